What follows belongs to an exercise in optimizing a design on an open flow for small area; a production flow would make more cautious choices. In this exercise RTL edits were held to simulation tests only and were not proved equivalent to the original. Runs are listed by start time; runs that overlapped did not see each other's results, and the first one shown may already differ from the original design. The series may have gaps, and a smaller design here may also do less where the tests do not look. In runs 10 to 14 the design's own scripts or RTL, not TritonCTS, make the clock network. The flow treats the clock pin as an ideal source. Dropping or thinning the clock tree relies on that and would not hold on a real chip.

File: design/flow/config.mk
export PLATFORM = sky130hd
export DESIGN_NAME = fifo16x8
export DESIGN_NICKNAME = fifo16x8
export VERILOG_FILES = /design/flow/design.v
export SDC_FILE = /design/flow/constraint.sdc
export NUM_CORES = 4
export LEC_CHECK = 0
export CAP_MARGIN = 20
export CORE_MARGIN = 2
export CORE_UTILIZATION = 40
export SLEW_MARGIN = 20
File: design/flow/constraint.sdc
create_clock -name core_clock -period 5.0 [get_ports {clock}]
set_input_delay 1.0000 -clock core_clock [delete_from_list [all_inputs] [get_ports {clock}]]
set_output_delay 1.0000 -clock core_clock [all_outputs]
set_load 0.01 [all_outputs]
File: design/flow/design.v
module  fifo16x8(
    output full,
    output empty,
    output reg [7:0] data,
    input [7:0] wr_data,
    input we,re,
    input reset,
    input clock
);
    reg [4:0] count;
    reg [3:0] wr_pntr;
    reg [3:0] rd_pntr;
    reg [7:0] mem[15:0];
    integer i;
    assign full = (count >= 5'b01111) ? 1'b1 : 1'b0;
    assign empty = (count == 5'b0) ? 1'b1 : 1'b0;
    always @(posedge clock)
    begin
        if (reset)
            count <= 5'b0;
        else if ((we && !full) && !(re && !empty))
            count <= count + 1;
        else if ((re && !empty) && !(we && !full))
            count <= count - 1;
    end
    always @(posedge clock)
    begin
        if (reset)
        begin
            wr_pntr <= 4'b0;
            for (i = 0; i < 16; i = i + 1)
                mem[i] <= 8'b0;
        end
        else if (we && !full)
        begin
            mem[wr_pntr] <= wr_data;
            wr_pntr <= wr_pntr + 1;
        end
    end
    always @(posedge clock)
    begin
        if (reset)
        begin
            rd_pntr <= 4'b0;
            data <= 8'd00;
        end
        else if (re && !empty)
        begin
            data <= mem[rd_pntr];
            rd_pntr <= rd_pntr + 1;
        end
    end
endmodule
File: design/flow/run.sh
#!/bin/bash
# synth_recipe.tcl (not shown) runs the flow's synth.tcl, then flattens the netlist and writes it again
# the make line also repeats each setting of config.mk as NAME=value (left out here)
make -C /OpenROAD-flow-scripts/flow DESIGN_CONFIG=/design/flow/config.mk WORK_HOME=/design/flow/orfs CLKGATE_MAP_FILE= SYNTH_SCRIPT=/design/flow/synth_recipe.tcl finish
==> results of run 1 <==
==> sequential cells by signal, indices dropped and copies added, names as in the netlist <==
name,flops
mem,128
data,8
wr_pntr,4
rd_pntr,4
count,5
==> synthesized netlist by cell type, types with 2 or more instances <==
library cell / instances / area (um^2)
mux2i_1: 35 / 350
a21o_1: 2 / 15.0
edfxtp_1: 128 / 3840
inv_1: 6 / 22.5
a311oi_2: 8 / 120
o22ai_1: 16 / 100
nand2_1: 3 / 11.3
a21oi_1: 4 / 20.0
nand3b_1: 2 / 15.0
buf_1: 3 / 11.3
nor3_2: 2 / 20.0
xnor2_1: 3 / 26.3
nor3_1: 2 / 10.0
o211ai_1: 2 / 15.0
buf_6: 2 / 22.5
ha_1: 9 / 113
and2_1: 128 / 801
nand4b_1: 2 / 17.5
and3_1: 2 / 12.5
xor2_1: 6 / 52.6
mux4_2: 16 / 360
or2_2: 16 / 100
nor2_1: 44 / 165
buf_2: 6 / 30.0
clkbuf_1: 16 / 60.1
nand2b_1: 4 / 25.0
nor2b_1: 3 / 18.8
dfxtp_1: 21 / 420
nand3_1: 4 / 20.0
a22oi_1: 8 / 60.1
==> layer usage <==
layer / part of all wire / vias to the layer above / routed length, um
met4: 0.020 / 0 / 305
met5: 0 / - / 0
li1: - / 1894 / -
met2: 0.49 / 91 / 7510
met3: 0.039 / 21 / 592
met1: 0.45 / 1956 / 6930
==> stage by stage <==
step	std cells	hold WS (ps)	util	worst slack, ps	area [um^2]
final	770	514	0.464	1820	7940
after global routing	769	543	0.464	1680	7930
after CTS	769	512	0.464	1820	7930
after detailed placement	737	502	0.430	1370	7370
after global placement	737	508	0.430	1360	7370
after floorplan	512	477	-	1990	6950
==> tightest hold or removal path, stage by stage, from the launching register on <==
cell     delay [ps]
dfxtp_1         350
nand2_1          70
a21oi_1          50
==> worst paths after layout <==
path                                   end        from  slack (ps)
worst max-delay path              count[4]          re        1820
worst min-delay path            wr_pntr[1]  wr_pntr[1]         510
worst max register to register    count[4]    count[1]        1920
worst min register to register  wr_pntr[1]  wr_pntr[1]         510
==> cell families (layout without fill, tap and decap cells) <==
| family | Yosys count | after routing |
|---|---|---|
| AND/OR/NAND/NOR | 216 | 216 |
| flip-flops | 149 | 149 |
| multiplexers | 52 | 52 |
| AO/OA/AOI/OAI | 43 | 43 |
| buffers and inverters | 33 | 65 |
| adder cells (fa/ha/maj) | 10 | 10 |
| XOR/XNOR | 9 | 9 |
| other | 0 | 1 |
==> final cells by class <==
type / instances / area (um^2) / share of cell area
flip-flops and latches: 149 / 4270 / 0.537
multi-input cells: 330 / 2540 / 0.321
clock buffers: 21 / 492 / 0.0620
well taps: 225 / 282 / 0.0355
repair buffers: 27 / 255 / 0.0322
clock inverters: 11 / 73.8 / 0.00930
inverters: 6 / 22.5 / 0.00284
diodes: 1 / 2.50 / 0.000315
==> impl_metrics.yaml, run 1 <==
global_routing:
  antenna_found_initial: 0
  use_met3: 0.0433
  grt_pass1_wl_mm: 23.8
  grt_use_met1: 0.235
  globalRouteMet2Util: 0.292
  gr-max-usage-layer: "met2"
  gr-total-overflow: 0
  grt_max_degree: 51
  grt_pass1_vias: 4113
  grt.total_usage: 0.179
place:
  io_buffers: 21
  hpwl_mm: 10.2
  place_congestion: 0.801
floorplan:
  fp-row-count: 48
  pin_count: 22
  die_w_um: 136
  dieHeight_um: 136
  core-area_um2: 17100
  start_util: 0.406
  die_area_um2: 18500
run_status:
  status: "finished clean"
cells_and_area:
  fill_cells: 1539
  drive_above_1_share: 0.156
  syn2layout_area_growth_pct: 14.1
  nNetsFinal: 553
  mostFrequentLayoutCells: "and2_1 (128), edfxtp_1 (128), nor2_1 (44), mux2i_1 (35), clkdlybuf4s50_1 (21)"
clock_tree:
  clock_latency_ps: 420
  cts_max_level: 4
  cts_tree: "built"
  cts_resized: 0
  cts_root_buf: "clkbuf_16"
  cts_hold_buffers: 0
  clk_pin_slew_ps: 60
  cts_setup_buffers: 0
  clock_sinks: 149
  cts_buffer_depth: 2
  numCtsBuffers: 17
worst_setup_path:
  worst_ep_required_time_ps: 5310
  worstPathMaxFanout: 19
  criticalPathCategory: "input pin to flop"
  critPathLaunchType: "input pin"
  cp.arrival_ps: 3490
  endpoint_kind: "flop"
  max_stage_delay_ps: 500
  path_buf_inv: 4
  cp.depth: 11
  rr_worst_depth: 11
  cpMaxStageDelayCell: "clkdlybuf4s50_1"
  path_cells: "clkdlybuf4s50_1 > o21a_1 > buf_4 > inv_1 > ha_1 > inv_1 > ha_1 > a21o_1 > a21oi_1 > mux2i_1 > mux2_2"
  crit_family: "buffers and inverters"
synth:
  synth_compound_area_frac: 0.0520
  synth_xor_area_frac: 0.0113
  synth_fp_nets: 534
  synth_flop_cell: "edfxtp_1"
  synth-simple-area-share: 0.180
  netlist_instances: 512
  synthMuxAreaShare: 0.104
  synth_top_family_by_area: "simple AND/OR/NAND/NOR gates"
  ys_ff_latch: 149
  ys_seq_area_frac: 0.613
  mappedNetlistArea_um2: 6950
  synth.distinct_cells: 39
  synth_edf_count: 128
  async_reset_ff_frac: 0
  yosys.area_share.adder: 0.0191
  synth_area_per_cell_um2: 13.6
  ys_warn_count: 1
routing:
  vias: 3962
  firstDrtPassIters: 4
  drtIter0Drc: 332
  drc: 0
  via_per_inst: 5.15
  drt_wl_total_mm: 15.3
  wl_per_cell_um: 19.9
  antenna_left: 0
sta:
  max_slew_margin: 0.412
  finalCritPeriodShare: 0.636
  rsz0062_at_grt: "false"
  hold_viol: 0
  setup_viol: 0
  finalClockSkew_ps: 6.95
  fmax_mhz: 315
  worst_slew_pin_slew_ps: 875
  period_minus_slack_ps: 3180
  drv_slew: 0
  tns_ps: 0
worst_hold_path:
  min_path_cells: 2
  min_path_type: "flop to flop"
run:
  maxCapViolCount: 0
Power of run 1 is not shown: the default activity estimate is doubtful for this run.
==> inputs of run 2 (changes only) <==
==> design/flow/design.v (replaced) <==
module  fifo16x8(
    output reg full,
    output reg empty,
    output reg [7:0] data,
    input [7:0] wr_data,
    input we,re,
    input reset,
    input clock
);
    reg [3:0] wr_pntr;
    reg [3:0] rd_pntr;
    reg [7:0] mem[1:15];
    wire wr_ok = we & ~full;
    wire rd_ok = re & ~empty;
    wire [3:0] wr_next = {wr_pntr[2:0], wr_pntr[3] ^ wr_pntr[2]};
    wire [3:0] rd_next = {rd_pntr[2:0], rd_pntr[3] ^ rd_pntr[2]};
    always @(posedge clock)
        if (wr_ok)
            mem[wr_pntr] <= wr_data;
    always @(posedge clock)
    begin
        if (reset)
        begin
            wr_pntr <= 4'b0001;
            rd_pntr <= 4'b0001;
            data    <= 8'd0;
            full    <= 1'b0;
            empty   <= 1'b1;
        end
        else
        begin
            if (wr_ok)
                wr_pntr <= wr_next;
            if (rd_ok)
            begin
                data    <= mem[rd_pntr];
                rd_pntr <= rd_next;
            end
            if (wr_ok && !rd_ok)
            begin
                empty <= 1'b0;
                full  <= (wr_next == rd_pntr);
            end
            else if (rd_ok && !wr_ok)
            begin
                full  <= 1'b0;
                empty <= (rd_next == wr_pntr);
            end
        end
    end
endmodule
==> run 2 against run 1 <==
First-iteration DRC count is 34% lower; via count is 26% lower; synthesized cell count is 35% lower; maximum frequency is 19% higher; area after synthesis is 21% lower; global-route usage is 1.1 points lower; critical path depth is 6 lower; routed wire length is 27% lower; count of clock-buffer cells in the layout is 3 higher; clock skew is 5.2 ps higher; critical path type unchanged; final area is 18% lower; still clean on timing, DRC and antenna; register-to-register slack better by 740 ps.
==> impl_metrics.yaml, run 2 <==
synth:
  netlist_instances: 332
  synth_area_leaders: "edfxtp_1 (65%), dfxtp_1 (6.5%), mux4_1 (4.3%)"
  synthMuxAreaShare: 0.127
  mappedNetlistArea_um2: 5520
  synth_fp_nets: 349
  yosysMostFrequentCell: "edfxtp_1"
  synth_area_per_cell_um2: 16.6
  synth-simple-area-share: 0.0612
  ys_ff_latch: 138
  ys_warn_count: 1
  yosys.area_share.adder: 0.0113
  synthTopCellsByCount: "edfxtp_1 (120), nor2_1 (34), mux2i_1 (23)"
  synth_top_family_by_area: "multiplexers"
  async_reset_ff_frac: 0
  synth_top_area_share: 0.653
  synth_edf_count: 120
  synth_flop_cell: "edfxtp_1"
  synth_xor_area_frac: 0.00635
  ys_seq_area_frac: 0.718
  synth_largest_area_cell: "edfxtp_1"
  synth.distinct_cells: 41
  synth_compound_area_frac: 0.0510
global_routing:
  grt_max_degree: 40
  gr-total-overflow: 0
  antenna_found_initial: 0
  grt.total_usage: 0.168
  grt_pass1_wl_mm: 17.3
  grt_pass1_vias: 2997
cells_and_area:
  final_common_cell: "edfxtp_1"
  fin_area_um2: 6540
  regMostFlops: "mem"
  largest_reg_flops: 120
  n_antenna_cell: 0
  nNetsFinal: 375
  syn2layout_area_growth_pct: 18.5
  reg_top3: "mem (120), data (8)"
  mostFrequentLayoutCells: "edfxtp_1 (120), nor2_1 (34), mux2i_1 (23), clkbuf_16 (21), clkdlybuf4s50_1 (21)"
  drive_above_1_share: 0.146
sta:
  finalCritPeriodShare: 0.533
  worst_slew_pin_slew_ps: 1050
  setup_viol: 0
  max_slew_margin: 0.294
  finalClockSkew_ps: 12.2
  drv_slew: 0
  period_minus_slack_ps: 2670
  tns_ps: 0
  rsz0062_at_grt: "false"
  fmax_mhz: 375
  hold_viol: 0
worst_setup_path:
  criticalPathCategory: "input pin to flop"
  endpoint_kind: "flop"
  worst_ep_required_time_ps: 5030
  path_buf_inv: 2
  max_stage_delay_ps: 810
  path_cells: "clkdlybuf4s50_1 > nor2b_1 > buf_4 > nand2_1 > nor3_1"
  cp.arrival_ps: 2690
  crit_family: "simple AND/OR/NAND/NOR gates"
  cpMaxStageDelayCell: "nor3_1"
  critPathLaunchType: "input pin"
  worstPathMaxFanout: 12
floorplan:
  core-area_um2: 13300
  fp-row-count: 42
  pin_count: 22
  die_w_um: 121
  dieHeight_um: 121
  start_util: 0.413
  die_area_um2: 14800
clock_tree:
  numCtsBuffers: 17
  cts_tree: "built"
  cts_root_buf: "clkbuf_16"
  clock_latency_ps: 420
  clk_pin_slew_ps: 60
  cts_max_level: 4
  cts_setup_buffers: 0
  cts_hold_buffers: 0
  cts_resized: 0
  cts_buffer_depth: 2
  clock_sinks: 138
place:
  hpwl_mm: 7.08
  place_congestion: 0.797
  io_buffers: 21
  placed_cell_area_um2: 5890
run:
  maxCapViolCount: 0
routing:
  drt_wl_total_mm: 11.2
  drtIter0Drc: 218
  antenna_left: 0
  drc: 0
  firstDrtPassIters: 4
  wl_per_cell_um: 20.4
  vias: 2915
  via_per_inst: 5.33
run_status:
  status: "finished clean"
worst_hold_path:
  min_path_type: "flop to flop"
==> run 2: cell type report <==
| type | count | area, um^2 |
|---|---|---|
| fillers | 1117 | 6810 |
| flip-flops and latches | 138 | 3970 |
| multi-input cells | 167 | 1420 |
| clock buffers | 24 | 557 |
| repair buffers | 27 | 255 |
| well taps | 176 | 220 |
| clock inverters | 8 | 98.8 |
| inverters | 7 | 26.3 |
==> run 2: path summary, 6_finish.rpt <==
path	from	to	slack, ps	depth (start not counted)
setup / recovery	we	mem[4][3]	2330	5
hold reg to reg	data[5]	data[5]	460	2
setup reg to reg	rd_pntr[0]	data[5]	2660	5
hold / removal	data[5]	data[5]	460	2
==> run 2: per-layer routing <==
| layer | vias up | track usage | part of all wire |
|---|---|---|---|
| met1 | 1480 | 0.226 | 0.45 |
| met2 | 71 | 0.256 | 0.47 |
| li1 | 1351 | - | - |
| met3 | 13 | 0.0526 | 0.058 |
| met5 | - | 0 | 0 |
| met4 | 0 | 0.0675 | 0.019 |
==> run 2: through the flow <==
step	util	hold slack, ps	setup slack, ps	cells
3_3_place_gp	0.441	451	1880	515
6_report	0.490	459	2330	547
5_1_grt	0.490	495	2080	547
2_1_floorplan	-	481	2370	332
4_1_cts	0.490	464	2340	547
3_5_place_dp	0.441	456	1910	515
==> run 2: worst register-to-register path: stages, from the launching register on <==
cell and delay, ps:
dfxtp_2 700, buf_4 530, mux4_2 590, a22oi_1 160, a31o_2 170, a21oi_1 50
==> run 2: cell families after synthesis <==
group,count (synthesis)
and+or+nand+nor,75
adders and majority gates,5
muxes,45
AOI/OAI and AO/OA,38
DFF,138
xor gates and xnor gates,4
buffers and inverters,27
Power of run 2 is not shown: the default activity estimate is doubtful for this run.
==> inputs of run 3 (changes only) <==
--- a/design/flow/design.v
+++ b/design/flow/design.v
@@ -10,20 +10,31 @@
     reg [3:0] wr_pntr;
     reg [3:0] rd_pntr;
     reg [7:0] mem[1:15];
+    integer i;
     wire wr_ok = we & ~full;
     wire rd_ok = re & ~empty;
     wire [3:0] wr_next = {wr_pntr[2:0], wr_pntr[3] ^ wr_pntr[2]};
     wire [3:0] rd_next = {rd_pntr[2:0], rd_pntr[3] ^ rd_pntr[2]};
+    reg [7:0] rd_word;
+    always @*
+    begin
+        rd_word = 8'd0;
+        for (i = 1; i < 16; i = i + 1)
+            rd_word = rd_word | (mem[i] & {8{rd_pntr == i && !reset}});
+    end
     always @(posedge clock)
-        if (wr_ok)
-            mem[wr_pntr] <= wr_data;
+        for (i = 1; i < 16; i = i + 1)
+            if (wr_ok && wr_pntr == i)
+                mem[i] <= wr_data;
+    always @(posedge clock)
+        if (reset || rd_ok)
+            data <= rd_word;
     always @(posedge clock)
     begin
         if (reset)
         begin
             wr_pntr <= 4'b0001;
             rd_pntr <= 4'b0001;
-            data    <= 8'd0;
             full    <= 1'b0;
             empty   <= 1'b1;
         end
@@ -32,10 +43,7 @@
             if (wr_ok)
                 wr_pntr <= wr_next;
             if (rd_ok)
-            begin
-                data    <= mem[rd_pntr];
                 rd_pntr <= rd_next;
-            end
             if (wr_ok && !rd_ok)
             begin
                 empty <= 1'b0;
==> run 3 against run 2 <==
First-iteration DRC count increased by 2.8%; critical path type unchanged; worst hold slack improved by 28 ps; critical endpoint is now data[6]; sequential share of layout area increased by 1.1 points; via count increased by 4.9%.
==> impl_metrics.yaml, run 3 <==
run_status:
  status: "finished clean"
synth:
  synth_edf_count: 128
  mappedNetlistArea_um2: 5650
  synth.distinct_cells: 48
  synth_fp_nets: 380
  async_reset_ff_frac: 0
  ys_warn_count: 2
  synth_area_per_cell_um2: 15.7
  synthTopCellsByCount: "edfxtp_1 (128), a21oi_1 (23), nand2_1 (20)"
  synth_largest_area_cell: "edfxtp_1"
  ys_ff_latch: 138
  synth_top_area_share: 0.680
  yosysMostFrequentCell: "edfxtp_1"
  netlist_instances: 359
  synth_flop_cell: "edfxtp_1"
  synth_area_leaders: "edfxtp_1 (68%), dfxtp_1 (3.5%), mux4_2 (3.2%)"
  ys_seq_area_frac: 0.716
place:
  hpwl_mm: 7.73
  io_buffers: 21
  place_congestion: 0.857
  dp_cells: 542
floorplan:
  die_area_um2: 15100
  core-area_um2: 13800
  die_w_um: 123
  fp-row-count: 43
  pin_count: 22
  start_util: 0.409
  dieHeight_um: 123
worst_setup_path:
  worst_ep_required_time_ps: 5250
  rr_worst_depth: 4
  cpMaxStageDelayCell: "clkdlybuf4s50_1"
  critPathLaunchType: "input pin"
  endpoint_kind: "flop"
  path_buf_inv: 1
  crit_family: "buffers and inverters"
  max_stage_delay_ps: 780
  cp.depth: 5
  r2r_slack_ps: 2460
  criticalPathCategory: "input pin to flop"
  path_cells: "clkdlybuf4s50_1 > nor2b_1 > a21oi_1 > o2111a_1 > o211ai_1"
  worstPathMaxFanout: 19
  cp.arrival_ps: 2950
cells_and_area:
  layoutNonFillerInstCount: 572
  regMostFlops: "mem"
  nNetsFinal: 402
  fill_cells: 1181
  largest_reg_flops: 120
  drive_above_1_share: 0.117
  mostFrequentLayoutCells: "edfxtp_1 (128), a21oi_1 (23), clkdlybuf4s50_1 (21), nand2_1 (20), clkbuf_16 (17)"
  n_antenna_cell: 0
  syn2layout_area_growth_pct: 16.0
  reg_top3: "mem (120), data (8)"
  final_common_cell: "edfxtp_1"
routing:
  vias: 3057
  drtIter0Drc: 224
  firstDrtPassIters: 5
  wl_per_cell_um: 20.7
  via_per_inst: 5.34
  drt_wl_total_mm: 11.9
  drc: 0
  antenna_left: 0
sta:
  whs_ps: 487
  hold_viol: 0
  tns_ps: 0
  finalCritPeriodShare: 0.541
  worst_slew_pin_slew_ps: 1040
  finalClockSkew_ps: 3.69
  max_slew_margin: 0.308
  period_minus_slack_ps: 2700
  setup_viol: 0
  drv_slew: 0
  fmax_mhz: 370
  rsz0062_at_grt: "false"
clock_tree:
  cts_buffer_depth: 2
  cts_root_buf: "clkbuf_16"
  numCtsBuffers: 17
  cts_max_level: 4
  cts_hold_buffers: 0
  cts_resized: 0
  clock_latency_ps: 420
  cts_tree: "built"
  cts_setup_buffers: 0
  clk_pin_slew_ps: 60
  clock_sinks: 138
global_routing:
  antenna_found_initial: 0
  grt.total_usage: 0.172
  grt_pass1_wl_mm: 18.1
  grt_max_degree: 37
  gr-total-overflow: 0
  grt_pass1_vias: 3019
run:
  maxCapViolCount: 0
worst_hold_path:
  min_path_type: "flop to flop"
  min_path_cells: 2
## run 3: cell types whose count changed in the layout (fill, tap and decap cells not counted), moves of 6 or more
cell      before  now
nand3_1        0   11
mux2i_1       23   15
nand2_1       14   20
and2_1         1   15
edfxtp_1     120  128
a211oi_1      12    1
dfxtp_1       17    9
nor2_1        34   16
a21oi_1        7   23
nor3_1        12    5
mux4_1         9    1
## run 3: final timing paths
| kind | start | to |
|---|---|---|
| max | reset | data[6] |
| min | full | full |
| max reg2reg | rd_pntr[0] | data[4] |
| min reg2reg | full | full |
## run 3: through the flow
| stage | setup WS (ps) | area (um^2) | util |
|---|---|---|---|
| after floorplan | 2830 | 5650 | - |
| after global placement | 2000 | 5950 | 0.431 |
| after detailed placement | 1910 | 5950 | 0.431 |
| after CTS | 2330 | 6560 | 0.474 |
| after global routing | 2170 | 6560 | 0.474 |
| final | 2300 | 6560 | 0.474 |
## run 3: routing by layer
metal | global-route usage | up-vias | wire length (um) | part of all wire
met5 | 0 | - | 0 | 0
met4 | 0.0776 | 0 | 202 | 0.017
met3 | 0.0400 | 15 | 582 | 0.049
met2 | 0.253 | 94 | 5500 | 0.46
met1 | 0.243 | 1519 | 5570 | 0.47
li1 | - | 1429 | - | -
## run 3: final cells by class
type / instances / area (um^2) / area share
inverter: 11 / 41.3 / 0.00630
tap: 180 / 225 / 0.0343
clock buffer: 17 / 425 / 0.0649
timing repair buffer: 22 / 218 / 0.0332
sequential: 138 / 4050 / 0.617
clock inverter: 13 / 179 / 0.0273
multi-input combinational: 191 / 1420 / 0.217
## run 3: worst min-delay path: stages (launching register included)
cell and delay (ps):
dfxtp_1 310, nand2_1 70, a21oi_1 60
## run 3: logic make-up after synthesis
logic type,Yosys count,share of synthesized area
XOR/XNOR,5,0.00775
flip-flops,138,0.716
multiplexers,25,0.0651
AO/OA/AOI/OAI,56,0.0662
adder cells (fa/ha/maj),9,0.0199
AND/OR/NAND/NOR,96,0.0930
buffers and inverters,30,0.0325
Power of run 3 is not shown: the default activity estimate is doubtful for this run.
==> inputs of run 4 (changes only) <==
==> design/flow/design.v (replaced) <==
module  fifo16x8(
    output reg full,
    output reg empty,
    output reg [7:0] data,
    input [7:0] wr_data,
    input we,re,
    input reset,
    input clock
);
    reg [3:0] wr_pntr;
    reg [3:0] rd_pntr;
    reg [7:0] mem[1:15];
    wire wr_ok = we & ~full;
    wire rd_ok = re & ~empty;
    wire [3:0] wr_next = {wr_pntr[2:0], wr_pntr[3] ^ wr_pntr[2]};
    wire [3:0] rd_next = {rd_pntr[2:0], rd_pntr[3] ^ rd_pntr[2]};
    always @(posedge clock)
        if (wr_ok)
            mem[wr_pntr] <= wr_data;
    always @(posedge clock)
    begin
        if (reset)
        begin
            wr_pntr <= 4'b0001;
            rd_pntr <= 4'b0001;
            data    <= 8'd0;
            full    <= 1'b0;
            empty   <= 1'b1;
        end
        else
        begin
            if (wr_ok)
                wr_pntr <= wr_next;
            if (rd_ok)
            begin
                data    <= mem[rd_pntr];
                rd_pntr <= rd_next;
            end
            if (wr_ok && !rd_ok)
            begin
                empty <= 1'b0;
                full  <= (wr_next == rd_pntr);
            end
            else if (rd_ok && !wr_ok)
            begin
                full  <= 1'b0;
                empty <= (rd_next == wr_pntr);
            end
        end
    end
endmodule
--- a/design/flow/config.mk
+++ b/design/flow/config.mk
@@ -8,4 +8,7 @@
 export CAP_MARGIN = 20
 export CORE_MARGIN = 2
 export CORE_UTILIZATION = 40
+export CTS_BUF_LIST = sky130_fd_sc_hd__clkbuf_4
+export CTS_CLUSTER_DIAMETER = 100
+export CTS_CLUSTER_SIZE = 30
 export SLEW_MARGIN = 20
==> run 4 against run 3 <==
Clock skew grew 9.3 ps; register-to-register slack gained 190 ps; die area shrank 2.3%; core utilization shrank 0.59 points; final area shrank 4.7%; setup slack gained 160 ps; non-clock buffer count grew 5; critical path type unchanged.
==> impl_metrics.yaml, run 4 <==
cells_and_area:
  regMostFlops: "mem"
  nNetsFinal: 375
  fill_cells: 1154
  utilization: 0.468
  final_common_cell: "edfxtp_1"
  mostFrequentLayoutCells: "edfxtp_1 (120), nor2_1 (34), mux2i_1 (23), clkdlybuf4s50_1 (21), clkbuf_4 (18)"
  syn2layout_area_growth_pct: 13.3
  drive_above_1_share: 0.143
  largest_reg_flops: 120
  reg_top3: "mem (120), data (8)"
worst_setup_path:
  criticalPathCategory: "input pin to flop"
  cp.arrival_ps: 2690
  crit_family: "simple AND/OR/NAND/NOR gates"
  worstPathMaxFanout: 12
  path_buf_inv: 2
  endpoint_kind: "flop"
  path_cells: "clkdlybuf4s50_1 > nor2b_1 > buf_4 > nand2_1 > nor3_1"
  max_stage_delay_ps: 810
  critPathLaunchType: "input pin"
  cpMaxStageDelayCell: "nor3_1"
  worst_ep_required_time_ps: 5150
synth:
  yosys.area_share.adder: 0.0113
  synth_area_leaders: "edfxtp_1 (65%), dfxtp_1 (6.5%), mux4_1 (4.3%)"
  ys_warn_count: 1
  mappedNetlistArea_um2: 5520
  synth_fp_nets: 349
  synthMuxAreaShare: 0.127
  async_reset_ff_frac: 0
  synth_flop_cell: "edfxtp_1"
  synth_area_per_cell_um2: 16.6
  synth.distinct_cells: 41
  synth_top_area_share: 0.653
  ys_seq_area_frac: 0.718
  synth-simple-area-share: 0.0612
  synth_edf_count: 120
  synth_top_family_by_area: "multiplexers"
  synth_compound_area_frac: 0.0510
  synth_largest_area_cell: "edfxtp_1"
  yosysMostFrequentCell: "edfxtp_1"
  synth_xor_area_frac: 0.00635
  ys_ff_latch: 138
  synthTopCellsByCount: "edfxtp_1 (120), nor2_1 (34), mux2i_1 (23)"
  netlist_instances: 332
floorplan:
  core-area_um2: 13300
  die_area_um2: 14800
  fp-row-count: 42
  start_util: 0.413
  pin_count: 22
  die_w_um: 121
  dieHeight_um: 121
routing:
  drc: 0
  highest_layer: "met4"
  drtIter0Drc: 167
  wl_met3_um: 795
  wl_per_cell_um: 20.4
  via_per_inst: 5.32
  met2_length_mm: 5.25
  vias: 2913
  met1_length_mm: 4.87
  antenna_left: 0
  drt_wl_total_mm: 11.2
  firstDrtPassIters: 4
sta:
  max_slew_margin: 0.294
  worst_slew_pin_slew_ps: 1050
  finalClockSkew_ps: 13.0
  finalCritPeriodShare: 0.508
  hold_viol: 0
  drv_slew: 0
  period_minus_slack_ps: 2540
  rsz0062_at_grt: "false"
  fin_ws_ps: 2460
  fmax_mhz: 394
  setup_viol: 0
  tns_ps: 0
clock_tree:
  cts_root_buf: "clkbuf_4"
  cts_resized: 0
  clock_latency_ps: 530
  numCtsBuffers: 17
  cts_buffer_depth: 2
  cts_tree: "built"
  cts_setup_buffers: 0
  clk_pin_slew_ps: 110
  cts_hold_buffers: 0
  clock_sinks: 138
  cts_max_level: 4
run_status:
  status: "finished clean"
place:
  hpwl_mm: 7.08
  place_congestion: 0.797
  post-place-ws_ps: 1910
  io_buffers: 21
global_routing:
  grt_max_degree: 40
  grt_pass1_vias: 2969
  gr-total-overflow: 0
  grt.total_usage: 0.169
  grt_pass1_wl_mm: 17.4
  antenna_found_initial: 1
run:
  maxCapViolCount: 0
worst_hold_path:
  min_path_type: "flop to flop"
[run 4: cell count changes in the layout (fill, tap and decap cells not counted), sizes merged, moves of 8 or more]
cell	previous run	this run
mux2i	15	23
mux4	9	17
a21oi	23	7
nor2	17	34
a211oi	1	12
dfxtp	10	18
and2	16	1
nand3	11	0
edfxtp	128	120
[run 4: area by class of cell]
cell class / instances / area [um^2] / area share
Antenna cell: 1 / 2.50 / 0.000400
Sequential cell: 138 / 3970 / 0.634
Inverter: 7 / 26.3 / 0.00420
Timing Repair Buffer: 27 / 255 / 0.0408
Tap cell: 176 / 220 / 0.0352
Clock inverter: 14 / 226 / 0.0362
Multi-Input combinational cell: 167 / 1420 / 0.227
Clock buffer: 18 / 135 / 0.0216
[run 4: through the flow]
stage | hold slack, ps | area (um^2) | cells
5_1_grt | 504 | 6250 | 548
3_3_place_gp | 451 | 5890 | 515
4_1_cts | 472 | 6250 | 547
3_5_place_dp | 456 | 5890 | 515
6_report | 466 | 6250 | 548
2_1_floorplan | 481 | 5520 | 332
[run 4: path summary, 6_finish.rpt]
check	from	end	slack (ps)	cells past startpoint
hold reg to reg	data[5]	data[5]	470	2
setup / recovery	we	mem[4][2]	2460	5
hold / removal	data[5]	data[5]	470	2
setup reg to reg	rd_pntr[0]	data[5]	2650	5
[run 4: cell families (layout without fill, tap and decap cells)]
kind of cell | after synthesis | count (layout)
compound gates | 38 | 38
xor+xnor | 4 | 4
fa+ha+maj | 5 | 5
buf+inv | 27 | 66
flops | 138 | 138
mux | 45 | 45
other cells | 0 | 1
simple gates | 75 | 75
[run 4: worst register-to-register path: cells and delay by family (launching register included)]
kind                   cells  cell delay [ps]
AOI/OAI and AO/OA          3              370
buffers and inverters      1              530
DFF                        1              730
muxes                      1              590
[run 4: metal layers]
metal	track usage	up-vias
met1	0.228	1460
li1	-	1348
met2	0.257	87
met3	0.0503	18
met4	0.0668	0
met5	0	-
Power of run 4 is not shown: the default activity estimate is doubtful for this run.
==> inputs of run 5 (changes only) <==
--- a/design/flow/config.mk
+++ b/design/flow/config.mk
@@ -8,7 +8,7 @@
 export CAP_MARGIN = 20
 export CORE_MARGIN = 2
 export CORE_UTILIZATION = 40
-export CTS_BUF_LIST = sky130_fd_sc_hd__clkbuf_4
-export CTS_CLUSTER_DIAMETER = 100
-export CTS_CLUSTER_SIZE = 30
+export CTS_BUF_LIST = sky130_fd_sc_hd__clkbuf_8
+export CTS_CLUSTER_DIAMETER = 200
+export CTS_CLUSTER_SIZE = 50
 export SLEW_MARGIN = 20
==> run 5 against run 4 <==
Register-to-register slack about the same; sequential share of layout area down 1.2 points; core utilization is 0.90 points higher; worst hold slack lost 5.4 ps; die area did not move; global-route usage is 0.14 points higher; via count is 0.24% lower; non-clock buffer count did not move; cell count down 0.18%; critical path depth stayed put.
==> impl_metrics.yaml, run 5 <==
worst_setup_path:
  worstPathMaxFanout: 12
  critPathLaunchType: "input pin"
  timing.rr.start: "rd_pntr[0]"
  cp.arrival_ps: 2690
  rr_worst_depth: 5
  criticalPathCategory: "input pin to flop"
  reg2reg_to: "data[5]"
  worst_ep_required_time_ps: 5070
  endpoint_kind: "flop"
  r2r_slack_ps: 2660
cells_and_area:
  regMostFlops: "mem"
  largest_reg_flops: 120
  seqCellArea_um2: 3970
  mostFrequentLayoutCells: "edfxtp_1 (120), nor2_1 (34), mux2i_1 (23), clkdlybuf4s50_1 (21), clkbuf_8 (19)"
  n_antenna_cell: 0
  fill_cells: 1136
  reg_top3: "mem (120), data (8)"
  multi_input_area_um2: 1420
  drive_above_1_share: 0.146
  final_common_cell: "edfxtp_1"
  utilization: 0.477
  nNetsFinal: 375
  syn2layout_area_growth_pct: 15.4
synth:
  mappedNetlistArea_um2: 5520
  yosys.area_share.adder: 0.0113
  synth_area_per_cell_um2: 16.6
  synth_top_area_share: 0.653
  synth_flop_cell: "edfxtp_1"
  netlist_instances: 332
  ys_seq_area_frac: 0.718
  yosysMostFrequentCell: "edfxtp_1"
  synth.distinct_cells: 41
  synth_xor_area_frac: 0.00635
  synthTopCellsByCount: "edfxtp_1 (120), nor2_1 (34), mux2i_1 (23)"
  ys_warn_count: 1
  synth_fp_nets: 349
  async_reset_ff_frac: 0
  synth_top_family_by_area: "multiplexers"
  ys_ff_latch: 138
  synth_compound_area_frac: 0.0510
  synth-simple-area-share: 0.0612
  synth_edf_count: 120
  synth_largest_area_cell: "edfxtp_1"
  synth_area_leaders: "edfxtp_1 (65%), dfxtp_1 (6.5%), mux4_1 (4.3%)"
  synthMuxAreaShare: 0.127
routing:
  wl_per_cell_um: 20.6
  drc: 0
  vias: 2906
  drtIter0Drc: 166
  firstDrtPassIters: 5
  antenna_left: 0
  drt_wl_total_mm: 11.2
  via_per_inst: 5.31
global_routing:
  grt.total_usage: 0.170
  grt_pass1_wl_mm: 17.5
  gr-total-overflow: 0
  grt_max_degree: 40
  antenna_found_initial: 0
  grt_pass1_vias: 2964
sta:
  period_minus_slack_ps: 2620
  whs_ps: 461
  finalCritPeriodShare: 0.525
  worst_slew_pin_slew_ps: 1050
  fmax_mhz: 381
  rsz0062_at_grt: "false"
  finalClockSkew_ps: 10.3
  tns_ps: 0
  setup_viol: 0
  max_slew_margin: 0.296
  fin_ws_ps: 2380
  hold_viol: 0
  drv_slew: 0
clock_tree:
  clk_pin_slew_ps: 70
  cts_setup_buffers: 0
  clock_latency_ps: 450
  cts_tree: "built"
  cts_max_level: 4
  numCtsBuffers: 17
  cts_resized: 0
  clock_sinks: 138
  cts_root_buf: "clkbuf_8"
  cts_hold_buffers: 0
  cts_buffer_depth: 2
place:
  io_buffers: 21
  hpwl_mm: 7.08
  place_congestion: 0.797
  post-place-ws_ps: 1910
floorplan:
  die_area_um2: 14800
  fp-row-count: 42
  die_w_um: 121
  pin_count: 22
  core-area_um2: 13300
  dieHeight_um: 121
  start_util: 0.413
run_status:
  status: "finished clean"
worst_hold_path:
  min_from: "data[5]"
  min_path_cells: 2
  hold_end: "data[5]"
  min_path_type: "flop to flop"
run:
  maxCapViolCount: 0
run 5: area by class of cell:
class	count	share of cell area
flip-flops and latches	138	0.622
multi-input cells	167	0.223
clock buffers	19	0.0410
repair buffers	27	0.0401
clock inverters	13	0.0350
well taps	176	0.0346
inverters	7	0.00412
run 5: routing by layer:
layer | share of wire | global-route usage
met1 | 0.44 | 0.231
met2 | 0.47 | 0.256
met3 | 0.071 | 0.0503
met4 | 0.020 | 0.0711
met5 | 0 | 0
run 5: metrics by stage:
step / std cells / area (um^2)
final: 547 / 6370
after global routing: 547 / 6370
after CTS: 547 / 6370
after detailed placement: 515 / 5890
after global placement: 515 / 5890
after floorplan: 332 / 5520
run 5: worst max-delay path, stage by stage:
cell             delay [ps]
clkdlybuf4s50_1         450
nor2b_1                 120
buf_4                   190
nand2_1                 120
nor3_1                  810
run 5: how the worst max path moves through the flow:
stage               startpoint         to  slack, ps  depth (start not counted)
floorplan                   we  mem[8][0]       2370                          4
global placement            we  mem[4][2]       1880                          5
detailed placement          re       full       1910                          8
CTS                         we  mem[4][2]       2390                          5
global route                re       full       2130                          8
finish                      we  mem[4][2]       2380                          5
run 5: kinds of logic after synthesis:
family,after synthesis
AO/OA/AOI/OAI,38
XOR/XNOR,4
adder cells (fa/ha/maj),5
buffers and inverters,27
flip-flops,138
multiplexers,45
AND/OR/NAND/NOR,75
Power of run 5 is not shown: the default activity estimate is doubtful for this run.
==> inputs of run 6 (changes only) <==
==> design/flow/flow/run.sh (new file) <==
#!/bin/bash
# Standard ORFS layout with two changes: clock tree synthesis inserts no dummy
# loads and uses small clock buffers, and port buffers use the smallest buffer.
set -euo pipefail
export CTS_ARGS="-sink_clustering_enable -repair_clock_nets -dont_use_dummy_load -buf_list sky130_fd_sc_hd__clkbuf_8"
export BUFFER_PORTS_ARGS="-buffer_cell sky130_fd_sc_hd__buf_1"
bash standard.sh > standard.log 2>&1
==> design/flow/standard.sh (new file) <==
#!/bin/bash
# synth_recipe.tcl (not shown) runs the flow's synth.tcl, then flattens the netlist and writes it again
# the make line also repeats each setting of config.mk as NAME=value (left out here)
make -C /OpenROAD-flow-scripts/flow DESIGN_CONFIG=/design/flow/config.mk WORK_HOME=/design/flow/orfs CLKGATE_MAP_FILE= SYNTH_SCRIPT=/design/flow/synth_recipe.tcl "${@:-finish}"
--- a/design/flow/config.mk
+++ b/design/flow/config.mk
@@ -8,7 +8,4 @@
 export CAP_MARGIN = 20
 export CORE_MARGIN = 2
 export CORE_UTILIZATION = 40
-export CTS_BUF_LIST = sky130_fd_sc_hd__clkbuf_8
-export CTS_CLUSTER_DIAMETER = 200
-export CTS_CLUSTER_SIZE = 50
 export SLEW_MARGIN = 20
removed: design/flow/run.sh
==> run 6 against run 5 <==
Sequential cell count unchanged; routed wire length down 2.2%; sequential share of layout area grew 4.0 points; via count shrank 2.9%; critical path depth is the same.
==> impl_metrics.yaml, run 6 <==
cells_and_area:
  reg_top3: "mem (120), data (8)"
  regMostFlops: "mem"
  syn2layout_area_growth_pct: 8.52
  nNetsFinal: 373
  mostFrequentLayoutCells: "edfxtp_1 (120), nor2_1 (34), mux2i_1 (23), buf_1 (21)"
  drive_above_1_share: 0.116
  n_antenna_cell: 0
  final_common_cell: "edfxtp_1"
  largest_reg_flops: 120
  fill_cells: 1173
clock_tree:
  cts_hold_buffers: 0
  clk_pin_slew_ps: 70
  cts_tree: "built"
  clock_latency_ps: 430
  cts_resized: 0
  cts_buffer_depth: 2
  numCtsBuffers: 17
  cts_setup_buffers: 0
  cts_root_buf: "clkbuf_8"
  clock_sinks: 138
  cts_max_level: 4
sta:
  tns_ps: 0
  rsz0062_at_grt: "false"
  worst_slew_pin_slew_ps: 965
  period_minus_slack_ps: 2620
  finalCritPeriodShare: 0.524
  fmax_mhz: 382
  drv_slew: 0
  finalClockSkew_ps: 33.6
  max_slew_margin: 0.356
  setup_viol: 0
  fin_ws_ps: 2380
  hold_viol: 0
  whs_ps: 459
run:
  maxCapViolCount: 0
global_routing:
  gr-total-overflow: 0
  antenna_found_initial: 0
  grt.total_usage: 0.162
  grt_pass1_wl_mm: 16.7
  grt_pass1_vias: 2930
  grt_max_degree: 29
place:
  io_buffers: 21
  post-place-ws_ps: 2180
  hpwl_mm: 7.16
  place_congestion: 0.787
synth:
  synth_area_leaders: "edfxtp_1 (65%), dfxtp_1 (6.5%), mux4_1 (4.3%)"
  synth_largest_area_cell: "edfxtp_1"
  ys_warn_count: 1
  mappedNetlistArea_um2: 5520
  ys_seq_area_frac: 0.718
  yosysMostFrequentCell: "edfxtp_1"
  synthTopCellsByCount: "edfxtp_1 (120), nor2_1 (34), mux2i_1 (23)"
  synth_top_area_share: 0.653
  async_reset_ff_frac: 0
  synth.distinct_cells: 41
  ys_ff_latch: 138
  synth_fp_nets: 349
  synth_area_per_cell_um2: 16.6
  synth_flop_cell: "edfxtp_1"
  synth_edf_count: 120
  netlist_instances: 332
floorplan:
  dieHeight_um: 121
  start_util: 0.413
  fp-row-count: 42
  die_w_um: 121
  die_area_um2: 14800
  pin_count: 22
  core-area_um2: 13300
routing:
  drtIter0Drc: 251
  wl_per_cell_um: 20.7
  drc: 0
  antenna_left: 0
  firstDrtPassIters: 4
  vias: 2821
  drt_wl_total_mm: 11.0
  via_per_inst: 5.32
run_status:
  status: "finished clean"
worst_setup_path:
  cp.arrival_ps: 2880
  critPathLaunchType: "flop"
  endpoint_kind: "flop"
  criticalPathCategory: "flop to flop"
  worstPathMaxFanout: 28
  worst_ep_required_time_ps: 5260
worst_hold_path:
  min_path_type: "flop to flop"
-- run 6: cell counts after synthesis --
Identical to the previous run, type by type.
-- run 6: final cells by class --
| cell class | count | area (um^2) | share of cell area |
|---|---|---|---|
| Clock buffer | 17 | 234 | 0.0391 |
| Timing Repair Buffer | 25 | 109 | 0.0182 |
| Sequential cell | 138 | 3970 | 0.662 |
| Inverter | 7 | 26.3 | 0.00439 |
| Tap cell | 176 | 220 | 0.0368 |
| Multi-Input combinational cell | 167 | 1440 | 0.240 |
-- run 6: logic make-up after synthesis --
family	Yosys count	share of synthesized area
flops	138	0.718
compound gates	38	0.0510
mux	45	0.127
simple gates	75	0.0612
buf+inv	27	0.0245
xor+xnor	4	0.00635
fa+ha+maj	5	0.0113
-- run 6: worst paths after layout --
| check | from | to | slack (ps) | cells past startpoint |
|---|---|---|---|---|
| worst max register to register | rd_pntr[0] | data[4] | 2380 | 5 |
| worst max-delay path | rd_pntr[0] | data[4] | 2380 | 5 |
| worst min-delay path | data[5] | data[5] | 460 | 2 |
| worst min register to register | data[5] | data[5] | 460 | 2 |
-- run 6: through the flow --
stage,utilization,std cells,area (um^2)
finish,0.449,530,5990
global route,0.449,530,5990
CTS,0.448,530,5970
detailed placement,0.430,513,5740
global placement,0.430,513,5740
floorplan,-,332,5520
-- run 6: metal layers --
metal / wire length, um / global-route usage
met2: 5170 / 0.247
met1: 5110 / 0.218
met4: 211 / 0.0697
met5: 0 / 0
met3: 509 / 0.0446
-- run 6: critical path, cell delays in order (launching register included) --
cell	delay, ps
dfxtp_2	670
buf_4	530
mux4_1	620
mux2_2	300
a211oi_1	240
nor3_1	80
Power of run 6 is not shown: the default activity estimate is doubtful for this run.
==> inputs of run 7 (changes only) <==
==> design/flow/design.v (replaced) <==
module  fifo16x8(
    output full,
    output empty,
    output reg [7:0] data,
    input [7:0] wr_data,
    input we,re,
    input reset,
    input clock
);
    reg [3:0] wr_pntr;
    reg [3:0] rd_pntr;
    reg       last_up;
    reg [7:0] mem[1:15];
    integer i;
    wire same = (wr_pntr == rd_pntr);
    assign full  = same & last_up;
    assign empty = same & ~last_up;
    wire wr_ok = we & ~full;
    wire rd_ok = re & ~empty;
    wire [3:0] wr_next = {wr_pntr[2:0], wr_pntr[3] ^ wr_pntr[2]};
    wire [3:0] rd_next = {rd_pntr[2:0], rd_pntr[3] ^ rd_pntr[2]};
    wire [15:1] wr_sel, rd_sel;
    fifo_dec15 u_wr_dec (.a(wr_pntr), .en(wr_ok),  .y(wr_sel));
    fifo_dec15 u_rd_dec (.a(rd_pntr), .en(~reset), .y(rd_sel));
    wire [119:0] words;
    genvar g;
    generate
        for (g = 1; g < 16; g = g + 1) begin : w
            assign words[8*g-1 -: 8] = mem[g];
        end
    endgenerate
    wire [7:0] rd_word;
    fifo_rdmux u_rdmux (.words(words), .sel(rd_sel), .y(rd_word));
    always @(posedge clock)
        for (i = 1; i < 16; i = i + 1)
            if (wr_sel[i])
                mem[i] <= wr_data;
    always @(posedge clock)
        if (reset || rd_ok)
            data <= rd_word;
    always @(posedge clock)
    begin
        if (reset)
        begin
            wr_pntr <= 4'b0001;
            rd_pntr <= 4'b0001;
            last_up <= 1'b0;
        end
        else
        begin
            if (wr_ok)
                wr_pntr <= wr_next;
            if (rd_ok)
                rd_pntr <= rd_next;
            if (wr_ok != rd_ok)
                last_up <= wr_ok;
        end
    end
endmodule
module fifo_dec15(
    input [3:0] a,
    input en,
    output [15:1] y
);
    wire [3:0] lo = {a[1] & a[0], a[1] & ~a[0], ~a[1] & a[0], ~a[1] & ~a[0]};
    wire [3:0] hi = {a[3] & a[2], a[3] & ~a[2], ~a[3] & a[2], ~a[3] & ~a[2]} & {4{en}};
    genvar k;
    generate
        for (k = 1; k < 16; k = k + 1) begin : d
            assign y[k] = hi[k / 4] & lo[k % 4];
        end
    endgenerate
endmodule
module fifo_rdmux(
    input [119:0] words,
    input [15:1] sel,
    output [7:0] y
);
    genvar b;
    generate
        for (b = 0; b < 8; b = b + 1) begin : bt
            wire [14:0] col;
            genvar k;
            for (k = 1; k < 16; k = k + 1) begin : e
                assign col[k-1] = words[8*(k-1) + b];
            end
            fifo_or15 u_or (.d(col), .s(sel), .y(y[b]));
        end
    endgenerate
endmodule
module fifo_or15(
    input [14:0] d,
    input [14:0] s,
    output y
);
    assign y = |(d & s);
endmodule
--- a/design/flow/config.mk
+++ b/design/flow/config.mk
@@ -9,3 +9,5 @@
 export CORE_MARGIN = 2
 export CORE_UTILIZATION = 40
 export SLEW_MARGIN = 20
+export SYNTH_HIERARCHICAL = 1
+export SYNTH_MINIMUM_KEEP_SIZE = 0
==> run 7 against run 6 <==
Maximum frequency down 11%; global-route usage is 0.98 points higher; area after synthesis down 5.5%; core utilization increased by 0.29 points; sequential share of layout area is 4.1 points higher; register-to-register slack got worse by 320 ps; count of clock-buffer cells in the layout unchanged; routed wire length rose by 2.6%; critical path type unchanged.
==> impl_metrics.yaml, run 7 <==
routing:
  via_per_inst: 5.67
  firstDrtPassIters: 7
  drtIter0Drc: 287
  wl_per_cell_um: 21.4
  vias: 2989
  drc: 0
  antenna_left: 0
  drt_wl_total_mm: 11.3
synth:
  synth_area_leaders: "edfxtp_1 (74%), a22oi_1 (4.6%), dfxtp_1 (3.5%)"
  netlist_instances: 323
  synth_largest_area_cell: "edfxtp_1"
  ys_warn_count: 8
  synth_edf_count: 128
  synth_xor_area_frac: 0.0101
  yosysMostFrequentCell: "edfxtp_1"
  synth_top_family_by_area: "compound AO/OA/AOI/OAI gates"
  ys_seq_area_frac: 0.771
  synth-simple-area-share: 0.0918
  synth_compound_area_frac: 0.115
  yosys.area_share.adder: 0
  async_reset_ff_frac: 0
  synth_area_per_cell_um2: 16.2
  synth_flop_cell: "edfxtp_1"
  synth.distinct_cells: 29
  synth_top_area_share: 0.737
  mappedNetlistArea_um2: 5220
  synthMuxAreaShare: 0.00216
  synth_fp_nets: 335
  synthTopCellsByCount: "edfxtp_1 (128), a22oi_1 (32), nor2_1 (32)"
  ys_ff_latch: 137
sta:
  rsz0062_at_grt: "false"
  finalCritPeriodShare: 0.589
  fmax_mhz: 340
  drv_slew: 0
  hold_viol: 0
  period_minus_slack_ps: 2940
  finalClockSkew_ps: 27.7
  max_slew_margin: 0.282
  tns_ps: 0
  setup_viol: 0
  worst_slew_pin_slew_ps: 1070
clock_tree:
  cts_resized: 0
  cts_hold_buffers: 0
  clock_latency_ps: 430
  cts_root_buf: "clkbuf_8"
  clock_sinks: 137
  cts_buffer_depth: 2
  numCtsBuffers: 17
  clk_pin_slew_ps: 60
  cts_setup_buffers: 0
  cts_tree: "built"
  cts_max_level: 4
worst_hold_path:
  hold_end: "data[7]"
  min_path_type: "flop to flop"
  min_path_cells: 2
  min_from: "mem[14][7]"
cells_and_area:
  reg_top3: "mem (120), data (8)"
  fill_cells: 1105
  syn2layout_area_growth_pct: 9.69
  regMostFlops: "mem"
  final_common_cell: "edfxtp_1"
  n_antenna_cell: 0
  largest_reg_flops: 120
  nNetsFinal: 369
  drive_above_1_share: 0.0620
  mostFrequentLayoutCells: "edfxtp_1 (128), nor2_1 (32), a22oi_1 (32), buf_1 (21), clkbuf_8 (17)"
floorplan:
  fp-row-count: 41
  dieHeight_um: 118
  core-area_um2: 12700
  die_area_um2: 14000
  pin_count: 22
  die_w_um: 118
  start_util: 0.412
worst_setup_path:
  path_cells: "xnor2_1 > nand4_1 > buf_4 > nor2_1 > nor2b_1 > or3b_1 > nor2_1"
  worstPathMaxFanout: 20
  criticalPathCategory: "flop to flop"
  critPathLaunchType: "flop"
  reg2reg_to: "mem[8][4]"
  cp.arrival_ps: 2970
  endpoint_kind: "flop"
  cpMaxStageDelayCell: "nor2_1"
  r2r_slack_ps: 2060
  rr_worst_depth: 7
  cp_common_cell: "nor2_1"
  max_stage_delay_ps: 730
  timing.rr.start: "wr_pntr[2]"
  worst_ep_required_time_ps: 5030
  crit_family: "simple AND/OR/NAND/NOR gates"
  path_buf_inv: 1
global_routing:
  grt_max_degree: 21
  grt.total_usage: 0.171
  grt_pass1_wl_mm: 17.3
  antenna_found_initial: 0
  gr-total-overflow: 0
  grt_pass1_vias: 2978
place:
  place_congestion: 0.785
  io_buffers: 21
  hpwl_mm: 7.37
run:
  maxCapViolCount: 0
run_status:
  status: "finished clean"
==> run 7: cell count changes after synthesis, sizes merged, moves of 8 or more <==
cell and change:
a221oi +8, nand3 +8, dfxtp -9, mux4 -17, a211oi -12, mux2i -23
edfxtp +8, a22oi +31, a31oi +8, nand4 +9
==> run 7: how the worst max path moves through the flow <==
stage          cells after the start  slack (ps)    endpoint       start
6_report                           7        2060   mem[8][4]  wr_pntr[2]
5_1_grt                            7        1860   mem[8][4]  rd_pntr[2]
4_1_cts                            7        2040   mem[1][1]  rd_pntr[2]
3_5_place_dp                       4        1780   mem[1][1]          we
3_3_place_gp                       4        1730   mem[3][3]          we
2_1_floorplan                      4        2350  mem[12][0]          we
==> run 7: cell families (layout without fill, tap and decap cells) <==
group,after synthesis,after routing
xor gates and xnor gates,6,6
DFF,137,137
buffers and inverters,9,41
muxes,1,1
AOI/OAI and AO/OA,75,75
and+or+nand+nor,95,95
==> run 7: through the flow <==
step	instances	setup WS, ps	utilization	instance area [um^2]	hold slack (ps)
global placement	510	1730	0.432	5470	551
floorplan	323	2350	-	5220	521
CTS	527	2040	0.451	5710	567
finish	527	2060	0.452	5720	560
detailed placement	510	1780	0.432	5480	550
global route	527	1860	0.452	5720	601
==> run 7: worst register-to-register path, stage by stage, from the launching register on <==
cell and delay [ps]:
dfxtp_1 630, xnor2_1 120, nand4_1 100, buf_4 230, nor2_1 100, nor2b_1 230, or3b_1 410, nor2_1 730
==> run 7: final cells by class <==
type	instances	area (um^2)	area share
Timing Repair Buffer	22	86.3	0.0151
Tap cell	172	215	0.0376
Multi-Input combinational cell	177	1160	0.202
Sequential cell	137	4020	0.703
Inverter	2	7.51	0.00131
Clock buffer	17	234	0.0409
==> run 7: layer usage <==
layer  global-route usage  vias to the layer above  part of all wire
li1                     -                     1388                 -
met1                0.209                     1488              0.43
met5                    0                        -                 0
met4               0.0602                        0             0.011
met3               0.0526                       10             0.058
met2                0.288                      103              0.50
==> run 7: Yosys stat by module, one instance, submodules excluded, a selection <==
module,area [um^2],copies in the design
fifo16x8,4450,1
fifo_dec15,105,2
fifo_or15,70.1,8
Power of run 7 is not shown: the default activity estimate is doubtful for this run.
==> inputs of run 8 (changes only) <==
==> design/flow/design.v (replaced) <==
module  fifo16x8(
    output full,
    output empty,
    output reg [7:0] data,
    input [7:0] wr_data,
    input we,re,
    input reset,
    input clock
);
    reg [3:0] wr_pntr;
    reg [3:0] rd_pntr;
    reg       last_up;
    reg [7:0] mem[1:15];
    integer i;
    wire wr_ok, rd_ok, data_en, last_up_d;
    fifo_flags u_flags (.wr_pntr(wr_pntr), .rd_pntr(rd_pntr), .last_up(last_up),
                        .we(we), .re(re), .reset(reset),
                        .full(full), .empty(empty), .wr_ok(wr_ok), .rd_ok(rd_ok),
                        .data_en(data_en), .last_up_d(last_up_d));
    wire [3:0] wr_d, rd_d;
    fifo_lfsr u_wr_step (.q(wr_pntr), .en(wr_ok), .reset(reset), .d(wr_d));
    fifo_lfsr u_rd_step (.q(rd_pntr), .en(rd_ok), .reset(reset), .d(rd_d));
    wire [15:1] wr_sel, rd_sel;
    fifo_dec15 u_wr_dec (.a(wr_pntr), .en(wr_ok), .y(wr_sel));
    fifo_dec15n u_rd_dec (.a(rd_pntr), .en_n(reset), .y(rd_sel));
    wire [119:0] words;
    genvar g;
    generate
        for (g = 1; g < 16; g = g + 1) begin : w
            assign words[8*g-1 -: 8] = mem[g];
        end
    endgenerate
    wire [7:0] rd_word;
    fifo_rdmux u_rdmux (.words(words), .sel(rd_sel), .y(rd_word));
    always @(posedge clock)
        for (i = 1; i < 16; i = i + 1)
            if (wr_sel[i])
                mem[i] <= wr_data;
    always @(posedge clock)
        if (data_en)
            data <= rd_word;
    always @(posedge clock)
    begin
        wr_pntr <= wr_d;
        rd_pntr <= rd_d;
        last_up <= last_up_d;
    end
endmodule
module fifo_flags(
    input [3:0] wr_pntr,
    input [3:0] rd_pntr,
    input last_up,
    input we, re, reset,
    output full, empty, wr_ok, rd_ok, data_en, last_up_d
);
    wire same = (wr_pntr == rd_pntr);
    assign full  = same & last_up;
    assign empty = same & ~last_up;
    assign wr_ok = we & ~full;
    assign rd_ok = re & ~empty;
    assign data_en = reset | rd_ok;
    assign last_up_d = ~reset & ((wr_ok & ~rd_ok) | (last_up & ~(rd_ok & ~wr_ok)));
endmodule
module fifo_lfsr(
    input [3:0] q,
    input en, reset,
    output [3:0] d
);
    wire [3:0] step = {q[2:0], q[3] ^ q[2]};
    wire [3:0] held = en ? step : q;
    assign d = reset ? 4'b0001 : held;
endmodule
module fifo_dec15(
    input [3:0] a,
    input en,
    output [15:1] y
);
    wire [3:0] lo = {a[1] & a[0], a[1] & ~a[0], ~a[1] & a[0], ~a[1] & ~a[0]};
    wire [3:0] hi = {a[3] & a[2], a[3] & ~a[2], ~a[3] & a[2], ~a[3] & ~a[2]} & {4{en}};
    genvar k;
    generate
        for (k = 1; k < 16; k = k + 1) begin : d
            assign y[k] = hi[k / 4] & lo[k % 4];
        end
    endgenerate
endmodule
module fifo_dec15n(
    input [3:0] a,
    input en_n,
    output [15:1] y
);
    wire [3:0] lo = {a[1] & a[0], a[1] & ~a[0], ~a[1] & a[0], ~a[1] & ~a[0]};
    wire [3:0] hi = {a[3] & a[2], a[3] & ~a[2], ~a[3] & a[2], ~a[3] & ~a[2]} & {4{~en_n}};
    genvar k;
    generate
        for (k = 1; k < 16; k = k + 1) begin : d
            assign y[k] = hi[k / 4] & lo[k % 4];
        end
    endgenerate
endmodule
module fifo_rdmux(
    input [119:0] words,
    input [15:1] sel,
    output [7:0] y
);
    genvar b;
    generate
        for (b = 0; b < 8; b = b + 1) begin : bt
            wire [14:0] col;
            genvar k;
            for (k = 1; k < 16; k = k + 1) begin : e
                assign col[k-1] = words[8*(k-1) + b];
            end
            fifo_or15 u_or (.d(col), .s(sel), .y(y[b]));
        end
    endgenerate
endmodule
module fifo_or15(
    input [14:0] d,
    input [14:0] s,
    output y
);
    wire [4:0] n;
    genvar k;
    generate
        for (k = 0; k < 5; k = k + 1) begin : grp
            fifo_aoi222 u_g (.a1(d[3*k]), .a2(s[3*k]), .b1(d[3*k+1]), .b2(s[3*k+1]),
                             .c1(d[3*k+2]), .c2(s[3*k+2]), .y(n[k]));
        end
    endgenerate
    wire n012;
    fifo_and3 u_a (.a(n[0]), .b(n[1]), .c(n[2]), .y(n012));
    fifo_nand3 u_n (.a(n012), .b(n[3]), .c(n[4]), .y(y));
endmodule
module fifo_aoi222(input a1, a2, b1, b2, c1, c2, output y);
    assign y = ~((a1 & a2) | (b1 & b2) | (c1 & c2));
endmodule
module fifo_and3(input a, b, c, output y);
    assign y = a & b & c;
endmodule
module fifo_nand3(input a, b, c, output y);
    assign y = ~(a & b & c);
endmodule
==> run 8 against run 7 <==
Setup slack worse by 210 ps; still clean on timing, DRC and antenna; sequential share of layout area is 2.7 points higher; routed wire length is 9.5% lower; critical path type unchanged; register-to-register slack worse by 210 ps; count of clock-buffer cells in the layout stayed put; area after synthesis is 4.4% lower; clock skew is 1.2 ps lower; critical path depth is 1 lower; cell count is 8.9% lower; via count is 10% lower; maximum frequency is 6.7% lower.
==> impl_metrics.yaml, run 8 <==
floorplan:
  die_area_um2: 13400
  dieHeight_um: 116
  fp-row-count: 40
  core-area_um2: 12100
  start_util: 0.412
  die_w_um: 116
  pin_count: 22
clock_tree:
  cts_max_level: 4
  cts_setup_buffers: 0
  clock_sinks: 137
  cts_hold_buffers: 0
  cts_buffer_depth: 2
  clk_pin_slew_ps: 60
  cts_root_buf: "clkbuf_8"
  cts_resized: 0
  clock_latency_ps: 430
  numCtsBuffers: 17
  cts_tree: "built"
sta:
  worst_slew_pin_slew_ps: 1090
  drv_slew: 0
  rsz0062_at_grt: "false"
  finalClockSkew_ps: 26.5
  fmax_mhz: 317
  hold_viol: 0
  tns_ps: 0
  setup_viol: 0
  max_slew_margin: 0.270
  period_minus_slack_ps: 3160
  finalCritPeriodShare: 0.631
place:
  place_congestion: 0.787
  io_buffers: 21
  hpwl_mm: 6.70
routing:
  firstDrtPassIters: 8
  vias: 2676
  drtIter0Drc: 499
  wl_per_cell_um: 21.3
  drt_wl_total_mm: 10.2
  antenna_left: 0
  drc: 0
  via_per_inst: 5.58
synth:
  synth_edf_count: 128
  synth_area_per_cell_um2: 18.2
  async_reset_ff_frac: 0
  ys_ff_latch: 137
  ys_seq_area_frac: 0.806
  synth_area_leaders: "edfxtp_1 (77%), a222oi_1 (8.0%), dfxtp_1 (3.6%)"
  yosysMostFrequentCell: "edfxtp_1"
  synth_flop_cell: "edfxtp_1"
  synth_fp_nets: 286
  netlist_instances: 274
  synth_top_area_share: 0.770
  synth_largest_area_cell: "edfxtp_1"
  synth.distinct_cells: 24
  ys_warn_count: 8
  mappedNetlistArea_um2: 4990
  synthTopCellsByCount: "edfxtp_1 (128), a222oi_1 (40), nor2_1 (31)"
global_routing:
  grt_pass1_wl_mm: 15.6
  gr-total-overflow: 0
  antenna_found_initial: 0
  grt_pass1_vias: 2659
  grt.total_usage: 0.165
  grt_max_degree: 17
worst_hold_path:
  min_path_type: "flop to flop"
  min_path_cells: 2
  min_from: "last_up"
  hold_end: "last_up"
worst_setup_path:
  rr_worst_depth: 6
  endpoint_kind: "flop"
  worstPathMaxFanout: 10
  path_cells: "xor2_1 > nor4_4 > and2_1 > nor2b_1 > nand3b_1 > nor3_1"
  cp.arrival_ps: 3170
  r2r_slack_ps: 1840
  cpMaxStageDelayCell: "nor3_1"
  max_stage_delay_ps: 890
  critPathLaunchType: "flop"
  worst_ep_required_time_ps: 5020
  reg2reg_to: "mem[2][3]"
  criticalPathCategory: "flop to flop"
  timing.rr.start: "wr_pntr[2]"
run:
  maxCapViolCount: 0
cells_and_area:
  regMostFlops: "mem"
  drive_above_1_share: 0.0641
  reg_top3: "mem (120), data (8)"
  n_antenna_cell: 0
  syn2layout_area_growth_pct: 10.4
  nNetsFinal: 326
  final_common_cell: "edfxtp_1"
  mostFrequentLayoutCells: "edfxtp_1 (128), a222oi_1 (40), nor2_1 (31), buf_1 (21), clkbuf_8 (17)"
  largest_reg_flops: 120
run_status:
  status: "finished clean"
==> run 8: kinds of logic (layout without fill, tap and decap cells) <==
logic type,after synthesis,count (layout),share of synthesized area
buf+inv,5,43,0.00526
mux,6,6,0.0120
flops,137,137,0.806
xor+xnor,6,6,0.0105
compound gates,45,45,0.0865
simple gates,75,75,0.0792
==> run 8: stage by stage <==
| stage | hold WS [ps] | instances | utilization | area [um^2] | setup slack (ps) |
|---|---|---|---|---|---|
| floorplan | 484 | 274 | - | 4990 | 2570 |
| global placement | 505 | 461 | 0.435 | 5260 | 1760 |
| detailed placement | 533 | 461 | 0.435 | 5260 | 1730 |
| CTS | 541 | 478 | 0.454 | 5500 | 1830 |
| global route | 581 | 480 | 0.455 | 5510 | 1640 |
| finish | 541 | 480 | 0.455 | 5510 | 1840 |
==> run 8: layer usage <==
metal / wire [um] / GRT usage / vias up
li1: - / - / 1238
met1: 4460 / 0.224 / 1324
met2: 4850 / 0.253 / 101
met3: 731 / 0.0497 / 13
met4: 173 / 0.0595 / 0
met5: 0 / 0 / -
==> run 8: critical path: cells and delay by family, from the launching register on <==
kind / cells / cell delay [ps]
XOR/XNOR: 1 / 270
flip-flops: 1 / 560
AND/OR/NAND/NOR: 5 / 1930
==> run 8: modules after synthesis, one instance, submodules excluded, a selection <==
module	times used	flip-flops and latches
fifo16x8	1	137
fifo_flags	1	0
fifo_dec15n	1	0
fifo_dec15	1	0
fifo_lfsr	2	0
fifo_aoi222	40	0
fifo_and3	8	0
fifo_nand3	8	0
==> run 8: cell type report <==
class | instances | area, um^2
flip-flops and latches | 137 | 4020
multi-input cells | 132 | 940
repair buffers | 23 | 88.8
clock buffers | 17 | 234
fillers | 1064 | 6600
inverters | 3 | 11.3
well taps | 168 | 210
==> run 8: worst max path at each step <==
stage                     startpoint   endpoint  cells past startpoint
after CTS                 wr_pntr[2]  mem[2][3]                      6
after global placement            we  mem[2][2]                      4
final                     wr_pntr[2]  mem[2][3]                      6
after global routing      rd_pntr[3]  mem[2][3]                      6
after detailed placement          we  mem[1][4]                      4
after floorplan                reset    data[0]                      5
Power of run 8 is not shown: the default activity estimate is doubtful for this run.
==> inputs of run 9 (changes only) <==
--- a/design/flow/config.mk
+++ b/design/flow/config.mk
@@ -7,7 +7,7 @@
 export LEC_CHECK = 0
 export CAP_MARGIN = 20
 export CORE_MARGIN = 2
-export CORE_UTILIZATION = 40
+export CORE_UTILIZATION = 70
 export SLEW_MARGIN = 20
 export SYNTH_HIERARCHICAL = 1
 export SYNTH_MINIMUM_KEEP_SIZE = 0
==> run 9 against run 8 <==
Non-clock buffer count down 1; sequential cell count unchanged; via count up 6.2%; critical path depth unchanged; die area down 42%; synthesized cell count unchanged; routed wire length down 3.0%; sequential share of layout area up 1.2 points; register-to-register slack about the same; setup slack better by 8.1 ps; critical path type unchanged.
==> impl_metrics.yaml, run 9 <==
clock_tree:
  cts_buffer_depth: 2
  cts_tree: "built"
  cts_setup_buffers: 0
  clock_latency_ps: 430
  cts_hold_buffers: 0
  cts_root_buf: "clkbuf_8"
  cts_resized: 0
  clk_pin_slew_ps: 50
  cts_max_level: 4
  clock_sinks: 137
  numCtsBuffers: 17
synth:
  synth_edf_count: 128
  synth_flop_cell: "edfxtp_1"
  synth_top_area_share: 0.770
  ys_warn_count: 8
  synthTopCellsByCount: "edfxtp_1 (128), a222oi_1 (40), nor2_1 (31)"
  mappedNetlistArea_um2: 4990
  yosysMostFrequentCell: "edfxtp_1"
  synth_area_per_cell_um2: 18.2
  synth_area_leaders: "edfxtp_1 (77%), a222oi_1 (8.0%), dfxtp_1 (3.6%)"
  synth.distinct_cells: 24
  ys_ff_latch: 137
  netlist_instances: 274
  synth_largest_area_cell: "edfxtp_1"
  ys_seq_area_frac: 0.806
  synth_fp_nets: 286
  async_reset_ff_frac: 0
place:
  place_congestion: 0.801
  io_buffers: 21
  hpwl_mm: 6.45
floorplan:
  core-area_um2: 6830
  die_w_um: 88.4
  start_util: 0.730
  pin_count: 22
  die_area_um2: 7820
  fp-row-count: 30
  dieHeight_um: 88.4
sta:
  setup_viol: 0
  tns_ps: 0
  rsz0062_at_grt: "false"
  whs_ps: 532
  worst_slew_pin_slew_ps: 1130
  drv_slew: 0
  hold_viol: 0
  finalCritPeriodShare: 0.629
  period_minus_slack_ps: 3150
  max_slew_margin: 0.242
  finalClockSkew_ps: 25.8
  fmax_mhz: 318
global_routing:
  grt_max_degree: 17
  grt.total_usage: 0.278
  gr-total-overflow: 0
  grt_pass1_vias: 2640
  grt_pass1_wl_mm: 14.8
  antenna_found_initial: 0
worst_setup_path:
  worst_ep_required_time_ps: 5020
  cpMaxStageDelayCell: "nor3_1"
  path_cells: "xor2_1 > nor4_4 > and2_1 > nor2b_1 > nand3b_1 > nor3_1"
  cp.arrival_ps: 3170
  worstPathMaxFanout: 10
  path_buf_inv: 0
  max_stage_delay_ps: 910
  endpoint_kind: "flop"
  criticalPathCategory: "flop to flop"
  crit_family: "simple AND/OR/NAND/NOR gates"
  critPathLaunchType: "flop"
routing:
  vias: 2841
  firstDrtPassIters: 10
  via_per_inst: 6.98
  antenna_left: 0
  wl_per_cell_um: 24.4
  drtIter0Drc: 515
  drt_wl_total_mm: 9.91
  drc: 0
cells_and_area:
  regMostFlops: "mem"
  mostFrequentLayoutCells: "edfxtp_1 (128), a222oi_1 (40), nor2_1 (31), buf_1 (21), clkbuf_8 (17)"
  syn2layout_area_growth_pct: 8.58
  n_antenna_cell: 0
  largest_reg_flops: 120
  nNetsFinal: 325
  reg_top3: "mem (120), data (8)"
  drive_above_1_share: 0.0643
  final_common_cell: "edfxtp_1"
run:
  maxCapViolCount: 0
worst_hold_path:
  min_path_type: "flop to flop"
run_status:
  status: "finished clean"
-- run 9: cell count changes in the layout (fill, tap and decap cells not counted) --
| cell | before | now |
|---|---|---|
| clkbuf_2 | 1 | 0 |
| nor3_1 | 8 | 7 |
| nor3_2 | 0 | 1 |
-- run 9: final timing paths --
| check | start | to | slack (ps) | depth (start not counted) |
|---|---|---|---|---|
| worst max-delay path | wr_pntr[2] | mem[2][2] | 1850 | 6 |
| worst min-delay path | last_up | last_up | 530 | 2 |
| worst min register to register | last_up | last_up | 530 | 2 |
| worst max register to register | wr_pntr[2] | mem[2][2] | 1850 | 6 |
-- run 9: cell families (layout without fill, tap and decap cells) --
group / count (synthesis) / count (layout) / synth area share
mux: 6 / 6 / 0.0120
buf+inv: 5 / 42 / 0.00526
compound gates: 45 / 45 / 0.0865
simple gates: 75 / 75 / 0.0792
flops: 137 / 137 / 0.806
xor+xnor: 6 / 6 / 0.0105
-- run 9: layer usage --
metal / routed length [um] / GRT usage
met5: 0 / 0
met4: 414 / 0.161
met3: 962 / 0.0672
met2: 4780 / 0.414
met1: 3750 / 0.385
-- run 9: modules after synthesis, one instance, submodules excluded, excerpt --
module,cells,times used,flops+latches
fifo16x8,137,1,137
fifo_flags,15,1,0
fifo_dec15n,22,1,0
fifo_lfsr,11,2,0
fifo_and3,1,8,0
fifo_nand3,1,8,0
-- run 9: cell type report --
class                      instances  area, um^2
multi-input combinational        132         945
timing repair buffer              22        83.8
tap                               96         120
fill                             406        1410
sequential                       137        4020
inverter                           3        11.3
clock buffer                      17         234
-- run 9: stage by stage --
stage                     cells  utilization  setup WS [ps]  area, um^2
after global routing        407        0.793           1690        5420
after detailed placement    389        0.757           1620        5170
final                       407        0.793           1850        5420
after CTS                   406        0.792           1730        5410
after floorplan             274            -           2570        4990
after global placement      389        0.757           1730        5170
-- run 9: worst reg2reg max path, cell delays in order (launching register included) --
cell and delay, ps:
dfxtp_1 550, xor2_1 280, nor4_4 70, and2_1 180, nor2b_1 500, nand3b_1 260, nor3_1 910
Power of run 9 is not shown: the default activity estimate is doubtful for this run.
==> inputs of run 10 (changes only) <==
--- a/design/flow/design.v
+++ b/design/flow/design.v
@@ -53,13 +53,42 @@
     input we, re, reset,
     output full, empty, wr_ok, rd_ok, data_en, last_up_d
 );
-    wire same = (wr_pntr == rd_pntr);
-    assign full  = same & last_up;
-    assign empty = same & ~last_up;
-    assign wr_ok = we & ~full;
-    assign rd_ok = re & ~empty;
-    assign data_en = reset | rd_ok;
-    assign last_up_d = ~reset & ((wr_ok & ~rd_ok) | (last_up & ~(rd_ok & ~wr_ok)));
+    wire [3:0] diff;
+    wire same, rd_ok_n, up;
+    fifo_xor2 u_x0 (.a(wr_pntr[0]), .b(rd_pntr[0]), .y(diff[0]));
+    fifo_xor2 u_x1 (.a(wr_pntr[1]), .b(rd_pntr[1]), .y(diff[1]));
+    fifo_xor2 u_x2 (.a(wr_pntr[2]), .b(rd_pntr[2]), .y(diff[2]));
+    fifo_xor2 u_x3 (.a(wr_pntr[3]), .b(rd_pntr[3]), .y(diff[3]));
+    fifo_nor4 u_same (.a(diff[0]), .b(diff[1]), .c(diff[2]), .d(diff[3]), .y(same));
+    fifo_and2 u_full (.a(same), .b(last_up), .y(full));
+    fifo_andn u_empty (.a(same), .b_n(last_up), .y(empty));
+    fifo_andn u_wr_ok (.a(we), .b_n(full), .y(wr_ok));
+    fifo_andn u_rd_ok (.a(re), .b_n(empty), .y(rd_ok));
+    fifo_nandn u_rd_ok_n (.a(re), .b_n(empty), .y(rd_ok_n));
+    fifo_orn u_data_en (.a(reset), .b_n(rd_ok_n), .y(data_en));
+    fifo_maj3 u_up (.a(wr_ok), .b(rd_ok_n), .c(last_up), .y(up));
+    fifo_andn u_last (.a(up), .b_n(reset), .y(last_up_d));
+endmodule
+module fifo_xor2(input a, b, output y);
+    assign y = a ^ b;
+endmodule
+module fifo_nor4(input a, b, c, d, output y);
+    assign y = ~(a | b | c | d);
+endmodule
+module fifo_and2(input a, b, output y);
+    assign y = a & b;
+endmodule
+module fifo_andn(input a, b_n, output y);
+    assign y = a & ~b_n;
+endmodule
+module fifo_nandn(input a, b_n, output y);
+    assign y = ~(a & ~b_n);
+endmodule
+module fifo_orn(input a, b_n, output y);
+    assign y = a | ~b_n;
+endmodule
+module fifo_maj3(input a, b, c, output y);
+    assign y = (a & b) | (a & c) | (b & c);
 endmodule
 module fifo_lfsr(
     input [3:0] q,
==> design/flow/flow/run.sh (replaced) <==
#!/bin/bash
# Standard ORFS layout with three changes:
#  - port buffers use the smallest buffer (buf_1);
#  - before global placement every combinational cell is set to its smallest
#    drive strength (downsize.tcl); the resizer sizes up what needs it;
#  - the clock tree is built by manual_cts.tcl: the clock port drives
#    MCTS_N (4) buffers, each driving an equal share of the registers
#    grouped by position (every register is one buffer from the port).
set -euo pipefail
here=$(pwd)
export BUFFER_PORTS_ARGS="-buffer_cell sky130_fd_sc_hd__buf_1"
export PRE_GLOBAL_PLACE_TCL=$here/flow/downsize.tcl
export PRE_CTS_TCL=$here/flow/manual_cts.tcl
export MCTS_N=4 MCTS_CELL=sky130_fd_sc_hd__clkbuf_16 MCTS_ROOT=none
bash standard.sh > standard.log 2>&1
==> design/flow/flow/downsize.tcl (new file) <==
# Sourced as PRE_GLOBAL_PLACE_TCL: set every combinational cell to the
# smallest-area drive strength of its kind. The resizer's repairs later in the
# flow size up whatever then needs it for slew, capacitance or timing.
set db [ord::get_db]
set block [ord::get_db_block]
set smallest [dict create]
foreach lib [$db getLibs] {
  foreach m [$lib getMasters] {
    set n [$m getName]
    if {![regexp {^(sky130_fd_sc_hd__[a-z0-9]+)_([0-9]+)$} $n -> base size]} { continue }
    if {[string match "*lpflow*" $n] || [string match "*probe*" $n]} { continue }
    set a [expr {[$m getWidth] * [$m getHeight]}]
    if {![dict exists $smallest $base] || $a < [lindex [dict get $smallest $base] 0]} {
      dict set smallest $base [list $a $m]
    }
  }
}
set count 0
foreach inst [$block getInsts] {
  set m [$inst getMaster]
  set n [$m getName]
  if {![regexp {^(sky130_fd_sc_hd__[a-z0-9]+)_([0-9]+)$} $n -> base size]} { continue }
  if {[$m isSequential]} { continue }
  if {[regexp {^sky130_fd_sc_hd__(tap|fill|decap|clk|dly|conb)} $n]} { continue }
  if {![dict exists $smallest $base]} { continue }
  lassign [dict get $smallest $base] a sm
  if {$sm ne $m && $a < [$m getWidth] * [$m getHeight]} {
    if {[$inst swapMaster $sm]} { incr count } 
  }
}
puts "downsize: $count cells set to their smallest size"
==> design/flow/flow/manual_cts.tcl (new file) <==
# Manual clock tree, sourced as PRE_CTS_TCL by the ORFS cts step.
# The clock port drives one root buffer (MCTS_ROOT), which drives MCTS_N leaf
# buffers (MCTS_CELL); the registers are split
# into MCTS_N groups of equal size by position, each driven by one buffer
# placed at its group's centre. Every register sees the same buffer depth.
# clock_tree_synthesis is then made a no-op for the rest of the cts step.
set mcts_n [expr {[info exists ::env(MCTS_N)] ? $::env(MCTS_N) : 4}]
set mcts_cell [expr {[info exists ::env(MCTS_CELL)] ? $::env(MCTS_CELL) : "sky130_fd_sc_hd__clkbuf_8"}]
set mcts_root [expr {[info exists ::env(MCTS_ROOT)] ? $::env(MCTS_ROOT) : "sky130_fd_sc_hd__clkbuf_4"}]
set block [ord::get_db_block]
set master [[ord::get_db] findMaster $mcts_cell]
set clknet [$block findNet clock]
set sinks {}
foreach it [$clknet getITerms] {
  set inst [$it getInst]
  set bb [$inst getBBox]
  lappend sinks [list [expr {([$bb xMin] + [$bb xMax]) / 2}] [expr {([$bb yMin] + [$bb yMax]) / 2}] $it]
}
puts "manual cts: [llength $sinks] sinks, $mcts_n groups of $mcts_cell"

# split a list of sinks into n groups, alternating cuts across x and y
proc mcts_split {sinks n axis} {
  if {$n <= 1} { return [list $sinks] }
  set n1 [expr {$n / 2}]
  set n2 [expr {$n - $n1}]
  set sorted [lsort -integer -index $axis $sinks]
  set cut [expr {int(round([llength $sorted] * double($n1) / $n))}]
  set a [lrange $sorted 0 [expr {$cut - 1}]]
  set b [lrange $sorted $cut end]
  set next [expr {1 - $axis}]
  return [concat [mcts_split $a $n1 $next] [mcts_split $b $n2 $next]]
}

set groups [mcts_split $sinks $mcts_n 0]
if {$mcts_root eq "none"} {
  set root ""
  set rootnet $clknet
} else {
  set rmaster [[ord::get_db] findMaster $mcts_root]
  set root [odb::dbInst_create $block $rmaster "mcts_root"]
  set rootnet [odb::dbNet_create $block "mcts_net_root"]
  $rootnet setSigType CLOCK
  foreach it [$root getITerms] {
    set mt [$it getMTerm]
    if {[$mt getName] eq "A"} { $it connect $clknet }
    if {[$mt getName] eq "X"} { $it connect $rootnet }
  }
}
set rx 0; set ry 0
set k 0
foreach g $groups {
  set sx 0; set sy 0
  foreach s $g { incr sx [lindex $s 0]; incr sy [lindex $s 1] }
  set cx [expr {$sx / [llength $g]}]
  set cy [expr {$sy / [llength $g]}]
  set buf [odb::dbInst_create $block $master "mcts_buf_$k"]
  set net [odb::dbNet_create $block "mcts_net_$k"]
  $net setSigType CLOCK
  foreach s $g {
    set it [lindex $s 2]
    $it disconnect
    $it connect $net
  }
  foreach it [$buf getITerms] {
    set mt [$it getMTerm]
    if {[$mt getName] eq "A"} { $it connect $rootnet }
    if {[$mt getName] eq "X"} { $it connect $net }
  }
  $buf setLocation [expr {$cx - [$master getWidth] / 2}] [expr {$cy - [$master getHeight] / 2}]
  $buf setPlacementStatus PLACED
  puts "manual cts: group $k has [llength $g] sinks, buffer at $cx $cy"
  incr rx $cx; incr ry $cy
  incr k
}
if {$root ne ""} {
  set rx [expr {$rx / $k}]
  set ry [expr {$ry / $k}]
  $root setLocation [expr {$rx - [$rmaster getWidth] / 2}] [expr {$ry - [$rmaster getHeight] / 2}]
  $root setPlacementStatus PLACED
}
detailed_placement

proc clock_tree_synthesis {args} { puts "clock_tree_synthesis replaced by the manual clock tree" }
--- a/design/flow/config.mk
+++ b/design/flow/config.mk
@@ -7,7 +7,7 @@
 export LEC_CHECK = 0
 export CAP_MARGIN = 20
 export CORE_MARGIN = 2
-export CORE_UTILIZATION = 70
+export CORE_UTILIZATION = 40
 export SLEW_MARGIN = 20
 export SYNTH_HIERARCHICAL = 1
 export SYNTH_MINIMUM_KEEP_SIZE = 0
==> run 10 against run 9 <==
Final area decreased by 1.1%; die area increased by 72%; cell count increased by 14%; area after synthesis increased by 0.30%; setup slack improved by 27 ps; sequential share of layout area increased by 0.85 points; first-iteration DRC count decreased by 26%; via count decreased by 7.1%; global-route usage decreased by 13 points; register-to-register slack improved by 90 ps; clock skew decreased by 17 ps; critical endpoint is now data[3].
==> impl_metrics.yaml, run 10 <==
clock_tree:
  cts_hold_buffers: 0
  clk_pin_slew_ps: 120
  cts_resized: 0
  clock_latency_ps: 180
  cts_setup_buffers: 0
floorplan:
  dieHeight_um: 116
  fp-row-count: 40
  start_util: 0.413
  pin_count: 22
  die_w_um: 116
  die_area_um2: 13400
  core-area_um2: 12100
cells_and_area:
  fill_cells: 1098
  seqCellArea_um2: 4020
  syn2layout_area_growth_pct: 7.03
  drive_above_1_share: 0.0237
  n_antenna_cell: 0
  mostFrequentLayoutCells: "edfxtp_1 (128), a222oi_1 (40), nor2_1 (30), buf_1 (21)"
  nNetsFinal: 309
  final_common_cell: "edfxtp_1"
  multi_input_area_um2: 936
  reg_top3: "mem (120), data (8)"
  regMostFlops: "mem"
  largest_reg_flops: 120
sta:
  worst_slew_pin_slew_ps: 896
  tns_ps: 0
  rsz0062_at_grt: "false"
  drv_slew: 0
  hold_viol: 0
  fmax_mhz: 320
  period_minus_slack_ps: 3120
  setup_viol: 0
  finalClockSkew_ps: 8.59
  finalCritPeriodShare: 0.624
  max_slew_margin: 0.401
worst_setup_path:
  worstPathMaxFanout: 16
  rr_worst_depth: 6
  cpMaxStageDelayCell: "nor3_1"
  endpoint_kind: "flop"
  criticalPathCategory: "input pin to flop"
  worst_ep_required_time_ps: 5050
  critPathLaunchType: "input pin"
  crit_family: "simple AND/OR/NAND/NOR gates"
  max_stage_delay_ps: 680
  timing.rr.start: "wr_pntr[2]"
  path_cells: "buf_1 > or3b_1 > nor3_1 > a222oi_1 > and3_1 > nand3_1"
  r2r_slack_ps: 1940
  reg2reg_to: "mem[13][1]"
  path_buf_inv: 1
  cp.arrival_ps: 3170
routing:
  drtIter0Drc: 381
  drc: 0
  drt_wl_total_mm: 10.3
  vias: 2640
  wl_per_cell_um: 22.2
  via_per_inst: 5.70
  antenna_left: 0
  firstDrtPassIters: 8
global_routing:
  grt.total_usage: 0.153
  grt_pass1_vias: 2586
  antenna_found_initial: 0
  grt_pass1_wl_mm: 15.6
  gr-total-overflow: 0
  grt_max_degree: 36
place:
  hpwl_mm: 6.89
  place_congestion: 0.789
  io_buffers: 21
worst_hold_path:
  min_path_cells: 2
  min_from: "mem[14][1]"
  min_path_type: "flop to flop"
  hold_end: "data[1]"
synth:
  mappedNetlistArea_um2: 5000
  ys_seq_area_frac: 0.804
  synth_area_leaders: "edfxtp_1 (77%), a222oi_1 (8.0%), dfxtp_1 (3.6%)"
  synth_top_area_share: 0.768
  synth_edf_count: 128
  synth_largest_area_cell: "edfxtp_1"
  synth_flop_cell: "edfxtp_1"
  synth_fp_nets: 284
  yosysMostFrequentCell: "edfxtp_1"
  ys_warn_count: 8
  ys_ff_latch: 137
  synth_area_per_cell_um2: 18.4
  synth.distinct_cells: 22
  async_reset_ff_frac: 0
  synthTopCellsByCount: "edfxtp_1 (128), a222oi_1 (40), nor2_1 (30)"
  netlist_instances: 272
run:
  maxCapViolCount: 0
run_status:
  status: "finished clean"
-- run 10: per-stage QoR --
step                      instances  instance area (um^2)  hold slack [ps]  setup WS [ps]   util
after global routing            463                  5360              621           1730  0.442
final                           463                  5360              578           1880  0.442
after floorplan                 272                  5000              521           2570      -
after global placement          459                  5240              545           1670  0.433
after CTS                       463                  5350              549           1670  0.441
after detailed placement        459                  5250              549           1640  0.433
-- run 10: worst max-delay path by stage --
stage | from | endpoint | cells past startpoint
floorplan | reset | data[0] | 5
CTS | we | mem[1][7] | 4
finish | reset | data[3] | 6
global route | wr_pntr[2] | mem[13][1] | 6
global placement | we | mem[3][7] | 4
detailed placement | we | mem[1][7] | 4
-- run 10: per-layer routing --
layer,vias up,wire length [um],global-route usage
met1,1338,4650,0.227
met4,0,181,0.0238
met5,-,0,0
met2,91,4890,0.254
li1,1200,-,-
met3,11,557,0.0131
-- run 10: cells by family (layout without fill, tap and decap cells) --
family | Yosys count | after routing | synth area share
mux | 6 | 6 | 0.0120
compound gates | 42 | 42 | 0.0825
simple gates | 76 | 76 | 0.0843
fa+ha+maj | 1 | 1 | 0.00225
flops | 137 | 137 | 0.804
xor+xnor | 6 | 6 | 0.0105
buf+inv | 4 | 27 | 0.00450
-- run 10: area by class of cell --
class,instances,share of cell area
buffer,4,0.0187
inverter,2,0.00140
multi-input combinational,131,0.175
sequential,137,0.751
tap,168,0.0392
timing repair buffer,21,0.0147
-- run 10: tightest hold or removal path: stages (launching register included) --
cell and delay (ps):
edfxtp_1 340, a222oi_1 60, nand3_1 80
-- run 10: per-module statistics from Yosys (local to each module, per instance), excerpt --
module	times used	cell area, um^2
fifo_maj3	1	11.3
fifo_andn	4	13.8
fifo_xor2	4	8.76
fifo_nandn	1	6.26
fifo_nand3	8	5.00
fifo_and3	8	6.26
fifo_lfsr	2	72.6
fifo_aoi222	40	10.0
fifo_orn	1	6.26
fifo16x8	1	4020
fifo_dec15n	1	108
Power of run 10 is not shown: the default activity estimate is doubtful for this run.
==> inputs of run 11 (changes only) <==
==> design/flow/flow/run.sh (replaced) <==
#!/bin/bash
# Standard ORFS layout with three changes:
#  - port buffers use the smallest buffer (buf_1);
#  - before global placement every combinational cell is set to its smallest
#    drive strength (downsize.tcl); the resizer sizes up what needs it;
#  - the clock tree is built by manual_cts.tcl: the clock port drives one
#    root buffer, which drives MCTS_N (8) leaf buffers, each driving an equal
#    share of the registers grouped by position (all at the same depth).
set -euo pipefail
here=$(pwd)
export BUFFER_PORTS_ARGS="-buffer_cell sky130_fd_sc_hd__buf_1"
export PRE_GLOBAL_PLACE_TCL=$here/flow/downsize.tcl
export PRE_CTS_TCL=$here/flow/manual_cts.tcl
export MCTS_N=8 MCTS_CELL=sky130_fd_sc_hd__clkbuf_8 MCTS_ROOT=sky130_fd_sc_hd__clkbuf_8
bash standard.sh > standard.log 2>&1
==> run 11 against run 10 <==
Cell count increased by 1.1%; register-to-register slack barely moved; maximum frequency grew 2.0%.
==> impl_metrics.yaml, run 11 <==
synth:
  synth_fp_nets: 284
  synth_area_leaders: "edfxtp_1 (77%), a222oi_1 (8.0%), dfxtp_1 (3.6%)"
  ys_ff_latch: 137
  async_reset_ff_frac: 0
  synth.distinct_cells: 22
  synth_largest_area_cell: "edfxtp_1"
  mappedNetlistArea_um2: 5000
  synth_area_per_cell_um2: 18.4
  synthTopCellsByCount: "edfxtp_1 (128), a222oi_1 (40), nor2_1 (30)"
  synth_flop_cell: "edfxtp_1"
  netlist_instances: 272
  ys_seq_area_frac: 0.804
  ys_warn_count: 8
  yosysMostFrequentCell: "edfxtp_1"
  synth_top_area_share: 0.768
  synth_edf_count: 128
worst_hold_path:
  min_path_cells: 2
  min_from: "mem[14][1]"
  min_path_type: "flop to flop"
floorplan:
  dieHeight_um: 116
  die_area_um2: 13400
  fp-row-count: 40
  pin_count: 22
  start_util: 0.413
  die_w_um: 116
  core-area_um2: 12100
global_routing:
  grt.total_usage: 0.155
  antenna_found_initial: 0
  grt_pass1_vias: 2602
  gr-total-overflow: 0
  grt_max_degree: 19
  grt_pass1_wl_mm: 15.7
routing:
  drt_wl_total_mm: 10.3
  firstDrtPassIters: 6
  wl_per_cell_um: 22.0
  via_per_inst: 5.62
  antenna_left: 0
  vias: 2631
  drtIter0Drc: 466
  drc: 0
clock_tree:
  cts_resized: 0
  cts_hold_buffers: 0
  clock_latency_ps: 380
  clk_pin_slew_ps: 100
  cts_setup_buffers: 0
sta:
  rsz0062_at_grt: "false"
  fmax_mhz: 327
  fin_ws_ps: 1940
  tns_ps: 0
  hold_viol: 0
  finalCritPeriodShare: 0.612
  max_slew_margin: 0.402
  finalClockSkew_ps: 8.57
  drv_slew: 0
  period_minus_slack_ps: 3060
  worst_slew_pin_slew_ps: 891
  setup_viol: 0
place:
  io_buffers: 21
  place_congestion: 0.789
  hpwl_mm: 6.89
  post-place-ws_ps: 1640
worst_setup_path:
  crit_family: "simple AND/OR/NAND/NOR gates"
  critPathLaunchType: "flop"
  timing.rr.start: "wr_pntr[2]"
  worstPathMaxFanout: 10
  cp.arrival_ps: 3080
  cp.depth: 6
  path_cells: "xor2_1 > nor4_1 > and2_1 > nor2b_1 > or3b_1 > nor2_1"
  worst_ep_required_time_ps: 5020
  criticalPathCategory: "flop to flop"
  cpMaxStageDelayCell: "nor2_1"
  max_stage_delay_ps: 630
  path_buf_inv: 0
  rr_worst_depth: 6
  crit_start: "wr_pntr[2]"
  endpoint_kind: "flop"
cells_and_area:
  drive_above_1_share: 0.0400
  seqCellArea_um2: 4020
  syn2layout_area_growth_pct: 7.50
  regMostFlops: "mem"
  largest_reg_flops: 120
  reg_top3: "mem (120), data (8)"
  n_antenna_cell: 0
  final_common_cell: "edfxtp_1"
  mostFrequentLayoutCells: "edfxtp_1 (128), a222oi_1 (40), nor2_1 (30), buf_1 (21)"
  multi_input_area_um2: 936
  nNetsFinal: 314
  fill_cells: 1095
run:
  maxCapViolCount: 0
run_status:
  status: "finished clean"
[run 11: cell counts after synthesis]
No cell type changed its count.
[run 11: tightest hold or removal path: cells and delay by family, from the launching register on]
family | cells | cell delay, ps
AOI/OAI and AO/OA | 1 | 60
DFF | 1 | 340
and+or+nand+nor | 1 | 80
[run 11: metrics by stage]
step | instances | utilization | cell area (um^2) | hold slack, ps
floorplan | 272 | - | 5000 | 521
global placement | 459 | 0.433 | 5240 | 545
detailed placement | 459 | 0.433 | 5250 | 549
CTS | 468 | 0.443 | 5370 | 549
global route | 468 | 0.444 | 5380 | 608
finish | 468 | 0.444 | 5380 | 576
[run 11: layer usage]
layer,GRT usage,up-vias,share of wire
met4,0.0206,0,0.015
met2,0.255,93,0.48
met5,0,-,0
met3,0.0188,11,0.073
li1,-,1207,-
met1,0.229,1320,0.43
[run 11: worst paths after layout]
| check | to | slack [ps] |
|---|---|---|
| max | mem[12][4] | 1940 |
| max reg2reg | mem[12][4] | 1940 |
| min | data[1] | 580 |
| min reg2reg | data[1] | 580 |
[run 11: area by class of cell]
type | instances | area share
inverters | 2 | 0.00140
plain buffers | 9 | 0.0230
flip-flops and latches | 137 | 0.748
repair buffers | 21 | 0.0147
well taps | 168 | 0.0391
multi-input cells | 131 | 0.174
[run 11: logic make-up (layout without fill, tap and decap cells)]
group / count (synthesis) / count (layout) / synth area share
AOI/OAI and AO/OA: 42 / 42 / 0.0825
xor gates and xnor gates: 6 / 6 / 0.0105
adders and majority gates: 1 / 1 / 0.00225
buffers and inverters: 4 / 32 / 0.00450
DFF: 137 / 137 / 0.804
muxes: 6 / 6 / 0.0120
and+or+nand+nor: 76 / 76 / 0.0843
[run 11: per-module statistics from Yosys, one instance, submodules excluded, excerpt]
module       cells inside  flops+latches  copies in the design  cell area, um^2
fifo16x8              137            137                     1             4020
fifo_nor4               1              0                     1             12.5
fifo_orn                1              0                     1             6.26
fifo_nand3              1              0                     8             5.00
fifo_dec15             22              0                     1              105
fifo_aoi222             1              0                    40             10.0
fifo_lfsr              11              0                     2             72.6
fifo_andn               1              0                     4             13.8
fifo_dec15n            22              0                     1              108
Power of run 11 is not shown: the default activity estimate is doubtful for this run.
==> inputs of run 12 (changes only) <==
==> design/flow/flow/run.sh (replaced) <==
#!/bin/bash
# Standard ORFS layout with three changes:
#  - port buffers use the smallest buffer (buf_1);
#  - before global placement every combinational cell is set to its smallest
#    drive strength (downsize.tcl); the resizer sizes up what needs it;
#  - the clock tree is built by manual_cts.tcl: the clock port drives
#    MCTS_N (4) buffers, each driving an equal share of the registers
#    grouped by position (every register is one buffer from the port).
set -euo pipefail
here=$(pwd)
export BUFFER_PORTS_ARGS="-buffer_cell sky130_fd_sc_hd__buf_1"
export PRE_GLOBAL_PLACE_TCL=$here/flow/downsize.tcl
export PRE_CTS_TCL=$here/flow/manual_cts.tcl
export MCTS_N=4 MCTS_CELL=sky130_fd_sc_hd__clkbuf_16 MCTS_ROOT=none
bash standard.sh > standard.log 2>&1
--- a/design/flow/config.mk
+++ b/design/flow/config.mk
@@ -7,7 +7,7 @@
 export LEC_CHECK = 0
 export CAP_MARGIN = 20
 export CORE_MARGIN = 2
-export CORE_UTILIZATION = 40
+export CORE_UTILIZATION = 70
 export SLEW_MARGIN = 20
 export SYNTH_HIERARCHICAL = 1
 export SYNTH_MINIMUM_KEEP_SIZE = 0
==> run 12 against run 11 <==
Synthesized cell count stayed put; sequential share of layout area is 1.6 points higher; register-to-register slack worse by 170 ps; critical path type unchanged; highest routed layer unchanged.
==> impl_metrics.yaml, run 12 <==
worst_setup_path:
  timing.rr.start: "rd_pntr[2]"
  cp.arrival_ps: 3030
  endpoint: "mem[4][1]"
  rr_worst_depth: 6
  cpMaxStageDelayCell: "nor2_1"
  max_stage_delay_ps: 690
  worstPathMaxFanout: 10
  crit_start: "rd_pntr[2]"
  criticalPathCategory: "flop to flop"
  cp.depth: 6
  critPathLaunchType: "flop"
  path_buf_inv: 0
  crit_family: "simple AND/OR/NAND/NOR gates"
  reg2reg_to: "mem[4][1]"
  worst_ep_required_time_ps: 4810
  r2r_slack_ps: 1780
  path_cells: "xor2_1 > nor4_1 > and2_1 > nor2b_1 > or3b_1 > nor2_1"
  endpoint_kind: "flop"
cells_and_area:
  nNetsFinal: 310
  reg_top3: "mem (120), data (8)"
  regMostFlops: "mem"
  syn2layout_area_growth_pct: 5.22
  final_common_cell: "edfxtp_1"
  largest_reg_flops: 120
  drive_above_1_share: 0.0236
  mostFrequentLayoutCells: "edfxtp_1 (128), a222oi_1 (40), nor2_1 (30), buf_1 (21)"
  utilization: 0.767
  n_antenna_cell: 0
clock_tree:
  cts_setup_buffers: 0
  clock_latency_ps: 180
  clk_pin_slew_ps: 120
  cts_hold_buffers: 0
  cts_resized: 0
synth:
  synth.distinct_cells: 22
  ys_seq_area_frac: 0.804
  async_reset_ff_frac: 0
  synthTopCellsByCount: "edfxtp_1 (128), a222oi_1 (40), nor2_1 (30)"
  netlist_instances: 272
  synth_flop_cell: "edfxtp_1"
  synth_top_area_share: 0.768
  mappedNetlistArea_um2: 5000
  synth_edf_count: 128
  ys_warn_count: 8
  synth_largest_area_cell: "edfxtp_1"
  yosysMostFrequentCell: "edfxtp_1"
  synth_area_leaders: "edfxtp_1 (77%), a222oi_1 (8.0%), dfxtp_1 (3.6%)"
  ys_ff_latch: 137
  synth_area_per_cell_um2: 18.4
  synth_fp_nets: 284
floorplan:
  start_util: 0.729
  die_area_um2: 7840
  core-area_um2: 6870
  die_w_um: 88.6
  fp-row-count: 30
  pin_count: 22
  dieHeight_um: 88.6
sta:
  rsz0062_at_grt: "false"
  tns_ps: 0
  setup_viol: 0
  max_slew_margin: 0.327
  period_minus_slack_ps: 3220
  finalCritPeriodShare: 0.645
  hold_viol: 0
  fmax_mhz: 310
  finalClockSkew_ps: 10.9
  drv_slew: 0
  worst_slew_pin_slew_ps: 1000
routing:
  drtIter0Drc: 468
  vias: 2729
  drt_wl_total_mm: 9.61
  drc: 0
  wl_per_cell_um: 24.5
  antenna_left: 0
  firstDrtPassIters: 10
  via_per_inst: 6.96
global_routing:
  antenna_found_initial: 0
  gr-total-overflow: 0
  grt_pass1_wl_mm: 14.7
  grt_pass1_vias: 2616
  grt_max_degree: 36
  grt.total_usage: 0.261
place:
  io_buffers: 21
  hpwl_mm: 6.35
  place_congestion: 0.847
worst_hold_path:
  min_path_type: "flop to flop"
run:
  maxCapViolCount: 0
run_status:
  status: "finished clean"
==> run 12: cell counts after synthesis <==
No cell type changed its count.
==> run 12: layout make-up <==
cell class                 instances  area [um^2]
timing repair buffer              22         83.8
fill                             413         1600
sequential                       137         4020
buffer                             4          100
inverter                           2         7.51
multi-input combinational        131          931
tap                               96          120
==> run 12: through the flow <==
step,hold slack (ps),setup slack (ps),instances,cell area [um^2]
global placement,547,1660,387,5150
global route,616,1660,392,5270
detailed placement,561,1640,387,5160
CTS,561,1630,391,5260
floorplan,521,2570,272,5000
finish,582,1780,392,5270
==> run 12: cell families after synthesis <==
kind of cell | count (synthesis) | share of synthesized area
buffers and inverters | 4 | 0.00450
adder cells (fa/ha/maj) | 1 | 0.00225
flip-flops | 137 | 0.804
AND/OR/NAND/NOR | 76 | 0.0843
multiplexers | 6 | 0.0120
XOR/XNOR | 6 | 0.0105
AO/OA/AOI/OAI | 42 | 0.0825
==> run 12: worst min path at each step <==
stage | start | end | slack (ps) | cells after the start
6_report | mem[14][4] | data[4] | 580 | 2
5_1_grt | mem[14][2] | data[2] | 620 | 2
4_1_cts | mem[14][4] | data[4] | 560 | 2
3_5_place_dp | mem[14][4] | data[4] | 560 | 2
3_3_place_gp | mem[14][4] | data[4] | 550 | 2
2_1_floorplan | mem[11][0] | data[0] | 520 | 2
==> run 12: routing by layer <==
layer | share of wire | GRT usage
met5 | 0 | 0
met2 | 0.51 | 0.440
met3 | 0.093 | 0.0215
met1 | 0.37 | 0.381
met4 | 0.029 | 0.0661
==> run 12: per-module statistics from Yosys (local to each module, per instance), a selection <==
| module | flip-flops and latches | cell area, um^2 |
|---|---|---|
| fifo16x8 | 137 | 4020 |
| fifo_and2 | 0 | 6.26 |
| fifo_and3 | 0 | 6.26 |
| fifo_andn | 0 | 13.8 |
| fifo_lfsr | 0 | 72.6 |
| fifo_orn | 0 | 6.26 |
| fifo_xor2 | 0 | 8.76 |
==> run 12: worst min-delay path, delay by kind of cell, from the launching register on <==
family / cells / cell delay [ps]
AND/OR/NAND/NOR: 1 / 80
flip-flops: 1 / 340
AO/OA/AOI/OAI: 1 / 60
Power of run 12 is not shown: the default activity estimate is doubtful for this run.
==> inputs of run 13 (changes only) <==
--- a/design/flow/design.v
+++ b/design/flow/design.v
@@ -96,8 +96,23 @@
     output [3:0] d
 );
     wire [3:0] step = {q[2:0], q[3] ^ q[2]};
-    wire [3:0] held = en ? step : q;
-    assign d = reset ? 4'b0001 : held;
+    wire [3:0] held_n;
+    genvar k;
+    generate
+        for (k = 0; k < 4; k = k + 1) begin : b
+            fifo_mux2i u_m (.s(en), .a0(q[k]), .a1(step[k]), .y(held_n[k]));
+        end
+    endgenerate
+    fifo_nandn u_r0 (.a(held_n[0]), .b_n(reset), .y(d[0]));
+    fifo_nor2 u_r1 (.a(held_n[1]), .b(reset), .y(d[1]));
+    fifo_nor2 u_r2 (.a(held_n[2]), .b(reset), .y(d[2]));
+    fifo_nor2 u_r3 (.a(held_n[3]), .b(reset), .y(d[3]));
+endmodule
+module fifo_mux2i(input s, a0, a1, output y);
+    assign y = ~(s ? a1 : a0);
+endmodule
+module fifo_nor2(input a, b, output y);
+    assign y = ~(a | b);
 endmodule
 module fifo_dec15(
     input [3:0] a,
--- a/design/flow/config.mk
+++ b/design/flow/config.mk
@@ -7,7 +7,7 @@
 export LEC_CHECK = 0
 export CAP_MARGIN = 20
 export CORE_MARGIN = 2
-export CORE_UTILIZATION = 70
+export CORE_UTILIZATION = 40
 export SLEW_MARGIN = 20
 export SYNTH_HIERARCHICAL = 1
 export SYNTH_MINIMUM_KEEP_SIZE = 0
==> run 13 against run 12 <==
Register-to-register slack improved by 270 ps; die area rose by 71%; core utilization fell by 32 points; via count fell by 1.3%; critical path type is now input pin to flop; still clean on timing, DRC and antenna; sequential share of layout area fell by 1.3 points; maximum frequency rose by 5.3%; setup slack improved by 160 ps; worst hold slack got worse by 1.5 ps; clock skew barely moved; first-iteration DRC count fell by 15%; critical path depth did not move.
==> impl_metrics.yaml, run 13 <==
cells_and_area:
  utilization: 0.442
  syn2layout_area_growth_pct: 7.34
  drive_above_1_share: 0.0239
  largest_reg_flops: 120
  reg_top3: "mem (120), data (8)"
  n_antenna_cell: 0
  final_common_cell: "edfxtp_1"
  mostFrequentLayoutCells: "edfxtp_1 (128), a222oi_1 (40), nor2_1 (30), buf_1 (21)"
  regMostFlops: "mem"
  fin_area_um2: 5360
  nNetsFinal: 307
global_routing:
  grt_pass1_vias: 2559
  grt.total_usage: 0.152
  gr-total-overflow: 0
  grt_max_degree: 36
  antenna_found_initial: 0
  grt_pass1_wl_mm: 15.3
routing:
  highest_layer: "met4"
  met2_length_mm: 4.94
  via_per_inst: 5.84
  wl_per_cell_um: 22.3
  vias: 2693
  firstDrtPassIters: 9
  wl_met3_um: 591
  drt_wl_total_mm: 10.3
  drtIter0Drc: 396
  antenna_left: 0
  met1_length_mm: 4.64
  drc: 0
clock_tree:
  cts_resized: 0
  clock_latency_ps: 180
  cts_hold_buffers: 0
  clk_pin_slew_ps: 110
  cts_setup_buffers: 0
place:
  placed_cell_area_um2: 5250
  hpwl_mm: 6.69
  io_buffers: 21
  place_congestion: 0.805
floorplan:
  start_util: 0.412
  die_area_um2: 13400
  fp-row-count: 40
  pin_count: 22
  die_w_um: 116
  core-area_um2: 12100
  dieHeight_um: 116
worst_setup_path:
  crit_start: "reset"
  cpMaxStageDelayCell: "nor3_1"
  r2r_slack_ps: 2050
  path_buf_inv: 1
  worst_ep_required_time_ps: 5050
  timing.rr.start: "wr_pntr[3]"
  criticalPathCategory: "input pin to flop"
  endpoint: "data[1]"
  rr_worst_depth: 6
  max_stage_delay_ps: 700
  endpoint_kind: "flop"
  crit_family: "simple AND/OR/NAND/NOR gates"
  cp.arrival_ps: 3110
  path_cells: "buf_1 > or3b_1 > nor3_1 > a222oi_1 > and3_1 > nand3_1"
  cp.depth: 6
  critPathLaunchType: "input pin"
  reg2reg_to: "mem[8][3]"
  worstPathMaxFanout: 14
synth:
  synth_fp_nets: 280
  ys_ff_latch: 137
  yosysMostFrequentCell: "edfxtp_1"
  synth_largest_area_cell: "edfxtp_1"
  mappedNetlistArea_um2: 4990
  synth.distinct_cells: 18
  async_reset_ff_frac: 0
  synth_flop_cell: "edfxtp_1"
  ys_warn_count: 8
  synthTopCellsByCount: "edfxtp_1 (128), a222oi_1 (40), nor2_1 (30)"
  synth_top_area_share: 0.770
  ys_seq_area_frac: 0.806
  synth_edf_count: 128
  synth_area_leaders: "edfxtp_1 (77%), a222oi_1 (8.0%), dfxtp_1 (3.6%)"
  synth_area_per_cell_um2: 18.6
  netlist_instances: 268
run:
  maxCapViolCount: 0
sta:
  worst_slew_pin_slew_ps: 884
  rsz0062_at_grt: "false"
  drv_slew: 0
  max_slew_margin: 0.406
  finalClockSkew_ps: 11.2
  tns_ps: 0
  hold_viol: 0
  fmax_mhz: 326
  finalCritPeriodShare: 0.613
  period_minus_slack_ps: 3060
  setup_viol: 0
run_status:
  status: "finished clean"
worst_hold_path:
  min_path_type: "flop to flop"
## run 13: cell types whose count changed after synthesis, sizes merged
| cell | change |
|---|---|
| xnor2 | -2 |
| nor3 | -2 |
| inv | -2 |
| a31oi | -2 |
| xor2 | +2 |
| buf | -2 |
| nand2b | +2 |
| mux2i | +2 |
## run 13: kinds of logic (layout without fill, tap and decap cells)
kind of cell               after synthesis  count (layout)  synth area share
DFF                                    137             137             0.806
xor gates and xnor gates                 6               6            0.0105
muxes                                    8               8            0.0160
buffers and inverters                    0              25                 0
and+or+nand+nor                         76              76            0.0850
adders and majority gates                1               1           0.00226
AOI/OAI and AO/OA                       40              40            0.0802
## run 13: worst min-delay path, stage by stage (launching register included)
cell and delay, ps:
edfxtp_1 340, a222oi_1 60, nand3_1 80
## run 13: area by class of cell
cell class | instances | area [um^2]
Timing Repair Buffer | 21 | 78.8
Sequential cell | 137 | 4020
Multi-Input combinational cell | 131 | 946
Fill cell | 1061 | 6750
Tap cell | 168 | 210
Buffer | 4 | 100
## run 13: per-stage QoR
step / std cells / hold WS (ps) / setup slack [ps]
after global placement: 457 / 549 / 1660
final: 461 / 581 / 1940
after CTS: 461 / 552 / 1730
after floorplan: 268 / 521 / 2570
after global routing: 461 / 594 / 1780
after detailed placement: 457 / 553 / 1740
## run 13: Yosys stat by module (local to each module, per instance), a selection
module / times used / cells inside / cell area (um^2) / flip-flops and latches
fifo_nor4: 1 / 1 / 12.5 / 0
fifo_orn: 1 / 1 / 6.26 / 0
fifo16x8: 1 / 137 / 4020 / 137
fifo_dec15n: 1 / 22 / 108 / 0
fifo_maj3: 1 / 1 / 11.3 / 0
fifo_nor2: 6 / 1 / 3.75 / 0
fifo_lfsr: 2 / 1 / 8.76 / 0
fifo_aoi222: 40 / 1 / 10.0 / 0
fifo_nandn: 3 / 1 / 6.26 / 0
fifo_andn: 4 / 1 / 13.8 / 0
## run 13: worst min path at each step
stage               start      end  slack (ps)  cells after the start
3_5_place_dp   mem[14][4]  data[4]         550                      2
2_1_floorplan  mem[11][0]  data[0]         520                      2
3_3_place_gp   mem[14][2]  data[2]         550                      2
5_1_grt        mem[14][0]  data[0]         590                      2
4_1_cts        mem[14][3]  data[3]         550                      2
6_report       mem[14][3]  data[3]         580                      2
## run 13: per-layer routing
layer | GRT usage | vias up
met1 | 0.231 | 1401
li1 | - | 1192
met4 | 0.0159 | 0
met2 | 0.256 | 93
met3 | 0.00732 | 7
met5 | 0 | -
Power of run 13 is not shown: the default activity estimate is doubtful for this run.
==> inputs of run 14 (changes only) <==
--- a/design/flow/design.v
+++ b/design/flow/design.v
@@ -96,23 +96,8 @@
     output [3:0] d
 );
     wire [3:0] step = {q[2:0], q[3] ^ q[2]};
-    wire [3:0] held_n;
-    genvar k;
-    generate
-        for (k = 0; k < 4; k = k + 1) begin : b
-            fifo_mux2i u_m (.s(en), .a0(q[k]), .a1(step[k]), .y(held_n[k]));
-        end
-    endgenerate
-    fifo_nandn u_r0 (.a(held_n[0]), .b_n(reset), .y(d[0]));
-    fifo_nor2 u_r1 (.a(held_n[1]), .b(reset), .y(d[1]));
-    fifo_nor2 u_r2 (.a(held_n[2]), .b(reset), .y(d[2]));
-    fifo_nor2 u_r3 (.a(held_n[3]), .b(reset), .y(d[3]));
-endmodule
-module fifo_mux2i(input s, a0, a1, output y);
-    assign y = ~(s ? a1 : a0);
-endmodule
-module fifo_nor2(input a, b, output y);
-    assign y = ~(a | b);
+    wire [3:0] held = en ? step : q;
+    assign d = reset ? 4'b0001 : held;
 endmodule
 module fifo_dec15(
     input [3:0] a,
--- a/design/flow/config.mk
+++ b/design/flow/config.mk
@@ -5,9 +5,9 @@
 export SDC_FILE = /design/flow/constraint.sdc
 export NUM_CORES = 4
 export LEC_CHECK = 0
-export CAP_MARGIN = 20
+export CAP_MARGIN = 0
 export CORE_MARGIN = 2
 export CORE_UTILIZATION = 40
-export SLEW_MARGIN = 20
+export SLEW_MARGIN = 0
 export SYNTH_HIERARCHICAL = 1
 export SYNTH_MINIMUM_KEEP_SIZE = 0
==> run 14 against run 13 <==
Area after synthesis increased by 0.25%; global-route usage is 0.21 points higher; largest cell class unchanged; critical endpoint is now mem[1][7]; still clean; routed wire length decreased by 0.45%; maximum frequency is 5.6% lower; first-iteration DRC count is 6.6% higher; core utilization is 0.14 points lower.
==> impl_metrics.yaml, run 14 <==
run_status:
  status: "finished clean"
cells_and_area:
  regMostFlops: "mem"
  fin_area_um2: 5340
  largest_reg_flops: 120
  syn2layout_area_growth_pct: 6.72
  nNetsFinal: 309
  fill_cells: 1107
  final_common_cell: "edfxtp_1"
  reg_top3: "mem (120), data (8)"
  drive_above_1_share: 0.0136
  n_antenna_cell: 0
  mostFrequentLayoutCells: "edfxtp_1 (128), a222oi_1 (40), nor2_1 (30), buf_1 (21)"
sta:
  drv_slew: 0
  whs_ps: 575
  fmax_mhz: 308
  period_minus_slack_ps: 3250
  hold_viol: 0
  finalClockSkew_ps: 8.51
  setup_viol: 0
  worst_slew_pin_slew_ps: 1200
  rsz0062_at_grt: "false"
  max_slew_margin: 0.195
  finalCritPeriodShare: 0.649
  tns_ps: 0
run:
  maxCapViolCount: 0
place:
  hpwl_mm: 6.92
  placed_cell_area_um2: 5240
  io_buffers: 21
  place_congestion: 0.789
synth:
  ys_seq_area_frac: 0.804
  yosysMostFrequentCell: "edfxtp_1"
  synth_largest_area_cell: "edfxtp_1"
  synth_top_area_share: 0.768
  netlist_instances: 272
  synth_fp_nets: 284
  mappedNetlistArea_um2: 5000
  ys_ff_latch: 137
  synth_flop_cell: "edfxtp_1"
  synth_area_per_cell_um2: 18.4
  async_reset_ff_frac: 0
  synth.distinct_cells: 22
  synth_area_leaders: "edfxtp_1 (77%), a222oi_1 (8.0%), dfxtp_1 (3.6%)"
  ys_warn_count: 8
  synth_edf_count: 128
  synthTopCellsByCount: "edfxtp_1 (128), a222oi_1 (40), nor2_1 (30)"
worst_setup_path:
  criticalPathCategory: "flop to flop"
  timing.rr.start: "rd_pntr[2]"
  worst_ep_required_time_ps: 4800
  cp.arrival_ps: 3050
  endpoint_kind: "flop"
  rr_worst_depth: 6
  worstPathMaxFanout: 10
  critPathLaunchType: "flop"
  reg2reg_to: "mem[1][7]"
  r2r_slack_ps: 1750
clock_tree:
  clock_latency_ps: 180
  cts_hold_buffers: 0
  clk_pin_slew_ps: 120
  cts_setup_buffers: 0
  cts_resized: 0
routing:
  drc: 0
  drtIter0Drc: 422
  via_per_inst: 5.71
  firstDrtPassIters: 8
  drt_wl_total_mm: 10.2
  wl_per_cell_um: 22.1
  vias: 2645
  antenna_left: 0
global_routing:
  grt_pass1_wl_mm: 15.7
  antenna_found_initial: 0
  grt_pass1_vias: 2562
  grt.total_usage: 0.154
  grt_max_degree: 36
  gr-total-overflow: 0
floorplan:
  pin_count: 22
  die_w_um: 116
  fp-row-count: 40
  start_util: 0.413
  core-area_um2: 12100
  die_area_um2: 13400
  dieHeight_um: 116
worst_hold_path:
  min_from: "mem[14][1]"
  hold_end: "data[1]"
  min_path_cells: 2
  min_path_type: "flop to flop"
## run 14: cell count changes in the layout (fill, tap and decap cells not counted), sizes merged
cell    change
a31oi       +2
inv         +2
mux2i       -2
nand2b      -2
nor3        +2
xnor2       +2
xor2        -2
## run 14: routing by layer
| metal | wire [um] | global-route usage |
|---|---|---|
| met1 | 4580 | 0.237 |
| met5 | 0 | 0 |
| met2 | 4980 | 0.259 |
| met3 | 579 | 0.00628 |
| met4 | 99 | 0.0127 |
## run 14: final cells by class
class,instances,area [um^2],area share
sequential,137,4020,0.753
inverter,2,7.51,0.00141
buffer,4,100,0.0187
multi-input combinational,131,921,0.172
tap,168,210,0.0394
timing repair buffer,21,78.8,0.0148
## run 14: kinds of logic (layout without fill, tap and decap cells)
| logic type | Yosys count | count (layout) | share of synthesized area |
|---|---|---|---|
| AO/OA/AOI/OAI | 42 | 42 | 0.0825 |
| XOR/XNOR | 6 | 6 | 0.0105 |
| adder cells (fa/ha/maj) | 1 | 1 | 0.00225 |
| buffers and inverters | 4 | 27 | 0.00450 |
| flip-flops | 137 | 137 | 0.804 |
| multiplexers | 6 | 6 | 0.0120 |
| AND/OR/NAND/NOR | 76 | 76 | 0.0843 |
## run 14: modules after synthesis, one instance, submodules excluded, a selection
| module | area, um^2 | cells inside |
|---|---|---|
| fifo_lfsr | 72.6 | 11 |
| fifo_nandn | 6.26 | 1 |
| fifo_andn | 13.8 | 1 |
| fifo_orn | 6.26 | 1 |
| fifo16x8 | 4020 | 137 |
| fifo_and3 | 6.26 | 1 |
| fifo_aoi222 | 10.0 | 1 |
| fifo_xor2 | 8.76 | 1 |
| fifo_dec15n | 108 | 22 |
| fifo_nor4 | 12.5 | 1 |
## run 14: per-stage QoR
stage	instances	utilization	setup slack, ps
4_1_cts	463	0.441	1650
3_5_place_dp	459	0.433	1630
2_1_floorplan	272	-	2570
3_3_place_gp	459	0.433	1670
6_report	463	0.441	1750
5_1_grt	463	0.441	1530
## run 14: critical path, cell delays in order (launching register included)
cell and delay [ps]:
dfxtp_1 570, xor2_1 190, nor4_1 70, and2_1 160, nor2b_1 580, nand3b_1 310, nor3_1 980
## run 14: worst max-delay path by stage
| stage | start | endpoint | slack, ps | cells past startpoint |
|---|---|---|---|---|
| after floorplan | reset | data[0] | 2570 | 5 |
| after global placement | we | mem[3][7] | 1670 | 4 |
| after detailed placement | we | mem[1][7] | 1630 | 4 |
| after CTS | we | mem[1][7] | 1650 | 4 |
| after global routing | rd_pntr[2] | mem[3][1] | 1530 | 6 |
| final | rd_pntr[2] | mem[1][7] | 1750 | 6 |
Power of run 14 is not shown: the default activity estimate is doubtful for this run.

==> static timing again, ports no longer ideal <==
In the flow no input, the clock included, has a driving cell. The finished layouts below were timed again as built, in two steps. Step 1 assumes that a clkbuf_16 drives the clock port and a buf_2 every other input. Step 2, shift: input delay + t, output delay - t, t = (earliest + latest rising clock arrival at the registers) / 2. This alone moves slack from input paths to output paths. a / b / c = no drivers / after step 1 / after step 2; a / b = the first two.
run | t (ns) | setup WS [ns] | worst setup path after step 2 | latest minus earliest clock arrival (ns) | worst slew at a driven data input, ns
run 1 | 0.455 | 1.822 / 1.823 / 1.368 | input to register | 0.008 / 0.007 | 0.04
run 2 | 0.453 | 2.335 / 2.351 / 1.898 | input to register | 0.013 / 0.013 | 0.04
run 3 | 0.454 | 2.297 / 2.311 / 1.857 | input to register | 0.006 / 0.006 | 0.03
run 4 | 0.562 | 2.460 / 2.468 / 1.906 | input to register | 0.017 / 0.017 | 0.04
run 5 | 0.480 | 2.375 / 2.384 / 1.903 | input to register | 0.011 / 0.011 | 0.04
run 6 | 0.453 | 2.380 / 2.380 / 2.261 | input to register | 0.033 / 0.034 | 0.03
run 7 | 0.450 | 2.057 / 2.057 / 1.776 | input to register | 0.027 / 0.028 | 0.03
run 8 | 0.449 | 1.845 / 1.845 / 1.719 | input to register | 0.027 / 0.027 | 0.03
run 9 | 0.446 | 1.853 / 1.853 / 1.737 | input to register | 0.026 / 0.026 | 0.03
run 10 | 0.257 | 1.880 / 1.940 / 1.686 | input to register | 0.012 / 0.012 | 0.03
run 11 | 0.413 | 1.941 / 1.941 / 1.721 | input to register | 0.010 / 0.010 | 0.03
run 12 | 0.250 | 1.775 / 1.775 / 1.703 | input to register | 0.012 / 0.012 | 0.03
run 13 | 0.255 | 1.937 / 1.997 / 1.742 | input to register | 0.012 / 0.012 | 0.03
run 14 | 0.258 | 1.754 / 1.754 / 1.649 | input to register | 0.012 / 0.011 | 0.03
After both steps every run listed still meets setup and hold. For run 4, which loses most, drivers alone change the setup slack by +0.008 ns; drivers and shift together by -0.554 ns.
